From an optimization exercise on the open Yosys and OpenROAD flow, aimed at small area; shortcuts taken in it are not production practice.
RTL that was checked went through simulation tests only; none was proved equivalent to the original.
The runs stand in the order in which they began. Some may have run side by side, so a run need not build on the results above it, and the first need not be the original design.
Not every run is shown, and edits may drop behaviour that the tests do not exercise.
For run 1, only the layout was checked, not whether the RTL still works.
No activity file was given, so power comes from the tool's default toggle rates.

### run.sh
#!/bin/bash
# synth_recipe.tcl (not shown) runs the flow's synth.tcl, then flattens the netlist and writes it again
# the make line also repeats each setting of config.mk as NAME=value (left out here)
make -C /OpenROAD-flow-scripts/flow DESIGN_CONFIG=/design/flow/config.mk WORK_HOME=/design/flow/orfs CLKGATE_MAP_FILE= SYNTH_SCRIPT=/design/flow/synth_recipe.tcl finish
### config.mk
export PLATFORM = sky130hd
export DESIGN_NAME = regfile2r1w
export DESIGN_NICKNAME = regfile2r1w
export VERILOG_FILES = /design/flow/design.v
export SDC_FILE = /design/flow/constraint.sdc
export NUM_CORES = 4
export LEC_CHECK = 0
export CAP_MARGIN = 20
export CORE_MARGIN = 2
export CORE_UTILIZATION = 40
export SLEW_MARGIN = 20
### constraint.sdc
create_clock -name core_clock -period 5.0 [get_ports {clk}]
set_input_delay 1.0000 -clock core_clock [delete_from_list [all_inputs] [get_ports {clk}]]
set_output_delay 1.0000 -clock core_clock [all_outputs]
set_load 0.01 [all_outputs]
### design.v
module regfile2r1w(
	input clk,
	input reset,
	input [3:0] add1,
	input [3:0] add2,
	output [31:0] dataout1,
	output [31:0] dataout2,
	input  wen,
	input [3:0] addw,
	input [31:0] datain
); 
(* mem2reg *) reg [31:0] regfile [15:0];
always @(posedge clk) 
begin
	if (reset==0) begin
		integer i;
		for(i=0;i<16;i++) regfile[i] <=0;
	end else 
		if (wen == 0) begin
			regfile[addw] <= datain;
		end
	begin
	end
end
assign dataout1 = regfile[add1];
assign dataout2 = regfile[add2];
endmodule
==> metrics.yaml, run 1 <==
required_ns: 4.00
ys_top_cells_by_area: "dfxtp_1, nand2_1, a21boi_0, a22oi_1, a21boi_1"
synth_top_area_share_pct: 37.6
clk_pin_slew_worst_paths_ns: 0.06
regToRegSetupSlack_ns: 4.14
fmax_ghz: 0.207
die_w_um: 265
fin_crit_ns: 4.84
synth-warning-count: 1
cp_slowest_stage_delay_ns: 0.91
yosysSeqAreaShare_pct: 37.6
grt_pass1_vias: 25542
r2r_cells: 2
grt_max_degree: 182
io_buffer_count: 110
crit_fanout: 30
whs_endpoint: "regfile[1][21]"
antenna_found_initial: 3
syn_to_final_growth_pct: 14.8
synth.distinct_cells: 63
path_depth: 7
grt_setup_unrepaired: "false"
crit_chain: "clkdlybuf4s50_1 -> buf_4 -> nor2b_4 -> a221oi_1 -> a21oi_1 -> o32a_1 -> clkdlybuf4s50_1"
cts_resized: 0
cts_sinks: 512
synth_fp_nets: 3594
leakage_nw: 9.79
fin_area_sq_um: 31300
startpoint_type: "primary input"
hold_viol: 0
skew_ns: 0
powerDensity_nw_per_um2: 324
viasPerCell: 6.36
syn_area_sq_um: 27300
cts.htree.levels: 2
arrival_ns: 3.84
clk_latency_ns: 0.63
largest_reg_flops: 512
postCtsSetupRepairBufs: 0
timing.rr.start: "regfile[2][0]"
core_area_sq_um: 67300
wl_per_cell_um: 27.3
clockBufferDepth: 3
place_area_sq_um: 29100
nNetsFinal: 3495
drt-initial-drc-count: 4205
min_from: "regfile[1][21]"
start_util_pct: 40.5
vias: 27804
cts_root_buffer: "clkbuf_16"
status: "finished clean"
path_buf_inv: 3
synth_area_leader_cell: "dfxtp_1"
hold_path_class: "flip-flop to flip-flop"
gp_congestion: 0.897
relSlewSlack_pct: 18.1
ios: 111
setup_viol: 0
synthTopCellsByCount: "nand2_1, dfxtp_1, a21boi_0"
crit_type: "primary input to primary output"
diodes: 0
maxSlewViolCount: 0
top_register: "regfile"
drt-pass1-iter-count: 6
cts_tree: "done"
cts_buffers: 58
drive_gt1_share_pct: 9.21
reg_top3: "regfile: 512 flops"
finalCritPeriodShare_pct: 96.7
min_path_cells: 2
ant_nets: 0
die_y_um: 265
endpoint_kind: "primary output"
grt-ovfl-total: 0
tns_ns: 0
ir_drop_mv: 0.306
synthFlopType: "dfxtp_1"
synthCells: 3547
syn_area_per_cell_sq_um: 7.69
die-area_sq_um: 70300
post-route-drc-count: 0
synthArstFlopShare_pct: 0
holdBufCountCts: 0
r2r-end: "regfile[2][0]"
synth_edf_count: 0
tightest_slew_ns: 1.23
wl_um: 119000
drv_cap: 0
crit_family: "buffers and inverters"
dpl.hpwl_um: 71900
grt_use_total_pct: 32.7
yosysMostFrequentCell: "nand2_1"
grt_pass1_wl_um: 172000
cpMostUsedCell: "clkdlybuf4s50_1"
crit_slowest_cell: "nor2b_4"
rows: 95
yosys_register_bits: 512
## cells by family (layout without fill, tap and decap cells)
kind of cell    count (synthesis)  count (layout)  synth area share (%)
compound gates               1299            1299                  34.6
simple gates                 1271            1271                  18.6
flops                         512             512                  37.6
buf+inv                       399             348                  6.62
mux                            66              66                  2.58
## placed cells by master (no fill, tap or decap), types with 61 or more instances in the layout
cell	netlist	final
o21ai_0	88	88
clkdlybuf4s50_1	0	102
a21boi_0	366	366
a21boi_1	174	174
a21oi_1	148	148
dfxtp_1	512	512
nand2_1	1097	1090
a221oi_1	91	91
clkbuf_16	0	61
nor2_1	85	78
buf_4	20	110
a22oi_1	241	241
## routing by layer
metal,routed length (um),GRT usage (%),vias up,part of all wire [%]
li1,-,-,12286,-
met1,51300,46.5,13275,43
met2,48500,46.5,1891,41
met3,14200,8.46,348,12
met4,5310,13.8,4,4.5
met5,17,0,-,0.014
## metrics by stage
stage	utilization (%)	total power [W]	hold slack, ns	setup slack, ns	cells
2_1_floorplan	-	0.00485	0.441	1.74	3547
3_3_place_gp	43.3	0.00533	0.453	0.243	4260
3_5_place_dp	43.3	0.00533	0.458	0.265	4260
4_1_cts	46.5	0.0101	0.465	0.247	4368
5_1_grt	46.5	0.0104	0.486	0.117	4369
6_report	46.5	0.0101	0.470	0.164	4369
## power by group
part / internal [W] / total (W) / switching (W) / leakage [nW]
clock: 0.00299 / 0.00485 / 0.00186 / 1.05
sequential: 0.00413 / 0.00418 / 0.0000467 / 4.13
combinational: 0.000365 / 0.00111 / 0.000748 / 4.61
## worst register-to-register path, cell delays in order (launching register included)
cell and delay, ns:
dfxtp_1 0.51, nand2_1 0.07, a21boi_0 0.20
## area by class of cell
| cell class | instances | area [sq um] |
|---|---|---|
| Multi-Input combinational cell | 2636 | 15500 |
| Clock buffer | 82 | 1710 |
| Timing Repair Buffer | 236 | 2300 |
| Clock inverter | 26 | 448 |
| Inverter | 4 | 15.0 |
| Fill cell | 6583 | 36000 |
| Tap cell | 873 | 1090 |
| Sequential cell | 512 | 10200 |
## how the worst max path moves through the flow
stage / from / to / slack, ns
5_1_grt: add2[1] / dataout2[0] / 0.12
3_3_place_gp: add2[1] / dataout2[0] / 0.24
2_1_floorplan: add1[2] / dataout1[10] / 1.74
6_report: add2[1] / dataout2[0] / 0.16
4_1_cts: add2[1] / dataout2[27] / 0.25
3_5_place_dp: add2[1] / dataout2[27] / 0.26
==> run 2: changes to the inputs <==
==> design.v (replaced) <==
module regfile2r1w(
	input clk,
	input reset,
	input [3:0] add1,
	input [3:0] add2,
	output [31:0] dataout1,
	output [31:0] dataout2,
	input  wen,
	input [3:0] addw,
	input [31:0] datain
);
reg ph;
always @(posedge clk)
	ph <= ~ph & reset;
wire [31:0] w = ~reset ? 32'hffffffff : (datain ^ {32{ph}});
wire [31:0] s1 [16:0];		 
wire [31:0] s2 [16:0];
assign s1[0] = 32'h0;
assign s2[0] = 32'h0;
genvar i;
generate
	for (i = 0; i < 16; i = i + 1) begin : g
		reg [31:0] q;
		wire ld = ~reset | (~wen & (addw == i));
		always @(posedge clk)
			q <= ~((q | {32{ld}}) & (w | {32{~ld}}));
		assign s1[i+1] = s1[i] | (q & {32{add1 == i}});
		assign s2[i+1] = s2[i] | (q & {32{add2 == i}});
	end
endgenerate
assign dataout1 = s1[16] ^ {32{ph}};
assign dataout2 = s2[16] ^ {32{ph}};
endmodule
--- a/config.mk
+++ b/config.mk
@@ -9,3 +9,3 @@
 export CORE_MARGIN = 2
-export CORE_UTILIZATION = 40
+export CORE_UTILIZATION = 65
 export SLEW_MARGIN = 20
==> run 2 against run 1 <==
Against the previous run:
- now fails the layout checks on negative setup slack
- non-clock buffer count down 11
- clock power down 19%
- routed wire length down 24%
- register-to-register slack worse by 1.5 ns
- sequential power up 21%
- die area down 45%
- flip-flop and latch count up 1
- worst setup slack worse by 0.23 ns
- maximum frequency down 4.6%
- critical path depth up 1
- sequential share of layout area up 4.6 points
- critical endpoint is now dataout2[13]
- largest cell class unchanged
- highest routed layer unchanged
==> metrics.yaml, run 2 <==
synth_top_family_by_area: "compound AO/OA/AOI/OAI gates"
synthFlopType: "dfxtp_1"
relSlewSlack_pct: 12.4  # -5.7 points
yosys_register_bits: 513  # +0.20%
yosysMostFrequentCell: "nand2_1"
cts.htree.levels: 2  # unchanged
top_register: "g.q"
dp.cells: 3317  # -22%
crit_path_start: "add2[0]"
die-area_sq_um: 38500  # -45%
synthXorXnorAreaFrac_pct: 3.50  # +3.5 points
path_buf_inv: 3  # unchanged
crit_family: "buffers and inverters"
synth_area_leader_cell: "dfxtp_1"
yosysSeqAreaShare_pct: 42.7  # +5.1 points
synth_top_area_share_pct: 42.7  # +5.1 points
synthCells: 2964  # -16%
post-route-drc-count: 0  # unchanged
skew_ns: 0.0128  # +0.0128 ns
nNetsFinal: 2952  # -16%
cts_tree: "done"
drt-pass1-iter-count: 7  # +1
hold_viol: 0  # unchanged
grt_pass1_wl_um: 136000  # -21%
rows: 70  # -26%
die_w_um: 196  # -26%
synthTopCellsByCount: "nand2_1, dfxtp_1, o21ai_0"
gp_congestion: 0.948  # +5.7%
power_w: 0.0113  # +11%
crit_slowest_cell: "nor2_2"
timing.rr.start: "ph"
ios: 111  # unchanged
r2r-end: "g[15].q[6]"
cts_sinks: 513  # +0.20%
drv_cap: 0  # unchanged
crit_type: "primary input to primary output"
postCtsSetupRepairBufs: 0  # unchanged
instances_no_fill: 3410  # -22%
min_path_cells: 1  # -1
synth_fp_nets: 3011  # -16%
die_y_um: 196  # -26%
synthArstFlopShare_pct: 0  # unchanged
crit_fanout: 18  # -40%
fin_crit_ns: 5.07  # +0.235 ns
leakage_nw: 9.90  # +1.1%
fmax_ghz: 0.197  # -4.6%
reg_top3: "g.q: 512 flops, ph: 1 flops"
synth-adder-area-share_pct: 0  # unchanged
whs_endpoint: "g[3].q[26]"
finalCritPeriodShare_pct: 101  # +4.7 points
grt_use_total_pct: 45.8  # +13 points
holdBufCountCts: 0  # unchanged
synthSimpleGateAreaFrac_pct: 12.8  # -5.8 points
grt_max_degree: 65  # -64%
powerDensity_nw_per_um2: 410  # +27%
cts_root_buffer: "clkbuf_16"
syn_area_per_cell_sq_um: 8.11  # +5.5%
synth-compound-area-share_pct: 30.1  # -4.6 points
dpl.hpwl_um: 54300  # -24%
wl_um: 91000  # -24%
vias: 24365  # -12%
clk_latency_ns: 0.62  # about the same
synth-warning-count: 1  # unchanged
arrival_ns: 4.07  # +0.23 ns
ant_nets: 0  # unchanged
largest_reg_flops: 512  # unchanged
start_util_pct: 65.8  # +25 points
synth.distinct_cells: 30  # -52%
setup_viol: 3  # +3
fin_ws_ns: -0.0705  # -0.235 ns
failed_checks: "negative setup slack"
final_cell_mix: "nand2_1, dfxtp_1, o21ai_0"
syn_area_sq_um: 24000  # -12%
required_ns: 4.00  # about the same
status: "complete, but fails checks"
ir_drop_mv: 0.318  # +4.0%
clockBufferDepth: 3  # unchanged
ys_top_cells_by_area: "dfxtp_1, a22oi_1, o21ai_0, nand2_1, mux2i_1"
drive_gt1_share_pct: 8.33  # -0.88 points
hold_path_class: "flip-flop to flip-flop"
synthMuxAreaShare_pct: 5.33  # +2.7 points
grt_setup_unrepaired: "false"
synth_edf_count: 0  # unchanged
io_buffer_count: 110  # unchanged
cp_slowest_stage_delay_ns: 1.05  # +0.14 ns
clk_pin_slew_worst_paths_ns: 0.06  # about the same
wl_per_cell_um: 26.7  # -2.3%
endpoint_kind: "primary output"
cts_buffers: 52  # -10%
viasPerCell: 7.15  # +12%
drt-initial-drc-count: 3458  # -18%
final_common_cell: "nand2_1"
crit_chain: "buf_2 -> nor2_2 -> buf_4 -> a22oi_1 -> o22ai_1 -> nor4_2 -> xnor2_1 -> clkdlybuf4s50_1"
antenna_found_initial: 1  # -2
min_from: "g[3].q[26]"
grt_pass1_vias: 23377  # -8.5%
r2r_cells: 5  # +3
core_area_sq_um: 36500  # -46%
tightest_slew_ns: 1.31  # +0.0837 ns
regToRegSetupSlack_ns: 2.66  # -1.48 ns
syn_to_final_growth_pct: 14.4
maxSlewViolCount: 0  # unchanged
startpoint_type: "primary input"
grt-ovfl-total: 0  # unchanged
## run 2: metrics by stage
stage	setup TNS (ns)	utilization, %	area (sq um)	worst slack [ns]	hold WS [ns]
after global placement	-0.223	70.4	25700	-0.140	0.448
after floorplan	0	-	24000	1.43	0.436
final	-0.0953	75.3	27500	-0.0705	0.467
after global routing	0	75.3	27500	0.0200	0.478
after CTS	-0.00398	75.1	27400	-0.00398	0.466
after detailed placement	-0.162	70.5	25700	-0.136	0.454
## run 2: cells by family after synthesis
group / Yosys count
AOI/OAI and AO/OA: 1168
and+or+nand+nor: 720
DFF: 513
buffers and inverters: 339
muxes: 128
xor gates and xnor gates: 96
## run 2: where the power goes
part           switching [W]  internal (W)  total, W
clock                0.00168       0.00226   0.00394
sequential          0.000414       0.00463   0.00504
combinational        0.00133      0.000959   0.00229
total                0.00342       0.00785    0.0113
## run 2: final cells by class
cell class,instances,area [sq um]
antenna,1,2.50
tap,468,586
timing repair buffer,225,2240
multi-input combinational,2113,12700
clock buffer,75,1490
clock inverter,15,183
sequential,513,10300
fill,2741,9010
## run 2: worst reg2reg max path: cells and delay by family (launching register included)
kind	cells	cell delay [ns]
AOI/OAI and AO/OA	1	0.12
xor gates and xnor gates	1	0.29
buffers and inverters	1	0.56
DFF	1	0.47
and+or+nand+nor	2	0.81
## run 2: timing repair
item	in CTS	in global routing
gates resized for setup	2	11
endpoints found under the setup margin	3	20
cloned	0	1
pin swaps	0	1
## run 2: worst max-delay path by stage
stage                               to  depth (start not counted)
after CTS                 dataout1[14]                          9
after detailed placement  dataout1[19]                         11
final                     dataout2[13]                          8
after global routing      dataout2[13]                          8
after floorplan           dataout1[10]                          8
after global placement    dataout1[19]                         11
## run 2: layer usage
layer	GRT usage, %	wire, um	vias to the layer above
met2	68.6	38200	2035
met3	12.9	13700	518
li1	-	-	10560
met1	59.5	33200	11250
met4	25.9	5800	2
met5	0	56	-
==> run 3: changes to the inputs <==
==> flow/run.sh (new file) <==
#!/bin/bash
# Own layout flow: the standard synthesis (for the flip-flops' names and cell
# types), then a hand-mapped netlist of the same design with those flip-flops
# (flow/gen_netlist.py) in place of the synthesised one, then the standard
# layout steps from floorplan to finish.
set -euo pipefail
R=orfs/results/${FLOW_PLATFORM}/regfile2r1w/base

bash standard.sh synth > synth_standard.log 2>&1
cp $R/1_2_yosys.v standard_1_2_yosys.v
python3 flow/gen_netlist.py standard_1_2_yosys.v netlist.v > gen_netlist.log 2>&1
cp netlist.v $R/1_2_yosys.v
rm -f $R/1_synth.odb $R/1_synth.sdc
touch $R/1_2_yosys.v

bash standard.sh \
  "BUFFER_PORTS_ARGS=-buffer_cell sky130_fd_sc_hd__buf_1" \
  finish > layout.log 2>&1
==> flow/gen_netlist.py (new file) <==
#!/usr/bin/env python3
"""Writes a hand-mapped gate netlist of regfile2r1w (the phase-toggled register
file of rtl/regfile.v) on sky130_fd_sc_hd cells.

usage: gen_netlist.py STANDARD_NETLIST OUT_NETLIST

The flip-flops keep the instance names and cell type that the standard
synthesis (STANDARD_NETLIST) gave them; the script stops with an error if that
netlist's flip-flops are not exactly the ones written here.
"""
import re
import sys

P = "sky130_fd_sc_hd__"
cells = []
wires = []
n_inst = [0]


def wire(name):
    wires.append(name)
    return name


def cell(kind, pins, name=None):
    if name is None:
        n_inst[0] += 1
        name = "u%d" % n_inst[0]
    conn = ", ".join(".%s(%s)" % (p, s) for p, s in pins)
    cells.append("  %s%s %s (%s);" % (P, kind, name, conn))


def ffname(i, b):
    return "\\g[%d].q[%d]$_DFF_P_ " % (i, b)


# ---------------------------------------------------------------- phase
ph = wire("ph")
cell("dfxtp_1", [("CLK", "clk"), ("D", wire("ph_d")), ("Q", ph)], "\\ph$_DFF_P_ ")
cell("nor2b_1", [("A", ph), ("B_N", "reset"), ("Y", "ph_d")])   # ~ph & reset

# ---------------------------------------------------------------- write data: w = datain ^ ph
for b in range(32):
    cell("xor2_1", [("A", "datain[%d]" % b), ("B", ph), ("X", wire("w%d" % b))])

# ---------------------------------------------------------------- write decode
# ld_i  = wr_i | ~reset   (load)
# ldn_i = ~(wr_i & reset) (keep; 1 under reset, so a reset loads 0)
rn = wire("rn")
cell("inv_1", [("A", "reset"), ("Y", rn)])
awn = []
for k in range(4):
    awn.append(wire("awn%d" % k))
    cell("inv_1", [("A", "addw[%d]" % k), ("Y", awn[k])])


def lit(bus, inv, k, v):
    # signal that is 0 when bit k equals v (for a NOR decoder)
    return inv[k] if v else "%s[%d]" % (bus, k)


wlo, whw, whr = [], [], []
for j in range(4):
    wlo.append(wire("wlo%d" % j))
    cell("nor2_1", [("A", lit("addw", awn, 1, j >> 1)), ("B", lit("addw", awn, 0, j & 1)), ("Y", wlo[j])])
for k in range(4):
    whw.append(wire("whw%d" % k))
    cell("nor3_1", [("A", "wen"), ("B", lit("addw", awn, 3, k >> 1)), ("C", lit("addw", awn, 2, k & 1)), ("Y", whw[k])])
    whr.append(wire("whr%d" % k))
    cell("nor4_1", [("A", "wen"), ("B", rn), ("C", lit("addw", awn, 3, k >> 1)), ("D", lit("addw", awn, 2, k & 1)), ("Y", whr[k])])
ld, ldn = [], []
for i in range(16):
    ld.append(wire("ld%d" % i))
    cell("a21o_1", [("A1", wlo[i & 3]), ("A2", whw[i >> 2]), ("B1", rn), ("X", ld[i])])
    ldn.append(wire("ldn%d" % i))
    cell("nand2_1", [("A", wlo[i & 3]), ("B", whr[i >> 2]), ("Y", ldn[i])])

# ---------------------------------------------------------------- storage
# q' = ~((ld | q) & (ldn | w)): not loaded -> ~q, loaded -> ~w, reset -> 0
for i in range(16):
    for b in range(32):
        q = wire("q_%d_%d" % (i, b))
        d = wire("d_%d_%d" % (i, b))
        cell("o22ai_1", [("A1", ld[i]), ("A2", q), ("B1", ldn[i]), ("B2", "w%d" % b), ("Y", d)])
        cell("dfxtp_1", [("CLK", "clk"), ("D", d), ("Q", q)], ffname(i, b))

# ---------------------------------------------------------------- read ports
for port, addr, out in ((1, "add1", "dataout1"), (2, "add2", "dataout2")):
    an = []
    for k in range(4):
        an.append(wire("a%dn%d" % (port, k)))
        cell("inv_1", [("A", "%s[%d]" % (addr, k)), ("Y", an[k])])
    lo, hi = [], []
    for j in range(4):
        lo.append(wire("r%dlo%d" % (port, j)))
        cell("nor2_1", [("A", lit(addr, an, 1, j >> 1)), ("B", lit(addr, an, 0, j & 1)), ("Y", lo[j])])
        hi.append(wire("r%dhi%d" % (port, j)))
        cell("nor2_1", [("A", lit(addr, an, 3, j >> 1)), ("B", lit(addr, an, 2, j & 1)), ("Y", hi[j])])
    nsel = []
    for i in range(16):
        nsel.append(wire("r%dns%d" % (port, i)))
        cell("nand2_1", [("A", lo[i & 3]), ("B", hi[i >> 2]), ("Y", nsel[i])])
    for b in range(32):
        ys = []
        for m in range(8):
            y = wire("r%dy_%d_%d" % (port, b, m))
            i0, i1 = 2 * m, 2 * m + 1
            cell("o22ai_1", [("A1", nsel[i0]), ("A2", "q_%d_%d" % (i0, b)),
                             ("B1", nsel[i1]), ("B2", "q_%d_%d" % (i1, b)), ("Y", y)])
            ys.append(y)
        n1 = wire("r%dn1_%d" % (port, b))
        n2 = wire("r%dn2_%d" % (port, b))
        z = wire("r%dz_%d" % (port, b))
        cell("nor4_1", [("A", ys[0]), ("B", ys[1]), ("C", ys[2]), ("D", ys[3]), ("Y", n1)])
        cell("nor4_1", [("A", ys[4]), ("B", ys[5]), ("C", ys[6]), ("D", ys[7]), ("Y", n2)])
        cell("nand2_1", [("A", n1), ("B", n2), ("Y", z)])      # ~stored bit
        cell("xnor2_1", [("A", z), ("B", ph), ("Y", "%s[%d]" % (out, b))])


def check_flops(path):
    want = set(["\\ph$_DFF_P_"] + ["\\g[%d].q[%d]$_DFF_P_" % (i, b) for i in range(16) for b in range(32)])
    got = {}
    text = open(path).read()
    for m in re.finditer(r"^\s*(sky130_fd_sc_hd__\w+)\s+(\\\S+|\w+)\s*\(", text, re.M):
        kind, name = m.group(1), m.group(2)
        if re.search(r"__(dfx|dfr|dfs|edf|sdf|dlx|dlr|sedf|dfb)", kind):
            got[name] = kind
    if set(got) != want or any(k != P + "dfxtp_1" for k in got.values()):
        sys.exit("gen_netlist: the standard synthesis's flip-flops differ from this netlist's: %d vs %d"
                 % (len(got), len(want)))


def main():
    check_flops(sys.argv[1])
    with open(sys.argv[2], "w") as f:
        f.write("module regfile2r1w(clk, reset, add1, add2, dataout1, dataout2, wen, addw, datain);\n")
        f.write("  input clk;\n  input reset;\n  input [3:0] add1;\n  input [3:0] add2;\n")
        f.write("  output [31:0] dataout1;\n  output [31:0] dataout2;\n")
        f.write("  input wen;\n  input [3:0] addw;\n  input [31:0] datain;\n")
        for w in wires:
            f.write("  wire %s;\n" % w)
        f.write("\n".join(cells))
        f.write("\nendmodule\n")


main()
==> standard.sh (new file) <==
#!/bin/bash
# synth_recipe.tcl (not shown) runs the flow's synth.tcl, then flattens the netlist and writes it again
# the make line also repeats each setting of config.mk as NAME=value (left out here)
make -C /OpenROAD-flow-scripts/flow DESIGN_CONFIG=/design/flow/config.mk WORK_HOME=/design/flow/orfs CLKGATE_MAP_FILE= SYNTH_SCRIPT=/design/flow/synth_recipe.tcl "${@:-finish}"
removed: run.sh
==> run 3 against run 2 <==
Against the previous run:
- now clean on timing, DRC and antenna
- utilization is 3.6 points higher
- synthesized cell count shrank 35%
- final cell count is 23% lower
- combinational power decreased by 34%
- worst setup slack gained 0.79 ns
- critical path type unchanged
- critical path depth up 2
- total power is 10% lower
- count of clock-buffer cells in the layout fell by 5
==> metrics.yaml, run 3 <==
rows: 62  # -11%
fin_crit_ns: 4.28  # -0.789 ns
fin_ws_ns: 0.719  # +0.789 ns
cts.htree.levels: 2  # unchanged
start_util_pct: 66.1  # +0.29 points
regArea_sq_um: 10300  # unchanged
r2r_cells: 3  # -2
multiInputGateArea_sq_um: 8920  # -30%
drive_gt1_share_pct: 8.99  # +0.66 points
drt-initial-drc-count: 4956  # +43%
hold_path_class: "flip-flop to flip-flop"
dpl.hpwl_um: 45800  # -16%
startpoint_type: "primary input"
grt_use_total_pct: 53.0  # +7.2 points
status: "finished clean"
holdBufCountCts: 0  # unchanged
die_w_um: 175  # -11%
relSlewSlack_pct: 25.7  # +13 points
grt-ovfl-total: 0  # unchanged
wl_per_cell_um: 32.2  # +21%
largest_reg_flops: 512  # unchanged
leakage_nw: 8.60  # -13%
synthCells: 1931  # -35%
fin_area_sq_um: 22700  # -17%
crit_fanout: 22  # +4
post-place-ws_ns: 0.878  # +1.01 ns
powerDensity_nw_per_um2: 446  # +8.7%
core_area_sq_um: 28800  # -21%
cts_buffers: 49  # -5.8%
place_area_sq_um: 20900  # -19%
crit_path_start: "add2[1]"
grt_setup_unrepaired: "false"
clk_latency_ns: 0.58  # -0.04 ns
clk_pin_slew_worst_paths_ns: 0.06  # about the same
cp-endpoint: "dataout2[29]"
top_register: "g.q"
fillers: 1945  # -29%
viasPerCell: 8.46  # +18%
cts_resized: 0  # -2
gp_congestion: 0.979  # +3.3%
drv_cap: 0  # unchanged
hold_viol: 0  # unchanged
r2r-end: "g[5].q[16]"
ios: 111  # unchanged
crit_type: "primary input to primary output"
arrival_ns: 3.28  # -0.79 ns
required_ns: 4.00  # about the same
post-route-drc-count: 0  # unchanged
ir_drop_mv: 0.339  # +6.6%
vias: 22073  # -9.4%
endpoint_kind: "primary output"
synth_fp_nets: 1978  # -34%
io_buffer_count: 110  # unchanged
wl_um: 84000  # -7.7%
regToRegSetupSlack_ns: 2.83  # +0.17 ns
reg_top3: "g.q: 512 flops, ph: 1 flops"
cts_tree: "done"
die_y_um: 175  # -11%
tns_ns: 0  # +0.0953 ns
syn_to_final_growth_pct: 19.4
postCtsSetupRepairBufs: 0  # unchanged
maxSlewViolCount: 0  # unchanged
final_common_cell: "o22ai_1"
tightest_slew_ns: 1.12  # -0.197 ns
finish.utilization_pct: 79.0  # +3.6 points
cts_sinks: 513  # unchanged
final_cell_mix: "o22ai_1, dfxtp_1, nor4_1"
die-area_sq_um: 30700  # -20%
finalCritPeriodShare_pct: 85.6  # -16 points
ant_nets: 0  # unchanged
fin_hold_ws_ns: 0.469  # +0.00171 ns
clockBufferDepth: 3  # unchanged
timing.rr.start: "ph"
fmax_ghz: 0.234  # +18%
antenna_found_initial: 0  # -1
syn_area_sq_um: 19000  # -21%
grt_pass1_wl_um: 124000  # -8.7%
synth-warning-count: 1  # unchanged
diodes: 0  # -1
drt-pass1-iter-count: 13  # +6
syn_area_per_cell_sq_um: 9.86  # +21%
grt_max_degree: 60  # -7.7%
cts_root_buffer: "clkbuf_16"
grt_pass1_vias: 21088  # -9.8%
nNetsFinal: 2236  # -24%
setup_viol: 0  # -3
skew_ns: 0.0215  # +0.00870 ns
-- run 3: where the power goes --
group	internal, W	switching (W)	total (W)	leakage, nW
registers	0.00445	0.000309	0.00476	4.30
clock network	0.00228	0.00159	0.00387	0.821
logic	0.000573	0.000928	0.00150	3.48
-- run 3: worst max-delay path, stage by stage --
cell and delay, ns:
buf_1 0.10, inv_1 0.08, nor2_1 0.08, nand2_1 0.47, buf_12 0.29, o22ai_1 0.13
nor4_1 0.59, nand2_1 0.17, xnor2_1 0.19, buf_1 0.16
-- run 3: routing by layer --
layer | vias to the layer above | global-route usage [%] | share of wire (%)
met5 | - | 0 | 0
met4 | 0 | 39.0 | 8.9
met3 | 762 | 20.6 | 17
met2 | 2561 | 77.6 | 41
met1 | 9982 | 63.0 | 32
li1 | 8768 | - | -
-- run 3: through the flow --
stage               std cells  power [W]
detailed placement       2521    0.00621
global route             2609     0.0104
finish                   2609     0.0101
floorplan                1931    0.00568
global placement         2520    0.00615
CTS                      2608    0.00997
-- run 3: cell type report --
class	count	area share, %
well taps	384	2.11
inverters	13	0.215
clock buffers	70	6.24
multi-input cells	1405	39.2
clock inverters	17	1.05
repair buffers	207	5.94
flip-flops and latches	513	45.2
-- run 3: how the worst min path moves through the flow --
stage | startpoint | end | slack [ns] | cells after the start
finish | g[14].q[2] | g[14].q[2] | 0.47 | 1
global route | g[7].q[17] | g[7].q[17] | 0.48 | 1
CTS | g[12].q[7] | g[12].q[7] | 0.47 | 1
detailed placement | g[12].q[7] | g[12].q[7] | 0.46 | 1
global placement | g[6].q[7] | g[6].q[7] | 0.45 | 1
floorplan | g[11].q[0] | g[11].q[0] | 0.45 | 1
==> run 4: changes to the inputs <==
--- a/flow/run.sh
+++ b/flow/run.sh
@@ -17,2 +17,3 @@
   "BUFFER_PORTS_ARGS=-buffer_cell sky130_fd_sc_hd__buf_1" \
+  "CTS_ARGS=-sink_clustering_enable -repair_clock_nets -dont_use_dummy_load -buf_list sky130_fd_sc_hd__clkbuf_4 -sink_clustering_size 10 -sink_clustering_max_diameter 40" \
   finish > layout.log 2>&1
--- a/flow/gen_netlist.py
+++ b/flow/gen_netlist.py
@@ -43,3 +43,3 @@
 for b in range(32):
-    cell("xor2_1", [("A", "datain[%d]" % b), ("B", ph), ("X", wire("w%d" % b))])
+    cell("xor2_2", [("A", "datain[%d]" % b), ("B", ph), ("X", wire("w%d" % b))])
 
@@ -73,5 +73,5 @@
     ld.append(wire("ld%d" % i))
-    cell("a21o_1", [("A1", wlo[i & 3]), ("A2", whw[i >> 2]), ("B1", rn), ("X", ld[i])])
+    cell("a21o_2", [("A1", wlo[i & 3]), ("A2", whw[i >> 2]), ("B1", rn), ("X", ld[i])])
     ldn.append(wire("ldn%d" % i))
-    cell("nand2_1", [("A", wlo[i & 3]), ("B", whr[i >> 2]), ("Y", ldn[i])])
+    cell("nand2_2", [("A", wlo[i & 3]), ("B", whr[i >> 2]), ("Y", ldn[i])])
 
@@ -101,3 +101,3 @@
         nsel.append(wire("r%dns%d" % (port, i)))
-        cell("nand2_1", [("A", lo[i & 3]), ("B", hi[i >> 2]), ("Y", nsel[i])])
+        cell("nand2_2", [("A", lo[i & 3]), ("B", hi[i >> 2]), ("Y", nsel[i])])
     for b in range(32):
--- a/config.mk
+++ b/config.mk
@@ -9,3 +9,4 @@
 export CORE_MARGIN = 2
-export CORE_UTILIZATION = 65
+export CORE_UTILIZATION = 70
+export GPL_TIMING_DRIVEN = 0
 export SLEW_MARGIN = 20
==> run 4 against run 3 <==
Against the previous run:
- still clean on timing, DRC and antenna
- first-iteration DRC count is 18% lower
- count of clock-buffer cells in the layout is 11 lower
- area after synthesis is 2.0% higher
- maximum frequency is 8.9% lower
- clock skew is 0.020 ns higher
- synthesized cell count stayed put
- register-to-register slack better by 0.03 ns
- flip-flop and latch count stayed put
- largest power group unchanged
==> metrics.yaml, run 4 <==
dpl.hpwl_um: 37800  # -17%
relSlewSlack_pct: 11.4  # -14 points
p_sw_w: 0.00249  # -12%
setup_viol: 0  # unchanged
top_register: "g.q"
ir_drop_mv: 0.249  # -26%
viasPerCell: 8.62  # +1.9%
final_cell_mix: "o22ai_1, dfxtp_1, nor4_1"
powerDensity_nw_per_um2: 385  # -13%
ios: 111  # unchanged
start_util_pct: 71.6  # +5.5 points
post-place-ws_ns: 0.718  # -0.160 ns
instances_no_fill: 2475  # -5.1%
multiInputGateArea_sq_um: 9100  # +2.1%
arrival_ns: 3.70  # +0.42 ns
crit_fanout: 32  # +45%
regArea_sq_um: 10300  # unchanged
antenna_found_initial: 1  # +1
fillers: 1973  # +1.4%
vias: 21344  # -3.3%
cts_tree: "done"
crit_type: "primary input to primary output"
holdBufCountCts: 0  # unchanged
cts_resized: 0  # unchanged
clockBufferDepth: 3  # unchanged
cts.htree.levels: 2  # unchanged
maxSlewViolCount: 0  # unchanged
fmax_ghz: 0.213  # -8.9%
met2_usage_pct: 77.4  # -0.20 points
tightest_slew_ns: 1.32  # +0.209 ns
combPwrFrac_pct: 18.1  # +3.3 points
post-route-drc-count: 0  # unchanged
cts_buffers: 59  # +20%
reg_top3: "g.q: 512 flops, ph: 1 flops"
ant_nets: 0  # unchanged
leakage_nw: 7.60  # -12%
swShare_pct: 31.1  # +3.2 points
whs_endpoint: "g[12].q[5]"
grt_pass1_wl_um: 116000  # -6.3%
drv_cap: 0  # unchanged
min_path_cells: 1  # unchanged
use_met3_pct: 23.9  # +3.2 points
clk_pin_slew_worst_paths_ns: 0.09  # +0.03 ns
die-area_sq_um: 29100  # -5.2%
p_clk_share_pct: 22.9  # -15 points
regToRegSetupSlack_ns: 2.86  # +0.03 ns
skew_ns: 0.0414  # +0.0199 ns
cpMostUsedCell: "buf_1"
core_area_sq_um: 27100  # -5.8%
min_from: "g[12].q[5]"
cts_root_buffer: "clkbuf_4"
postCtsSetupRepairBufs: 0  # unchanged
syn_to_final_growth_pct: 7.17
final_common_cell: "o22ai_1"
finalCritPeriodShare_pct: 94.0  # +8.4 points
grt_use_met1_pct: 62.8  # -0.25 points
fin_crit_ns: 4.70  # +0.419 ns
wl_per_cell_um: 32.5  # +0.93%
rows: 60  # -3.2%
drive_gt1_share_pct: 7.52  # -1.5 points
busiest_layer: "met2"
grt_setup_unrepaired: "false"
timing.rr.start: "ph"
nNetsFinal: 2151  # -3.8%
largest_reg_flops: 512  # unchanged
drt-initial-drc-count: 4085  # -18%
syn_area_per_cell_sq_um: 10.1  # +2.0%
crit_slowest_cell: "nand2_2"
grt_max_degree: 40  # -33%
pwr-share-seq_pct: 59.0  # +12 points
required_ns: 4.00  # about the same
die_y_um: 171  # -2.6%
tns_ns: 0  # unchanged
drt-pass1-iter-count: 9  # -4
grt_use_total_pct: 53.6  # +0.65 points
fin_ws_ns: 0.300  # -0.419 ns
crit_chain: "buf_1 -> inv_1 -> nor2_1 -> nand2_2 -> o22ai_1 -> nor4_1 -> nand2_1 -> xnor2_1 -> buf_1"
status: "finished clean"
endpoint_kind: "primary output"
synth_fp_nets: 1978  # unchanged
grt-ovfl-total: 0  # unchanged
clk_latency_ns: 0.78  # +0.20 ns
gp_congestion: 0.874  # -11%
syn_area_sq_um: 19400  # +2.0%
r2r-end: "g[1].q[10]"
hold_path_class: "flip-flop to flip-flop"
dp.cells: 2415  # -4.2%
r2r_cells: 3  # unchanged
intPower_w: 0.00553  # -24%
cts_sinks: 513  # unchanged
wl_um: 80400  # -4.3%
cp_slowest_stage_delay_ns: 0.90  # +0.31 ns
synth-warning-count: 1  # unchanged
die_w_um: 171  # -2.6%
grt_pass1_vias: 20434  # -3.1%
startpoint_type: "primary input"
io_buffer_count: 110  # unchanged
hold_viol: 0  # unchanged
synthCells: 1931  # unchanged
run 4: changes by cell type in the layout (fill, tap and decap cells not counted), sizes merged:
cell and delta:
buf -95, bufinv -6, clkbuf -11, clkinv -10
diode +1, inv -1
run 4: worst max path at each step:
stage,startpoint,to,slack (ns),cells after the start
after floorplan,ph,dataout1[0],1.40,1
after global placement,ph,dataout1[29],0.60,2
after detailed placement,add2[3],dataout2[1],0.72,9
after CTS,add1[1],dataout1[4],0.68,9
after global routing,add2[0],dataout2[24],0.18,9
final,add2[3],dataout2[29],0.30,9
run 4: power by group through the flow:
stage / clock [W] / sequential, W / combinational, W
after global placement: 0 / 0.00480 / 0.00131
after global routing: 0.00196 / 0.00477 / 0.00150
after floorplan: 0 / 0.00476 / 0.000934
final: 0.00183 / 0.00473 / 0.00145
after detailed placement: 0 / 0.00481 / 0.00137
after CTS: 0.00179 / 0.00472 / 0.00137
run 4: final cells by class:
class	count	share of cell area (%)
inverters	13	0.235
well taps	372	2.24
multi-input cells	1405	43.8
clock buffers	59	2.13
flip-flops and latches	513	49.4
repair buffers	112	2.25
diodes	1	0.0120
run 4: per-stage QoR:
step | power (W) | util, % | hold slack, ns | instance area, sq um
2_1_floorplan | 0.00570 | - | 0.445 | 19400
3_3_place_gp | 0.00611 | 74.9 | 0.453 | 20300
3_5_place_dp | 0.00618 | 75.1 | 0.461 | 20400
4_1_cts | 0.00788 | 76.7 | 0.473 | 20800
5_1_grt | 0.00823 | 76.8 | 0.490 | 20800
6_report | 0.00802 | 76.8 | 0.477 | 20800
run 4: routing by layer:
metal / part of all wire (%) / wire length [um]
met2: 41 / 32800
met4: 9.3 / 7460
met1: 32 / 25800
met5: 0 / 0
met3: 18 / 14400
run 4: worst max-delay path: cells and delay by family:
kind	cells	cell delay [ns]
AOI/OAI and AO/OA	1	0.24
xor gates and xnor gates	1	0.46
buffers and inverters	3	0.40
and+or+nand+nor	4	1.60
==> run 5: changes to the inputs <==
--- a/flow/run.sh
+++ b/flow/run.sh
@@ -17,3 +17,3 @@
   "BUFFER_PORTS_ARGS=-buffer_cell sky130_fd_sc_hd__buf_1" \
-  "CTS_ARGS=-sink_clustering_enable -repair_clock_nets -dont_use_dummy_load -buf_list sky130_fd_sc_hd__clkbuf_4 -sink_clustering_size 10 -sink_clustering_max_diameter 40" \
+  "CTS_ARGS=-sink_clustering_enable -repair_clock_nets -dont_use_dummy_load -buf_list sky130_fd_sc_hd__clkbuf_4 -sink_clustering_size 9 -sink_clustering_max_diameter 40" \
   finish > layout.log 2>&1
--- a/flow/gen_netlist.py
+++ b/flow/gen_netlist.py
@@ -43,3 +43,3 @@
 for b in range(32):
-    cell("xor2_2", [("A", "datain[%d]" % b), ("B", ph), ("X", wire("w%d" % b))])
+    cell("xor2_1", [("A", "datain[%d]" % b), ("B", ph), ("X", wire("w%d" % b))])
 
==> run 5 against run 4 <==
Against the previous run:
- utilization increased by 0.44 points
- maximum frequency increased by 3.7%
- register-to-register slack got worse by 0.04 ns
- critical endpoint is now dataout2[28]
- largest cell class unchanged
- largest power group unchanged
==> metrics.yaml, run 5 <==
status: "finished clean"
wl_per_cell_um: 32.6  # +0.40%
die-area_sq_um: 28700  # -1.2%
swShare_pct: 30.9  # -0.22 points
synth-warning-count: 1  # unchanged
final_common_cell: "o22ai_1"
powerDensity_nw_per_um2: 390  # +1.3%
io_buffer_count: 110  # unchanged
die_y_um: 170  # -0.61%
intPower_w: 0.00562  # +1.6%
fin_hold_ws_ns: 0.476  # -0.000694 ns
clk_pin_slew_worst_paths_ns: 0.10  # about the same
skew_ns: 0.0682  # +0.0268 ns
cts_root_buffer: "clkbuf_4"
ir_drop_mv: 0.266  # +6.8%
cp_slowest_stage_delay_ns: 0.86  # -0.04 ns
fillers: 1931  # -2.1%
crit_fanout: 32  # unchanged
gp_congestion: 0.892  # +2.1%
endpoint_kind: "primary output"
largest_reg_flops: 512  # unchanged
finalCritPeriodShare_pct: 90.7  # -3.3 points
startpoint_type: "primary input"
drt-initial-drc-count: 3869  # -5.3%
die_w_um: 170  # -0.61%
fin_area_sq_um: 20800  # about the same
p_clk_share_pct: 23.9  # +1.0 points
post-place-ws_ns: 0.734  # +0.0163 ns
syn_area_sq_um: 19200  # -1.2%
clk_latency_ns: 0.74  # -0.04 ns
maxSlewViolCount: 0  # unchanged
cts_buffers: 68  # +15%
cts_tree: "done"
antenna_found_initial: 1  # unchanged
p_sw_w: 0.00251  # +0.60%
final_cell_mix: "o22ai_1, dfxtp_1, nor4_1"
holdBufCountCts: 0  # unchanged
drive_gt1_share_pct: 7.86  # +0.34 points
dpl.hpwl_um: 38300  # +1.3%
grt_setup_unrepaired: "false"
grt_pass1_vias: 20258  # -0.86%
crit_type: "primary input to primary output"
synthCells: 1931  # unchanged
cts.htree.levels: 3  # +1
viasPerCell: 8.73  # +1.2%
wl_um: 80100  # -0.45%
multiInputGateArea_sq_um: 9080  # -0.27%
cts_resized: 0  # unchanged
fmax_ghz: 0.221  # +3.7%
crit_chain: "buf_1 -> nor2_1 -> nand2_2 -> o22ai_1 -> nor4_1 -> nand2_1 -> xnor2_1 -> buf_1"
fin_ws_ns: 0.465  # +0.166 ns
tightest_slew_ns: 1.24  # -0.0834 ns
drv_cap: 0  # unchanged
ios: 111  # unchanged
ant_nets: 0  # unchanged
start_util_pct: 71.1  # -0.49 points
cpMostUsedCell: "buf_1"
required_ns: 4.00  # about the same
core_area_sq_um: 27000  # -0.55%
setup_viol: 0  # unchanged
grt_max_degree: 40  # unchanged
regArea_sq_um: 10300  # unchanged
cts_sinks: 513  # unchanged
grt-ovfl-total: 0  # unchanged
clockBufferDepth: 3  # unchanged
arrival_ns: 3.53  # -0.17 ns
synth_fp_nets: 1978  # unchanged
vias: 21416  # +0.34%
fin_crit_ns: 4.53  # -0.166 ns
syn_area_per_cell_sq_um: 9.93  # -1.2%
top_register: "g.q"
leakage_nw: 7.62  # +0.24%
crit_slowest_cell: "nand2_2"
postCtsSetupRepairBufs: 0  # unchanged
grt_pass1_wl_um: 116000  # -0.31%
syn_to_final_growth_pct: 8.54
relSlewSlack_pct: 17.0  # +5.6 points
nNetsFinal: 2161  # +0.46%
grt_use_total_pct: 53.2  # -0.37 points
place_area_sq_um: 20100  # -1.1%
rows: 60  # unchanged
reg_top3: "g.q: 512 flops, ph: 1 flops"
post-route-drc-count: 0  # unchanged
hold_viol: 0  # unchanged
drt-pass1-iter-count: 14  # +5
pwr-share-seq_pct: 58.3  # -0.7 points
hold_path_class: "flip-flop to flip-flop"
combPwrFrac_pct: 17.8  # -0.3 points
## run 5: final timing paths
kind                                   from            to  slack [ns]  depth (start not counted)
worst min-delay path            g[11].q[23]   g[11].q[23]        0.48                          1
worst min register to register  g[11].q[23]   g[11].q[23]        0.48                          1
worst max-delay path                add2[2]  dataout2[28]        0.47                          8
worst max register to register           ph   g[11].q[13]        2.82                          3
## run 5: metrics by stage
step / total power, W / TNS (ns) / instances / util, %
3_3_place_gp: 0.00610 / -640.46 / 2382 / 74.3
3_5_place_dp: 0.00617 / 0 / 2384 / 74.7
4_1_cts: 0.00799 / 0 / 2452 / 76.6
2_1_floorplan: 0.00569 / 0 / 1931 / -
5_1_grt: 0.00834 / 0 / 2454 / 77.2
6_report: 0.00812 / 0 / 2454 / 77.2
## run 5: layout make-up
class	count	area share, %
Antenna cell	1	0.0120
Clock buffer	68	2.45
Inverter	13	0.234
Multi-Input combinational cell	1405	43.6
Sequential cell	513	49.4
Tap cell	341	2.05
Timing Repair Buffer	113	2.25
## run 5: power groups by stage
stage	Clock, W	Sequential [W]	Combinational [W]
global placement	0	0.00480	0.00130
global route	0.00207	0.00477	0.00150
finish	0.00194	0.00473	0.00145
CTS	0.00192	0.00472	0.00136
floorplan	0	0.00476	0.000929
detailed placement	0	0.00481	0.00136
## run 5: critical path, delay by kind of cell
| family | cells | cell delay (ns) |
|---|---|---|
| compound gates | 1 | 0.24 |
| simple gates | 4 | 1.70 |
| buf+inv | 2 | 0.34 |
| xor+xnor | 1 | 0.19 |
## run 5: per-layer routing
| layer | vias up | wire, um | GRT usage (%) |
|---|---|---|---|
| li1 | 8580 | - | - |
| met1 | 9624 | 25500 | 62.7 |
| met2 | 2394 | 32800 | 78.9 |
| met3 | 818 | 13600 | 19.0 |
| met4 | 0 | 8220 | 42.0 |
| met5 | - | 0 | 0.522 |
==> run 6: changes to the inputs <==
--- a/config.mk
+++ b/config.mk
@@ -7,3 +7,3 @@
 export LEC_CHECK = 0
-export CAP_MARGIN = 20
+export CAP_MARGIN = 5
 export CORE_MARGIN = 2
@@ -11,2 +11,2 @@
 export GPL_TIMING_DRIVEN = 0
-export SLEW_MARGIN = 20
+export SLEW_MARGIN = 5
==> run 6 against run 5 <==
Against the previous run:
- sequential power about the same
- global-route usage up 0.75 points
- total power about the same
- largest power group unchanged
- still clean on timing, DRC and antenna
==> metrics.yaml, run 6 <==
status: "finished clean"
relSlewSlack_pct: 10.7  # -6.3 points
gp_congestion: 0.892  # unchanged
synth_fp_nets: 1978  # unchanged
start_util_pct: 71.1  # unchanged
grt_use_total_pct: 54.0  # +0.75 points
hold_path_class: "flip-flop to flip-flop"
core_area_sq_um: 27000  # unchanged
die-area_sq_um: 28700  # unchanged
fmax_ghz: 0.215  # -2.7%
grt_pass1_vias: 20482  # +1.1%
rows: 60  # unchanged
top_register: "g.q"
syn_to_final_growth_pct: 7.41
crit_fanout: 32  # unchanged
cts.htree.levels: 3  # unchanged
endpoint_kind: "primary output"
fin_crit_ns: 4.66  # +0.125 ns
wl_per_cell_um: 32.7  # +0.17%
fillers: 1978  # +2.4%
viasPerCell: 8.80  # +0.87%
powerDensity_nw_per_um2: 395  # +1.1%
wl_um: 80200  # +0.21%
power_w: 0.00813  # about the same
post-route-drc-count: 0  # unchanged
setup_viol: 0  # unchanged
startpoint_type: "primary input"
synth-warning-count: 1  # unchanged
clk_pin_slew_worst_paths_ns: 0.09  # about the same
arrival_ns: 3.66  # +0.13 ns
required_ns: 4.00  # about the same
final_common_cell: "o22ai_1"
leakage_nw: 7.59  # -0.43%
syn_area_per_cell_sq_um: 9.93  # unchanged
finalCritPeriodShare_pct: 93.2  # +2.5 points
die_y_um: 170  # unchanged
clk_latency_ns: 0.75  # about the same
grt_max_degree: 40  # unchanged
drive_gt1_share_pct: 6.49  # -1.4 points
ant_nets: 0  # unchanged
cts_buffers: 69  # +1.5%
cts_tree: "done"
tightest_slew_ns: 1.34  # +0.0948 ns
ir_drop_mv: 0.284  # +6.8%
dpl.hpwl_um: 38100  # -0.49%
syn_area_sq_um: 19200  # unchanged
crit_slowest_cell: "nand2_2"
holdBufCountCts: 0  # unchanged
nNetsFinal: 2161  # unchanged
antenna_found_initial: 2  # +1
io_buffer_count: 110  # unchanged
fin_hold_ws_ns: 0.474  # -0.00193 ns
skew_ns: 0.0963  # +0.0281 ns
vias: 21612  # +0.92%
cts_root_buffer: "clkbuf_4"
crit_chain: "buf_1 -> inv_1 -> nor2_1 -> nand2_2 -> o22ai_1 -> nor4_1 -> nand2_1 -> xnor2_1 -> buf_1"
cpMostUsedCell: "buf_1"
postCtsSetupRepairBufs: 0  # unchanged
final_cell_mix: "o22ai_1, dfxtp_1, nor4_1"
grt-ovfl-total: 0  # unchanged
die_w_um: 170  # unchanged
drv_cap: 0  # unchanged
hold_viol: 0  # unchanged
largest_reg_flops: 512  # unchanged
drt-initial-drc-count: 4456  # +15%
cp_slowest_stage_delay_ns: 0.89  # +0.03 ns
drt-pass1-iter-count: 13  # -1
clockBufferDepth: 3  # unchanged
maxSlewViolCount: 0  # unchanged
cts_resized: 0  # unchanged
grt_pass1_wl_um: 117000  # +0.80%
reg_top3: "g.q: 512 flops, ph: 1 flops"
ios: 111  # unchanged
grt_setup_unrepaired: "false"
crit_type: "primary input to primary output"
cts_sinks: 513  # unchanged
synthCells: 1931  # unchanged
regToRegSetupSlack_ns: 2.57  # -0.25 ns
-- run 6: critical path, delay by kind of cell --
family                    cells  cell delay, ns
and+or+nand+nor               4            1.83
buffers and inverters         3            0.36
AOI/OAI and AO/OA             1            0.22
xor gates and xnor gates      1            0.22
-- run 6: layer usage --
metal	global-route usage, %	wire [um]
met5	0.870	0
met4	43.0	7940
met3	23.2	14000
met2	77.5	32700
met1	63.0	25600
-- run 6: metrics by stage --
stage	area [sq um]	setup TNS [ns]	util, %	std cells	setup slack (ns)
final	20600	0	76.4	2455	0.340
after global routing	20600	0	76.4	2454	0.342
after CTS	20600	0	76.4	2453	0.698
after detailed placement	20100	0	74.4	2384	0.699
after global placement	20000	-640.46	74.3	2382	-1.35
after floorplan	19200	0	-	1931	0.404
-- run 6: where the power goes --
part / switching (W) / internal (W) / leakage (nW) / total (W)
logic: 0.000895 / 0.000534 / 2.97 / 0.00143
clock network: 0.00133 / 0.000637 / 0.317 / 0.00197
registers: 0.000285 / 0.00445 / 4.30 / 0.00473
total: 0.00251 / 0.00562 / 7.59 / 0.00813
-- run 6: layout make-up --
cell class / instances / area, sq um / share of cell area, %
Antenna cell: 2 / 5.00 / 0.0243
Sequential cell: 513 / 10300 / 49.9
Clock buffer: 69 / 518 / 2.52
Inverter: 13 / 48.8 / 0.237
Tap cell: 341 / 427 / 2.07
Timing Repair Buffer: 112 / 460 / 2.24
Multi-Input combinational cell: 1405 / 8860 / 43.0
-- run 6: path summary, 6_finish.rpt --
path                                 start      endpoint  cells after the start
worst min-delay path            g[6].q[29]    g[6].q[29]                      1
worst min register to register  g[6].q[29]    g[6].q[29]                      1
worst max-delay path               add1[0]  dataout1[28]                      9
worst max register to register          ph   g[12].q[18]                      3
==> run 7: changes to the inputs <==
--- a/flow/run.sh
+++ b/flow/run.sh
@@ -15,5 +15,7 @@
 
+export PRE_GLOBAL_PLACE_SKIP_IO_TCL=$PWD/flow/place.tcl
+export POST_GLOBAL_PLACE_TCL=$PWD/flow/unfix.tcl
 bash standard.sh \
   "BUFFER_PORTS_ARGS=-buffer_cell sky130_fd_sc_hd__buf_1" \
-  "CTS_ARGS=-sink_clustering_enable -repair_clock_nets -dont_use_dummy_load -buf_list sky130_fd_sc_hd__clkbuf_4 -sink_clustering_size 9 -sink_clustering_max_diameter 40" \
+  "CTS_ARGS=-sink_clustering_enable -repair_clock_nets -dont_use_dummy_load -buf_list sky130_fd_sc_hd__clkbuf_4 -sink_clustering_size 10 -sink_clustering_max_diameter 50" \
   finish > layout.log 2>&1
--- a/flow/gen_netlist.py
+++ b/flow/gen_netlist.py
@@ -41,5 +41,10 @@
 
-# ---------------------------------------------------------------- write data: w = datain ^ ph
+# ---------------------------------------------------------------- write data: w = datain ^ ph = xnor(datain, ~ph)
+# ph is fanned out through three inverters, each driving 32 XOR/XNOR inputs
+phn = []
+for k in range(3):
+    phn.append(wire("phn%d" % k))
+    cell("inv_2", [("A", ph), ("Y", phn[k])])
 for b in range(32):
-    cell("xor2_1", [("A", "datain[%d]" % b), ("B", ph), ("X", wire("w%d" % b))])
+    cell("xnor2_1", [("A", "datain[%d]" % b), ("B", phn[0]), ("Y", wire("w%d" % b))])
 
@@ -83,3 +88,4 @@
         d = wire("d_%d_%d" % (i, b))
-        cell("o22ai_1", [("A1", ld[i]), ("A2", q), ("B1", ldn[i]), ("B2", "w%d" % b), ("Y", d)])
+        cell("o22ai_1", [("A1", ld[i]), ("A2", q), ("B1", ldn[i]), ("B2", "w%d" % b), ("Y", d)],
+             "nx_%d_%d" % (i, b))
         cell("dfxtp_1", [("CLK", "clk"), ("D", d), ("Q", q)], ffname(i, b))
@@ -108,3 +114,4 @@
             cell("o22ai_1", [("A1", nsel[i0]), ("A2", "q_%d_%d" % (i0, b)),
-                             ("B1", nsel[i1]), ("B2", "q_%d_%d" % (i1, b)), ("Y", y)])
+                             ("B1", nsel[i1]), ("B2", "q_%d_%d" % (i1, b)), ("Y", y)],
+                 "rd%d_%d_%d" % (port, m, b))
             ys.append(y)
@@ -116,3 +123,3 @@
         cell("nand2_1", [("A", n1), ("B", n2), ("Y", z)])      # ~stored bit
-        cell("xnor2_1", [("A", z), ("B", ph), ("Y", "%s[%d]" % (out, b))])
+        cell("xor2_1", [("A", z), ("B", phn[port]), ("X", "%s[%d]" % (out, b))])
 
==> flow/place.tcl (new file) <==
# Structured pre-placement, run before the first global placement: the 512
# storage bits are laid out as an array. Registers 2m and 2m+1 share a band
# of rows; in it, bit b is a unit of the two flip-flops, their next-state
# gates and the two read gates of the pair. Units sit at the same place in
# every band, so a bit's column runs through all bands. The array cells are
# FIRM during global placement (unfix.tcl releases them afterwards).
set block [ord::get_db_block]
set rows {}
foreach r [$block getRows] { lappend rows [list [lindex [$r getOrigin] 1] $r] }
set rows [lsort -integer -index 0 $rows]
set nrows [llength $rows]
set site_w [[[lindex [lindex $rows 0] 1] getSite] getWidth]

set NB 8
set UPR 5
set RPB [expr {(32 + $UPR - 1) / $UPR}]
set first [expr {($nrows - $NB * $RPB) / 2}]
if {$first < 0} { error "place.tcl: $nrows rows are too few for the array" }

# blocked intervals (fixed cells, i.e. tap cells) per row y
array set blocked {}
foreach inst [$block getInsts] {
  if {[$inst isFixed]} {
    set bb [$inst getBBox]
    lappend blocked([$bb yMin]) [list [$bb xMin] [$bb xMax]]
  }
}

proc find_inst {name} {
  set i [[ord::get_db_block] findInst $name]
  if {$i eq "NULL"} { error "place.tcl: no instance $name" }
  return $i
}

set placed 0
for {set m 0} {$m < $NB} {incr m} {
  for {set b 0} {$b < 32} {incr b} {
    set r [expr {$first + $m * $RPB + $b / $UPR}]
    set k [expr {$b % $UPR}]
    set row [lindex [lindex $rows $r] 1]
    set y [lindex [lindex $rows $r] 0]
    set x0 [lindex [$row getOrigin] 0]
    set nsites [$row getSiteCount]
    set pitch [expr {$nsites / $UPR}]
    set x [expr {$x0 + ($k * $pitch + ($pitch - 52) / 2) * $site_w}]
    set i0 [expr {2 * $m}]
    set i1 [expr {2 * $m + 1}]
    set names [list "g\[$i0\].q\[$b\]\$_DFF_P_" nx_${i0}_$b rd1_${m}_$b rd2_${m}_$b nx_${i1}_$b "g\[$i1\].q\[$b\]\$_DFF_P_"]
    foreach n $names {
      set inst [find_inst $n]
      set w [[$inst getMaster] getWidth]
      set moved 1
      while {$moved} {
        set moved 0
        if {[info exists blocked($y)]} {
          foreach iv $blocked($y) {
            if {$x < [lindex $iv 1] && $x + $w > [lindex $iv 0]} { set x [lindex $iv 1]; set moved 1 }
          }
        }
      }
      if {$x + $w > $x0 + $nsites * $site_w} { error "place.tcl: row $r overflows" }
      $inst setOrient [$row getOrient]
      $inst setLocation $x $y
      $inst setPlacementStatus FIRM
      lappend blocked($y) [list $x [expr {$x + $w}]]
      set x [expr {$x + $w}]
      incr placed
    }
  }
}
puts "place.tcl: placed $placed array cells in rows $first..[expr {$first + $NB * $RPB - 1}] of $nrows"
==> flow/unfix.tcl (new file) <==
# Releases the array cells that place.tcl fixed, once global placement is done.
set n 0
foreach inst [[ord::get_db_block] getInsts] {
  if {[$inst getPlacementStatus] eq "FIRM"} { $inst setPlacementStatus PLACED; incr n }
}
puts "unfix.tcl: released $n cells"
--- a/config.mk
+++ b/config.mk
@@ -9,3 +9,3 @@
 export CORE_MARGIN = 2
-export CORE_UTILIZATION = 70
+export CORE_UTILIZATION = 65
 export GPL_TIMING_DRIVEN = 0
==> run 7 against run 6 <==
Against the previous run:
- the flow now stops in global placement without I/O (3_1_place_gp_skip_io)
- area after synthesis about the same
- synthesized cell count grew 0.16%
==> metrics.yaml, run 7 <==
status: "stopped before the end"
stop_stage: "global placement without I/O (3_1_place_gp_skip_io)"
tool.error: "Error: global_place_skip_io.tcl, 4 place.tcl: no instance g[0].q[0]$_DFF_P_"
syn_area_per_cell_sq_um: 9.92  # about the same
rows: 62  # +3.3%
start_util_pct: 66.5  # -4.7 points
synthCells: 1934  # +0.16%
synth-warning-count: 1  # unchanged
die_w_um: 176  # +3.7%
syn_area_sq_um: 19200  # about the same
synth_fp_nets: 1981  # +0.15%
die_y_um: 176  # +3.7%
==> run 8: changes to the inputs <==
--- a/flow/place.tcl
+++ b/flow/place.tcl
@@ -47,3 +47,6 @@
     set i1 [expr {2 * $m + 1}]
-    set names [list "g\[$i0\].q\[$b\]\$_DFF_P_" nx_${i0}_$b rd1_${m}_$b rd2_${m}_$b nx_${i1}_$b "g\[$i1\].q\[$b\]\$_DFF_P_"]
+    # the database keeps the backslashes of the escaped Verilog names
+    set f0 [format {g\[%d\].q\[%d\]$_DFF_P_} $i0 $b]
+    set f1 [format {g\[%d\].q\[%d\]$_DFF_P_} $i1 $b]
+    set names [list $f0 nx_${i0}_$b rd1_${m}_$b rd2_${m}_$b nx_${i1}_$b $f1]
     foreach n $names {
==> run 8 against run 7 <==
Against the previous run:
- synthesized cell count did not move
- area after synthesis did not move
- now clean on timing, DRC and antenna
==> metrics.yaml, run 8 <==
status: "finished clean"
crit_fanout: 32
setup_viol: 0
drt-pass1-iter-count: 14
clk_latency_ns: 0.75
syn_area_per_cell_sq_um: 9.92  # unchanged
die_w_um: 176  # unchanged
start_util_pct: 66.5  # unchanged
cts_resized: 0
fmax_ghz: 0.216
endpoint_kind: "primary output"
fin_crit_ns: 4.63
vias: 18967
post-route-drc-count: 0
drive_gt1_share_pct: 7.56
synth_fp_nets: 1981  # unchanged
maxSlewViolCount: 0
arrival_ns: 3.63
powerDensity_nw_per_um2: 384
grt_pass1_vias: 16225
largest_reg_flops: 512
syn_to_final_growth_pct: 8.34
power_w: 0.00799
timing.rr.start: "ph"
p_sw_w: 0.00249
intPower_w: 0.00550
p_clk_share_pct: 21.7
relSlewSlack_pct: 16.3
syn_area_sq_um: 19200  # unchanged
synth-warning-count: 1  # unchanged
grt_use_total_pct: 42.5
tightest_slew_ns: 1.25
holdBufCountCts: 0
grt_setup_unrepaired: "false"
drv_cap: 0
drt-initial-drc-count: 4604
grt_max_degree: 33
grt-ovfl-total: 0
startpoint_type: "primary input"
cts.htree.levels: 2
min_from: "g[0].q[3]"
clk_pin_slew_worst_paths_ns: 0.10
wl_um: 68400
core_area_sq_um: 28900
crit_path_start: "add2[0]"
cts_tree: "done"
final_cell_mix: "o22ai_1, dfxtp_1, nor4_1"
hold_viol: 0
cts_buffers: 58
cts_root_buffer: "clkbuf_4"
skew_ns: 0.0318
reg_top3: "g.q: 512 flops, ph: 1 flops"
die_y_um: 176  # unchanged
io_buffer_count: 110
viasPerCell: 7.62
crit_type: "primary input to primary output"
synthCells: 1934  # unchanged
postCtsSetupRepairBufs: 0
dpl.hpwl_um: 46000
ios: 111
final_common_cell: "o22ai_1"
swShare_pct: 31.1
die-area_sq_um: 30900
required_ns: 4.00
top_register: "g.q"
tns_ns: 0
antenna_found_initial: 3
rows: 62  # unchanged
leakage_nw: 7.78
nNetsFinal: 2153
dp.cells: 2430
fillers: 1760
ant_nets: 0
clockBufferDepth: 3
combPwrFrac_pct: 19.2
instances_no_fill: 2490
finalCritPeriodShare_pct: 92.6
ir_drop_mv: 0.239
cts_sinks: 513
grt_pass1_wl_um: 100000
hold_path_class: "flip-flop to flip-flop"
wl_per_cell_um: 27.5
pwr-share-seq_pct: 59.1
-- run 8: power groups by stage --
stage | Clock (W) | Combinational, W | Sequential, W
after floorplan | 0 | 0.000916 | 0.00474
after CTS | 0.00173 | 0.00143 | 0.00470
after global routing | 0.00191 | 0.00157 | 0.00477
final | 0.00173 | 0.00153 | 0.00472
after global placement | 0 | 0.00140 | 0.00479
after detailed placement | 0 | 0.00143 | 0.00478
-- run 8: per-layer routing --
layer / global-route usage [%] / vias up / share of wire (%)
met5: 0 / - / 0.12
met4: 24.2 / 6 / 10
met3: 10.3 / 617 / 17
met2: 64.0 / 2338 / 39
met1: 56.4 / 7387 / 34
li1: - / 8619 / -
-- run 8: through the flow --
step	utilization [%]	setup WS [ns]	hold slack, ns	instance area [sq um]
floorplan	-	1.75	0.445	19200
global placement	69.6	0.628	0.466	20100
detailed placement	70.5	0.617	0.461	20300
CTS	72.0	0.595	0.476	20800
global route	72.0	0.414	0.493	20800
finish	72.0	0.370	0.474	20800
-- run 8: area by class of cell --
type	instances	area [sq um]	share of cell area, %
flip-flops and latches	513	10300	49.4
multi-input cells	1405	9090	43.8
well taps	384	480	2.31
clock buffers	58	435	2.09
repair buffers	112	435	2.09
inverters	16	62.6	0.301
diodes	2	5.00	0.0241
-- run 8: critical path, cell delays in order --
cell,delay [ns]
buf_1,0.13
inv_1,0.09
nor2_1,0.12
nand2_2,0.56
o22ai_1,0.26
nor4_1,0.82
nand2_1,0.14
xor2_1,0.29
buf_1,0.19
-- run 8: path summary, 6_finish.rpt --
kind	endpoint	cells past startpoint	slack, ns
setup / recovery	dataout2[28]	9	0.37
hold / removal	g[0].q[3]	1	0.47
setup reg to reg	g[3].q[21]	3	2.79
hold reg to reg	g[0].q[3]	1	0.47
==> run 9: changes to the inputs <==
--- a/flow/run.sh
+++ b/flow/run.sh
@@ -15,7 +15,5 @@
 
-export PRE_GLOBAL_PLACE_SKIP_IO_TCL=$PWD/flow/place.tcl
-export POST_GLOBAL_PLACE_TCL=$PWD/flow/unfix.tcl
 bash standard.sh \
   "BUFFER_PORTS_ARGS=-buffer_cell sky130_fd_sc_hd__buf_1" \
-  "CTS_ARGS=-sink_clustering_enable -repair_clock_nets -dont_use_dummy_load -buf_list sky130_fd_sc_hd__clkbuf_4 -sink_clustering_size 10 -sink_clustering_max_diameter 50" \
+  "CTS_ARGS=-sink_clustering_enable -repair_clock_nets -dont_use_dummy_load -buf_list sky130_fd_sc_hd__clkbuf_4 -sink_clustering_size 9 -sink_clustering_max_diameter 40" \
   finish > layout.log 2>&1
--- a/flow/gen_netlist.py
+++ b/flow/gen_netlist.py
@@ -88,4 +88,3 @@
         d = wire("d_%d_%d" % (i, b))
-        cell("o22ai_1", [("A1", ld[i]), ("A2", q), ("B1", ldn[i]), ("B2", "w%d" % b), ("Y", d)],
-             "nx_%d_%d" % (i, b))
+        cell("o22ai_1", [("A1", ld[i]), ("A2", q), ("B1", ldn[i]), ("B2", "w%d" % b), ("Y", d)])
         cell("dfxtp_1", [("CLK", "clk"), ("D", d), ("Q", q)], ffname(i, b))
@@ -114,4 +113,3 @@
             cell("o22ai_1", [("A1", nsel[i0]), ("A2", "q_%d_%d" % (i0, b)),
-                             ("B1", nsel[i1]), ("B2", "q_%d_%d" % (i1, b)), ("Y", y)],
-                 "rd%d_%d_%d" % (port, m, b))
+                             ("B1", nsel[i1]), ("B2", "q_%d_%d" % (i1, b)), ("Y", y)])
             ys.append(y)
--- a/config.mk
+++ b/config.mk
@@ -9,4 +9,5 @@
 export CORE_MARGIN = 2
-export CORE_UTILIZATION = 65
+export CORE_UTILIZATION = 70
 export GPL_TIMING_DRIVEN = 0
+export SETUP_SLACK_MARGIN = 0.1
 export SLEW_MARGIN = 5
removed: flow/place.tcl
removed: flow/unfix.tcl
==> run 9 against run 8 <==
Against the previous run:
- the layout now fails its checks (negative setup slack)
- synthesized cell count is the same
- first-iteration DRC count grew 4.3%
- clock skew grew 0.022 ns
- worst hold slack lost 0.00073 ns
- total power grew 3.0%
- area after synthesis is the same
- final cell count shrank 1.4%
- clock power grew 13%
- worst setup slack lost 0.44 ns
- largest cell class unchanged
==> metrics.yaml, run 9 <==
cts_root_buffer: "clkbuf_4"
clockBufferDepth: 3  # unchanged
cpMostUsedCell: "buf_1"
setup_viol: 1  # +1
post-place-ws_ns: 0.517  # -0.0993 ns
nNetsFinal: 2163  # +0.46%
top_register: "g.q"
gp_congestion: 0.969
die_w_um: 170  # -3.6%
grt_pass1_vias: 21090  # +30%
die-area_sq_um: 28700  # -7.0%
cts_sinks: 513  # unchanged
power_w: 0.00823  # +3.0%
cts.htree.levels: 3  # +1
finalCritPeriodShare_pct: 101  # +8.8 points
dpl.hpwl_um: 41800  # -9.2%
arrival_ns: 4.07  # +0.44 ns
tns_ns: -0.0690  # -0.0690 ns
drv_cap: 0  # unchanged
endpoint_kind: "primary output"
drt-pass1-iter-count: 11  # -3
die_y_um: 170  # -3.6%
grt_pass1_wl_um: 121000  # +21%
fin_area_sq_um: 20800  # about the same
fmax_ghz: 0.197  # -8.7%
startpoint_type: "primary input"
powerDensity_nw_per_um2: 396  # +3.1%
syn_to_final_growth_pct: 8.30  # about the same
hold_path_class: "flip-flop to flip-flop"
grt_setup_unrepaired: "false"
maxSlewViolCount: 0  # unchanged
grt_use_total_pct: 56.2  # +14 points
finish.utilization_pct: 77.1  # +5.1 points
leakage_nw: 7.82  # +0.44%
cp_slowest_stage_delay_ns: 0.84  # +0.02 ns
clk_pin_slew_worst_paths_ns: 0.05  # -0.05 ns
crit_type: "primary input to primary output"
synth-warning-count: 1  # unchanged
drt-initial-drc-count: 4800  # +4.3%
final_common_cell: "o22ai_1"
required_ns: 4.00  # about the same
wl_um: 84300  # +23%
start_util_pct: 71.2  # +4.7 points
busiest_layer: "met2"
largest_reg_flops: 512  # unchanged
grt_use_met1_pct: 64.9  # +8.5 points
core_area_sq_um: 27000  # -6.6%
fin_crit_ns: 5.07  # +0.439 ns
ios: 111  # unchanged
failed_checks: "negative setup slack"
reg_top3: "g.q: 512 flops, ph: 1 flops"
fin_ws_ns: -0.0690  # -0.439 ns
vias: 21922  # +16%
final_cell_mix: "o22ai_1, dfxtp_1, nor4_1"
met2_usage_pct: 80.5  # +16 points
wl_per_cell_um: 34.3  # +25%
skew_ns: 0.0541  # +0.0222 ns
syn_area_per_cell_sq_um: 9.92  # unchanged
hold_viol: 0  # unchanged
place_area_sq_um: 20000  # -1.5%
relSlewSlack_pct: 8.99  # -7.3 points
io_buffer_count: 110  # unchanged
viasPerCell: 8.93  # +17%
crit_chain: "buf_1 -> inv_1 -> nor2_1 -> nand2_2 -> o22ai_1 -> nor4_1 -> nand2_1 -> xor2_1 -> buf_1"
clk_latency_ns: 0.75  # about the same
use_met3_pct: 23.8  # +14 points
crit_fanout: 32  # unchanged
tightest_slew_ns: 1.36  # +0.105 ns
post-route-drc-count: 0  # unchanged
cts_buffers: 68  # +17%
grt_max_degree: 33  # unchanged
crit_slowest_cell: "nand2_2"
synthCells: 1934  # unchanged
rows: 60  # -3.2%
synth_fp_nets: 1981  # unchanged
syn_area_sq_um: 19200  # unchanged
ant_nets: 0  # unchanged
status: "complete, but fails checks"
ir_drop_mv: 0.260  # +9.1%
antenna_found_initial: 1  # -2
cts_tree: "done"
grt-ovfl-total: 0  # unchanged
drive_gt1_share_pct: 7.85  # +0.30 points
[run 9: report_power, final]
part           switching, W  internal, W  leakage (nW)  total, W
registers          0.000279      0.00445          4.30   0.00472
clock network       0.00133     0.000628         0.313   0.00196
logic               0.00102     0.000528          3.20   0.00155
total               0.00263      0.00560          7.82   0.00823
[run 9: worst max-delay path, delay by kind of cell]
family / cells / cell delay [ns]
AND/OR/NAND/NOR: 4 / 1.90
buffers and inverters: 3 / 0.41
AO/OA/AOI/OAI: 1 / 0.24
XOR/XNOR: 1 / 0.48
[run 9: worst paths after layout]
kind                             startpoint     endpoint  slack, ns  cells past startpoint
worst max-delay path                add1[3]  dataout1[4]      -0.07                      9
worst min-delay path            g[15].q[10]  g[15].q[10]       0.47                      1
worst max register to register           ph   g[3].q[11]       1.56                      3
worst min register to register  g[15].q[10]  g[15].q[10]       0.47                      1
[run 9: repair_timing]
| action | in CTS | in global routing |
|---|---|---|
| setup buffers | 0 | 0 |
| hold buffers | 0 | 0 |
| endpoints found under the setup margin | 0 | 1 |
| resized for setup | 0 | 1 |
| endpoints found under the hold margin | 0 | 0 |
[run 9: layout make-up]
cell class,instances,area (sq um)
clock buffer,68,510
antenna,1,2.50
sequential,513,10300
tap,341,427
multi-input combinational,1405,9080
fill,1913,6170
inverter,16,61.3
timing repair buffer,112,428
[run 9: per-layer routing]
layer | share of wire, % | up-vias
met4 | 11 | 0
met2 | 40 | 2522
met1 | 31 | 9801
met5 | 0 | -
met3 | 18 | 982
li1 | - | 8617
[run 9: metrics by stage]
stage               hold WS (ns)  cells
detailed placement         0.461   2386
floorplan                  0.445   1934
global route               0.487   2456
finish                     0.473   2456
global placement           0.453   2385
CTS                        0.470   2454
==> run 10: changes to the inputs <==
--- a/config.mk
+++ b/config.mk
@@ -10,3 +10,3 @@
 export CORE_UTILIZATION = 70
-export GPL_TIMING_DRIVEN = 0
+export GPL_TIMING_DRIVEN = 1
 export SETUP_SLACK_MARGIN = 0.1
==> run 10 against run 9 <==
Against the previous run:
- now clean on timing, DRC and antenna
- clock power is essentially flat
- utilization grew 2.3 points
- first-iteration DRC count grew 2.8%
- maximum frequency grew 8.2%
- die area is the same
- final cell count grew 3.7%
- worst hold slack gained 0.0024 ns
- clock skew grew 0.0018 ns
- critical path type unchanged
==> metrics.yaml, run 10 <==
grt-ovfl-total: 0  # unchanged
holdBufCountCts: 0  # unchanged
die_y_um: 170  # unchanged
fillers: 1813  # -5.2%
viasPerCell: 8.65  # -3.1%
largest_reg_flops: 512  # unchanged
syn_area_per_cell_sq_um: 9.92  # unchanged
nNetsFinal: 2253  # +4.2%
crit_slowest_cell: "nor4_1"
final_common_cell: "o22ai_1"
cp-endpoint: "dataout2[30]"
crit_chain: "buf_1 -> inv_1 -> nor2_1 -> nand2_2 -> o22ai_1 -> nor4_1 -> nand2_1 -> xor2_1 -> buf_1"
power_w: 0.00831  # +0.91%
grt_use_total_pct: 54.0  # -2.3 points
clk_latency_ns: 0.78  # +0.03 ns
required_ns: 4.00  # about the same
arrival_ns: 3.68  # -0.39 ns
syn_to_final_growth_pct: 11.5
die-area_sq_um: 28700  # unchanged
dp.cells: 2477  # +3.8%
drt-initial-drc-count: 4934  # +2.8%
clk_pin_slew_worst_paths_ns: 0.09  # +0.04 ns
startpoint_type: "primary input"
finalCritPeriodShare_pct: 93.7  # -7.7 points
cts.htree.levels: 3  # unchanged
crit_path_start: "add2[1]"
vias: 22033  # +0.51%
grt_pass1_vias: 20319  # -3.7%
multiInputGateArea_sq_um: 8950  # -1.4%
cts_root_buffer: "clkbuf_4"
synth_fp_nets: 1981  # unchanged
syn_area_sq_um: 19200  # unchanged
r2r_cells: 4  # +1
relSlewSlack_pct: 15.6  # +6.6 points
core_area_sq_um: 27000  # unchanged
timing.rr.start: "ph"
postCtsSetupRepairBufs: 0  # unchanged
clockBufferDepth: 3  # unchanged
leakage_nw: 8.14  # +4.1%
top_register: "g.q"
cpMostUsedCell: "buf_1"
tightest_slew_ns: 1.26  # -0.0949 ns
skew_ns: 0.0559  # +0.00184 ns
regToRegSetupSlack_ns: 2.73  # +1.17 ns
wl_per_cell_um: 31.8  # -7.2%
wl_um: 81100  # -3.8%
maxSlewViolCount: 0  # unchanged
ant_nets: 0  # unchanged
r2r-end: "g[11].q[25]"
place_area_sq_um: 20900  # +4.2%
drive_gt1_share_pct: 10.9  # +3.0 points
final_cell_mix: "o22ai_1, dfxtp_1, nor4_1"
ir_drop_mv: 0.349  # +34%
status: "finished clean"
dpl.hpwl_um: 48600  # +16%
reg_top3: "g.q: 512 flops, ph: 1 flops"
hold_viol: 0  # unchanged
drv_cap: 0  # unchanged
tns_ns: 0  # +0.0690 ns
io_buffer_count: 110  # unchanged
powerDensity_nw_per_um2: 388  # -2.0%
antenna_found_initial: 1  # unchanged
fin_area_sq_um: 21400  # +3.0%
fin_crit_ns: 4.68  # -0.386 ns
drt-pass1-iter-count: 17  # +6
grt_pass1_wl_um: 119000  # -2.2%
gp_congestion: 1.09  # +12%
instances_no_fill: 2547  # +3.7%
regArea_sq_um: 10300  # unchanged
rows: 60  # unchanged
crit_type: "primary input to primary output"
cts_buffers: 68  # unchanged
endpoint_kind: "primary output"
synth-warning-count: 1  # unchanged
fmax_ghz: 0.214  # +8.2%
hold_path_class: "flip-flop to flip-flop"
ios: 111  # unchanged
post-route-drc-count: 0  # unchanged
cp_slowest_stage_delay_ns: 0.88  # +0.04 ns
cts_tree: "done"
start_util_pct: 71.2  # unchanged
grt_setup_unrepaired: "false"
cts_sinks: 513  # unchanged
setup_viol: 0  # -1
synthCells: 1934  # unchanged
crit_fanout: 23  # -28%
cts_resized: 0  # unchanged
grt_max_degree: 33  # unchanged
die_w_um: 170  # unchanged
## run 10: changes by cell type in the layout (fill, tap and decap cells not counted), sizes merged
cell and change:
buf +90, clkinv -1, diode +1, inv +1
## run 10: final cells by class
type,count,area share (%)
Antenna cell,2,0.0234
Multi-Input combinational cell,1405,41.9
Inverter,16,0.281
Clock buffer,68,2.39
Tap cell,341,1.99
Timing Repair Buffer,202,5.45
Sequential cell,513,48.0
## run 10: power breakdown
part           internal (W)  switching, W
Combinational      0.000567       0.00105
Sequential          0.00445      0.000297
Clock              0.000628       0.00132
Total               0.00564       0.00267
## run 10: per-stage QoR
step | hold slack [ns] | worst slack (ns) | util, %
after floorplan | 0.445 | 1.75 | -
after global placement | 0.453 | 0.744 | 77.5
after detailed placement | 0.461 | 0.700 | 77.5
after CTS | 0.472 | 0.691 | 79.4
after global routing | 0.492 | 0.441 | 79.4
final | 0.475 | 0.317 | 79.4
## run 10: how the worst min path moves through the flow
stage                start          end  cells past startpoint
6_report        g[9].q[31]   g[9].q[31]                      1
5_1_grt          g[1].q[8]    g[1].q[8]                      1
4_1_cts        g[11].q[11]  g[11].q[11]                      1
3_5_place_dp   g[11].q[11]  g[11].q[11]                      1
3_3_place_gp    g[4].q[16]   g[4].q[16]                      1
2_1_floorplan   g[11].q[0]   g[11].q[0]                      1
## run 10: critical path: cells and delay by family
family          cells  cell delay, ns
simple gates        4            1.90
buf+inv             3            0.36
xor+xnor            1            0.23
compound gates      1            0.19
## run 10: metal layers
layer	track usage (%)	share of wire [%]	wire, um
met5	0	0	0
met4	31.7	8.6	6990
met3	20.4	18	14300
met2	79.0	41	32900
met1	68.2	33	26900
==> run 11: changes to the inputs <==
--- a/config.mk
+++ b/config.mk
@@ -10,4 +10,4 @@
 export CORE_UTILIZATION = 70
-export GPL_TIMING_DRIVEN = 1
-export SETUP_SLACK_MARGIN = 0.1
+export GPL_TIMING_DRIVEN = 0
+export SETUP_SLACK_MARGIN = 0.3
 export SLEW_MARGIN = 5
==> run 11 against run 10 <==
Against the previous run:
- non-clock buffer count is 90 lower
- routed wire length grew 4.0%
- count of clock-buffer cells in the layout stayed put
- first-iteration DRC count down 1.5%
- final area shrank 2.5%
- total power shrank 0.82%
- global-route usage increased by 2.3 points
- sequential share of layout area rose by 1.2 points
- area after synthesis is the same
- clock power about the same
- die area unchanged
- synthesized cell count stayed put
- largest cell class unchanged
==> metrics.yaml, run 11 <==
status: "finished clean"
dpl.hpwl_um: 41800  # -14%
grt_pass1_vias: 21090  # +3.8%
drv_cap: 0  # unchanged
grt_use_total_pct: 56.2  # +2.3 points
relSlewSlack_pct: 11.5  # -4.1 points
fin_crit_ns: 4.86  # +0.178 ns
reg_top3: "g.q: 512 flops, ph: 1 flops"
wl_um: 84400  # +4.0%
antenna_found_initial: 1  # unchanged
post-route-drc-count: 0  # unchanged
drive_gt1_share_pct: 7.85  # -3.0 points
whs_endpoint: "g[3].q[18]"
fin_area_sq_um: 20900  # -2.5%
wl_per_cell_um: 34.3  # +7.9%
clk_pin_slew_worst_paths_ns: 0.08  # about the same
power_w: 0.00824  # -0.82%
tns_ns: 0  # unchanged
grt_pass1_wl_um: 121000  # +2.2%
syn_area_sq_um: 19200  # unchanged
crit_chain: "buf_1 -> nor2_1 -> nand2_2 -> o22ai_1 -> nor4_1 -> nand2_1 -> xor2_1 -> buf_1"
ir_drop_mv: 0.263  # -25%
cp_slowest_stage_delay_ns: 0.95  # +0.07 ns
required_ns: 4.00  # about the same
top_register: "g.q"
powerDensity_nw_per_um2: 395  # +1.7%
regToRegSetupSlack_ns: 1.60  # -1.13 ns
tightest_slew_ns: 1.32  # +0.0580 ns
clk_latency_ns: 0.75  # -0.03 ns
die-area_sq_um: 28700  # unchanged
min_path_cells: 1  # unchanged
vias: 22138  # +0.48%
cts_buffers: 68  # unchanged
min_from: "g[3].q[18]"
arrival_ns: 3.86  # +0.18 ns
syn_to_final_growth_pct: 8.75
skew_ns: 0.0590  # +0.00315 ns
crit_fanout: 32  # +39%
synth-warning-count: 1  # unchanged
grt_max_degree: 33  # unchanged
finalCritPeriodShare_pct: 97.2  # +3.6 points
r2r-end: "g[15].q[11]"
timing.rr.start: "ph"
crit_slowest_cell: "nand2_2"
cts_tree: "done"
crit_type: "primary input to primary output"
clockBufferDepth: 3  # unchanged
maxSlewViolCount: 0  # unchanged
synthCells: 1934  # unchanged
ant_nets: 0  # unchanged
startpoint_type: "primary input"
nNetsFinal: 2163  # -4.0%
cts_sinks: 513  # unchanged
fmax_ghz: 0.206  # -3.7%
die_y_um: 170  # unchanged
grt_setup_unrepaired: "true"
die_w_um: 170  # unchanged
hold_path_class: "flip-flop to flip-flop"
cts_resized: 0  # unchanged
cts.htree.levels: 3  # unchanged
endpoint_kind: "primary output"
start_util_pct: 71.2  # unchanged
syn_area_per_cell_sq_um: 9.92  # unchanged
largest_reg_flops: 512  # unchanged
postCtsSetupRepairBufs: 0  # unchanged
hold_viol: 0  # unchanged
setup_viol: 0  # unchanged
cts_root_buffer: "clkbuf_4"
r2r_cells: 3  # -1
leakage_nw: 7.98  # -2.0%
rows: 60  # unchanged
gp_congestion: 0.969  # -11%
holdBufCountCts: 0  # unchanged
io_buffer_count: 110  # unchanged
final_cell_mix: "o22ai_1, dfxtp_1, nor4_1"
drt-pass1-iter-count: 14  # -3
viasPerCell: 9.01  # +4.2%
grt-ovfl-total: 0  # unchanged
core_area_sq_um: 27000  # unchanged
cpMostUsedCell: "buf_1"
final_common_cell: "o22ai_1"
drt-initial-drc-count: 4862  # -1.5%
ios: 111  # unchanged
synth_fp_nets: 1981  # unchanged
place_area_sq_um: 20000  # -4.0%
==> run 11: how the worst max path moves through the flow <==
stage,from,end,slack (ns),cells past startpoint
2_1_floorplan,add1[3],dataout1[0],1.75,7
3_3_place_gp,add2[1],dataout2[4],0.57,9
3_5_place_dp,add2[1],dataout2[4],0.52,9
4_1_cts,add2[1],dataout2[4],0.51,9
5_1_grt,add1[0],dataout1[6],0.19,9
6_report,add2[1],dataout2[13],0.14,8
==> run 11: power breakdown <==
group	switching, W	internal [W]
combinational	0.00103	0.000528
sequential	0.000280	0.00445
clock	0.00133	0.000628
total	0.00263	0.00560
==> run 11: per-stage QoR <==
step	setup slack, ns	utilization, %	hold slack (ns)	instances
finish	0.139	77.4	0.473	2457
global route	0.187	77.4	0.487	2456
CTS	0.507	76.2	0.470	2454
detailed placement	0.517	74.4	0.461	2386
global placement	0.569	74.3	0.453	2385
floorplan	1.75	-	0.445	1934
==> run 11: cell type report <==
class / count / area (sq um)
fill: 1904 / 6090
tap: 341 / 427
timing repair buffer: 112 / 428
antenna: 2 / 5.00
multi-input combinational: 1405 / 9160
sequential: 513 / 10300
inverter: 16 / 61.3
clock buffer: 68 / 510
==> run 11: layer usage <==
| layer | global-route usage (%) | part of all wire [%] | vias to the layer above | routed length [um] |
|---|---|---|---|---|
| met2 | 80.5 | 40 | 2633 | 33600 |
| met1 | 64.9 | 31 | 9940 | 26200 |
| met3 | 23.8 | 18 | 946 | 15400 |
| met4 | 47.9 | 11 | 2 | 9130 |
| met5 | 0.522 | 0.039 | - | 33 |
| li1 | - | - | 8617 | - |
==> run 11: worst max-delay path, delay by kind of cell <==
kind | cells | cell delay, ns
simple gates | 4 | 1.98
xor+xnor | 1 | 0.25
buf+inv | 2 | 0.33
compound gates | 1 | 0.26
==> run 12: changes to the inputs <==
--- a/flow/gen_netlist.py
+++ b/flow/gen_netlist.py
@@ -103,6 +103,9 @@
         cell("nor2_1", [("A", lit(addr, an, 3, j >> 1)), ("B", lit(addr, an, 2, j & 1)), ("Y", hi[j])])
+    # each select line is driven twice, once for bits 0-15 and once for 16-31
     nsel = []
-    for i in range(16):
-        nsel.append(wire("r%dns%d" % (port, i)))
-        cell("nand2_2", [("A", lo[i & 3]), ("B", hi[i >> 2]), ("Y", nsel[i])])
+    for h in range(2):
+        nsel.append([])
+        for i in range(16):
+            nsel[h].append(wire("r%dns%d_%d" % (port, i, h)))
+            cell("nand2_2", [("A", lo[i & 3]), ("B", hi[i >> 2]), ("Y", nsel[h][i])])
     for b in range(32):
@@ -112,4 +115,5 @@
             i0, i1 = 2 * m, 2 * m + 1
-            cell("o22ai_1", [("A1", nsel[i0]), ("A2", "q_%d_%d" % (i0, b)),
-                             ("B1", nsel[i1]), ("B2", "q_%d_%d" % (i1, b)), ("Y", y)])
+            ns = nsel[b >> 4]
+            cell("o22ai_1", [("A1", ns[i0]), ("A2", "q_%d_%d" % (i0, b)),
+                             ("B1", ns[i1]), ("B2", "q_%d_%d" % (i1, b)), ("Y", y)])
             ys.append(y)
--- a/config.mk
+++ b/config.mk
@@ -11,3 +11,3 @@
 export GPL_TIMING_DRIVEN = 0
-export SETUP_SLACK_MARGIN = 0.3
+export SETUP_SLACK_MARGIN = 0.2
 export SLEW_MARGIN = 5
==> run 12 against run 11 <==
Against the previous run:
- still clean on timing, DRC and antenna
- count of clock-buffer cells in the layout shrank 1
- routed wire length shrank 6.4%
- via count shrank 2.9%
- critical path depth is the same
- maximum frequency grew 0.61%
- synthesized cell count grew 1.7%
- global-route usage shrank 3.7 points
- total power grew 0.18%
- non-clock buffer count is the same
- worst hold slack is essentially flat
- sequential power is essentially flat
- critical path type unchanged
==> metrics.yaml, run 12 <==
status: "finished clean"
clockBufferDepth: 3  # unchanged
crit_type: "primary input to primary output"
multiInputGateArea_sq_um: 9300  # +1.5%
wl_um: 79000  # -6.4%
cp-endpoint: "dataout1[30]"
final_cell_mix: "o22ai_1, dfxtp_1, nor4_1"
hold_path_class: "flip-flop to flip-flop"
syn_to_final_growth_pct: 8.61
die-area_sq_um: 29000  # +1.0%
grt_pass1_vias: 19556  # -7.3%
reg_top3: "g.q: 512 flops, ph: 1 flops"
cts_buffers: 67  # -1.5%
cts_sinks: 513  # unchanged
maxSlewViolCount: 0  # unchanged
fillers: 1931  # +1.4%
place_area_sq_um: 20400  # +1.9%
postCtsSetupRepairBufs: 0  # unchanged
drt-initial-drc-count: 4958  # +2.0%
ant_nets: 0  # unchanged
cts_resized: 0  # unchanged
tns_ns: 0  # unchanged
syn_area_sq_um: 19400  # +1.0%
regArea_sq_um: 10300  # unchanged
nNetsFinal: 2194  # +1.4%
powerDensity_nw_per_um2: 392  # -0.72%
grt_pass1_wl_um: 115000  # -4.8%
finalCritPeriodShare_pct: 96.6  # -0.59 points
dpl.hpwl_um: 45500  # +9.1%
viasPerCell: 8.52  # -5.5%
gp_congestion: 1.04  # +7.4%
die_w_um: 170  # +0.51%
ir_drop_mv: 0.274  # +4.3%
required_ns: 4.00  # about the same
die_y_um: 170  # +0.51%
clk_latency_ns: 0.77  # +0.02 ns
fmax_ghz: 0.207  # +0.61%
r2r_cells: 4  # +1
rows: 60  # unchanged
wl_per_cell_um: 31.3  # -8.8%
endpoint_kind: "primary output"
grt_max_degree: 33  # unchanged
grt_setup_unrepaired: "true"
drt-pass1-iter-count: 9  # -5
power_w: 0.00825  # +0.18%
regToRegSetupSlack_ns: 1.90  # +0.30 ns
timing.rr.start: "ph"
top_register: "g.q"
largest_reg_flops: 512  # unchanged
instances_no_fill: 2524  # +2.7%
io_buffer_count: 110  # unchanged
final_common_cell: "o22ai_1"
core_area_sq_um: 27100  # +0.56%
vias: 21502  # -2.9%
holdBufCountCts: 0  # unchanged
fin_hold_ws_ns: 0.473  # +0.000153 ns
arrival_ns: 3.83  # -0.03 ns
cts.htree.levels: 3  # unchanged
tightest_slew_ns: 1.20  # -0.123 ns
fin_crit_ns: 4.83  # -0.0297 ns
crit_fanout: 16  # -50%
ios: 111  # unchanged
fin_area_sq_um: 21100  # +0.91%
synthCells: 1966  # +1.7%
hold_viol: 0  # unchanged
skew_ns: 0.0816  # +0.0225 ns
cts_tree: "done"
grt_use_total_pct: 52.5  # -3.7 points
synth_fp_nets: 2013  # +1.6%
startpoint_type: "primary input"
cts_root_buffer: "clkbuf_4"
synth-warning-count: 1  # unchanged
relSlewSlack_pct: 20.3  # +8.8 points
crit_path_start: "add1[0]"
drv_cap: 0  # unchanged
grt-ovfl-total: 0  # unchanged
syn_area_per_cell_sq_um: 9.86  # -0.60%
dp.cells: 2450  # +2.7%
clk_pin_slew_worst_paths_ns: 0.09  # about the same
drive_gt1_share_pct: 9.56  # +1.7 points
leakage_nw: 7.86  # -1.5%
antenna_found_initial: 9  # +8
setup_viol: 0  # unchanged
start_util_pct: 71.5  # +0.34 points
post-route-drc-count: 0  # unchanged
r2r-end: "g[3].q[24]"
## run 12: changes by cell type in the layout (fill, tap and decap cells not counted), moves of 2 or more
cell / previous run / this run
nor2_2: 0 / 6
nor2_1: 20 / 14
nand2_4: 18 / 0
buf_4: 2 / 0
nand2_2: 30 / 80
diode_2: 2 / 7
buf_6: 0 / 2
## run 12: worst min-delay path by stage
stage | from | end | slack, ns | cells after the start
finish | g[7].q[11] | g[7].q[11] | 0.47 | 1
global route | g[15].q[4] | g[15].q[4] | 0.49 | 1
CTS | g[0].q[29] | g[0].q[29] | 0.47 | 1
detailed placement | g[9].q[23] | g[9].q[23] | 0.46 | 1
global placement | g[0].q[24] | g[0].q[24] | 0.45 | 1
floorplan | g[11].q[0] | g[11].q[0] | 0.45 | 1
## run 12: critical path, stage by stage
cell,delay (ns)
buf_1,0.23
nor2_1,0.30
nand2_2,0.46
o22ai_1,0.17
nor4_1,0.94
nand2_1,0.16
xor2_1,0.36
buf_1,0.19
## run 12: report_power, final
group | internal (W) | switching [W] | leakage [nW]
registers | 0.00445 | 0.000284 | 4.30
clock network | 0.000619 | 0.00132 | 0.308
logic | 0.000531 | 0.00105 | 3.24
## run 12: area by class of cell
class	count	area share, %
Multi-Input combinational cell	1437	44.2
Antenna cell	7	0.0832
Sequential cell	513	48.8
Tap cell	372	2.21
Inverter	16	0.291
Timing Repair Buffer	112	2.07
Clock buffer	67	2.39
## run 12: per-layer routing
| layer | share of wire, % | wire, um | global-route usage, % |
|---|---|---|---|
| met1 | 34 | 27000 | 68.2 |
| met2 | 40 | 31600 | 74.2 |
| met3 | 19 | 14900 | 23.6 |
| met4 | 7.0 | 5520 | 25.2 |
| met5 | 0 | 0 | 0 |
## run 12: stage by stage
stage               util [%]  setup slack (ns)
floorplan                  -              1.58
global placement        74.8             0.546
detailed placement      75.4             0.405
global route            77.7             0.156
finish                  77.7             0.168
CTS                     77.2             0.412
==> run 13: changes to the inputs <==
--- a/flow/gen_netlist.py
+++ b/flow/gen_netlist.py
@@ -41,10 +41,10 @@
 
-# ---------------------------------------------------------------- write data: w = datain ^ ph = xnor(datain, ~ph)
-# ph is fanned out through three inverters, each driving 32 XOR/XNOR inputs
-phn = []
-for k in range(3):
+# ---------------------------------------------------------------- write data: w = datain ^ ph
+for b in range(32):
+    cell("xor2_1", [("A", "datain[%d]" % b), ("B", ph), ("X", wire("w%d" % b))])
+# for the read ports, ph is fanned out through two inverters, one per port
+phn = [None]
+for k in (1, 2):
     phn.append(wire("phn%d" % k))
     cell("inv_2", [("A", ph), ("Y", phn[k])])
-for b in range(32):
-    cell("xnor2_1", [("A", "datain[%d]" % b), ("B", phn[0]), ("Y", wire("w%d" % b))])
 
@@ -103,9 +103,6 @@
         cell("nor2_1", [("A", lit(addr, an, 3, j >> 1)), ("B", lit(addr, an, 2, j & 1)), ("Y", hi[j])])
-    # each select line is driven twice, once for bits 0-15 and once for 16-31
     nsel = []
-    for h in range(2):
-        nsel.append([])
-        for i in range(16):
-            nsel[h].append(wire("r%dns%d_%d" % (port, i, h)))
-            cell("nand2_2", [("A", lo[i & 3]), ("B", hi[i >> 2]), ("Y", nsel[h][i])])
+    for i in range(16):
+        nsel.append(wire("r%dns%d" % (port, i)))
+        cell("nand2_2", [("A", lo[i & 3]), ("B", hi[i >> 2]), ("Y", nsel[i])])
     for b in range(32):
@@ -115,5 +112,4 @@
             i0, i1 = 2 * m, 2 * m + 1
-            ns = nsel[b >> 4]
-            cell("o22ai_1", [("A1", ns[i0]), ("A2", "q_%d_%d" % (i0, b)),
-                             ("B1", ns[i1]), ("B2", "q_%d_%d" % (i1, b)), ("Y", y)])
+            cell("o22ai_1", [("A1", nsel[i0]), ("A2", "q_%d_%d" % (i0, b)),
+                             ("B1", nsel[i1]), ("B2", "q_%d_%d" % (i1, b)), ("Y", y)])
             ys.append(y)
==> run 13 against run 12 <==
Against the previous run:
- first-iteration DRC count fell by 7.9%
- final cell count fell by 2.7%
- worst setup slack improved by 0.081 ns
- flip-flop and latch count did not move
- global-route usage rose by 2.3 points
- worst hold slack improved by 0.00098 ns
- clock power barely moved
- combinational power fell by 5%
- area after synthesis fell by 1.1%
- non-clock buffer count did not move
==> metrics.yaml, run 13 <==
status: "finished clean"
finalCritPeriodShare_pct: 95.0  # -1.6 points
ir_drop_mv: 0.293  # +7.0%
maxSlewViolCount: 0  # unchanged
powerDensity_nw_per_um2: 397  # +1.4%
ant_nets: 0  # unchanged
hold_viol: 0  # unchanged
clockBufferDepth: 3  # unchanged
start_util_pct: 71.2  # -0.36 points
relSlewSlack_pct: 7.50  # -13 points
setup_viol: 0  # unchanged
syn_to_final_growth_pct: 7.55
p_sw_w: 0.00262  # -1.5%
antenna_found_initial: 1  # -8
arrival_ns: 3.75  # -0.08 ns
gp_congestion: 0.911  # -12%
cts_resized: 0  # unchanged
crit_slowest_cell: "nand2_2"
cts.htree.levels: 3  # unchanged
syn_area_per_cell_sq_um: 9.92  # +0.64%
die_w_um: 170  # -0.51%
cp_slowest_stage_delay_ns: 0.86  # -0.08 ns
fmax_ghz: 0.210  # +1.7%
regToRegSetupSlack_ns: 2.65  # +0.75 ns
leakage_nw: 7.72  # -1.7%
grt_pass1_wl_um: 119000  # +3.0%
cts_root_buffer: "clkbuf_4"
grt_pass1_vias: 20777  # +6.2%
wl_per_cell_um: 33.3  # +6.3%
hold_path_class: "flip-flop to flip-flop"
tns_ns: 0  # unchanged
rows: 60  # unchanged
r2r_cells: 3  # -1
cpMostUsedCell: "buf_1"
timing.rr.start: "ph"
die-area_sq_um: 28700  # -1.0%
ios: 111  # unchanged
clk_pin_slew_worst_paths_ns: 0.10  # about the same
reg_top3: "g.q: 512 flops, ph: 1 flops"
intPower_w: 0.00558  # -0.29%
viasPerCell: 8.83  # +3.6%
vias: 21669  # +0.78%
drive_gt1_share_pct: 6.91  # -2.6 points
tightest_slew_ns: 1.38  # +0.187 ns
fin_hold_ws_ns: 0.474  # +0.000979 ns
drt-initial-drc-count: 4566  # -7.9%
dpl.hpwl_um: 41800  # -8.2%
grt-ovfl-total: 0  # unchanged
fin_ws_ns: 0.249  # +0.0806 ns
skew_ns: 0.102  # +0.0206 ns
synth-warning-count: 1  # unchanged
path_buf_inv: 3  # +1
crit_chain: "buf_1 -> inv_1 -> nor2_1 -> nand2_2 -> o22ai_1 -> nor4_1 -> nand2_1 -> xor2_1 -> buf_1"
grt_max_degree: 33  # unchanged
post-place-ws_ns: 0.593  # +0.188 ns
cts_buffers: 68  # +1.5%
combPwrFrac_pct: 18.3  # -0.9 points
swShare_pct: 31.9  # -0.27 points
synth_fp_nets: 1980  # -1.6%
clk_latency_ns: 0.76  # about the same
grt_use_total_pct: 54.8  # +2.3 points
wl_um: 81700  # +3.4%
startpoint_type: "primary input"
postCtsSetupRepairBufs: 0  # unchanged
largest_reg_flops: 512  # unchanged
r2r-end: "g[2].q[17]"
holdBufCountCts: 0  # unchanged
crit_family: "simple AND/OR/NAND/NOR gates"
min_from: "g[2].q[5]"
finish.utilization_pct: 76.5  # -1.1 points
post-route-drc-count: 0  # unchanged
drv_cap: 0  # unchanged
p_clk_share_pct: 24.0  # +0.5 points
top_register: "g.q"
syn_area_sq_um: 19200  # -1.1%
whs_endpoint: "g[2].q[5]"
synthCells: 1933  # -1.7%
die_y_um: 170  # -0.51%
min_path_cells: 1  # unchanged
grt_setup_unrepaired: "false"
core_area_sq_um: 27000  # -0.55%
endpoint_kind: "primary output"
crit_fanout: 32  # +16
required_ns: 4.00  # about the same
final_common_cell: "o22ai_1"
drt-pass1-iter-count: 15  # +6
crit_type: "primary input to primary output"
cts_sinks: 513  # unchanged
cts_tree: "done"
final_cell_mix: "o22ai_1, dfxtp_1, nor4_1"
fin_crit_ns: 4.75  # -0.0806 ns
io_buffer_count: 110  # unchanged
pwr-share-seq_pct: 57.7  # +0.4 points
nNetsFinal: 2162  # -1.5%
## run 13: how the worst max path moves through the flow
stage,start,end,slack (ns),cells after the start
3_5_place_dp,add2[3],dataout2[22],0.59,9
4_1_cts,add2[3],dataout2[22],0.58,9
3_3_place_gp,ph,dataout2[13],0.45,3
2_1_floorplan,ph,dataout1[0],1.69,2
6_report,add2[1],dataout2[19],0.25,9
5_1_grt,add2[0],dataout2[29],0.34,9
## run 13: per-layer routing
| metal | wire, um | GRT usage, % | vias up |
|---|---|---|---|
| met4 | 8890 | 46.7 | 4 |
| li1 | - | - | 8576 |
| met5 | 97 | 1.04 | - |
| met3 | 13700 | 22.4 | 897 |
| met2 | 33100 | 79.0 | 2420 |
| met1 | 25900 | 63.0 | 9772 |
## run 13: power by group through the flow
stage / clock network [W] / logic, W / registers [W]
after floorplan: 0 / 0.000902 / 0.00475
after global placement: 0 / 0.00134 / 0.00478
after detailed placement: 0 / 0.00138 / 0.00481
after CTS: 0.00193 / 0.00139 / 0.00471
after global routing: 0.00208 / 0.00153 / 0.00477
final: 0.00197 / 0.00150 / 0.00473
## run 13: per-stage QoR
| stage | area, sq um | power (W) | std cells |
|---|---|---|---|
| 2_1_floorplan | 19200 | 0.00565 | 1933 |
| 3_3_place_gp | 20000 | 0.00612 | 2384 |
| 3_5_place_dp | 20000 | 0.00619 | 2385 |
| 4_1_cts | 20600 | 0.00802 | 2453 |
| 5_1_grt | 20600 | 0.00837 | 2455 |
| 6_report | 20600 | 0.00820 | 2455 |
## run 13: area by class of cell
type / instances / area (sq um)
fill: 1950 / 6320
sequential: 513 / 10300
antenna: 1 / 2.50
tap: 341 / 427
inverter: 15 / 56.3
clock buffer: 68 / 510
multi-input combinational: 1405 / 8920
timing repair buffer: 112 / 440
==> run 14: changes to the inputs <==
--- a/flow/run.sh
+++ b/flow/run.sh
@@ -4,3 +4,4 @@
 # (flow/gen_netlist.py) in place of the synthesised one, then the standard
-# layout steps from floorplan to finish.
+# layout steps from floorplan to finish, with the storage array pre-placed
+# (flow/place.tcl).
 set -euo pipefail
@@ -15,2 +16,4 @@
 
+export PRE_GLOBAL_PLACE_SKIP_IO_TCL=$PWD/flow/place.tcl
+export POST_GLOBAL_PLACE_TCL=$PWD/flow/unfix.tcl
 bash standard.sh \
--- a/flow/gen_netlist.py
+++ b/flow/gen_netlist.py
@@ -88,3 +88,4 @@
         d = wire("d_%d_%d" % (i, b))
-        cell("o22ai_1", [("A1", ld[i]), ("A2", q), ("B1", ldn[i]), ("B2", "w%d" % b), ("Y", d)])
+        cell("o22ai_1", [("A1", ld[i]), ("A2", q), ("B1", ldn[i]), ("B2", "w%d" % b), ("Y", d)],
+             "nx_%d_%d" % (i, b))
         cell("dfxtp_1", [("CLK", "clk"), ("D", d), ("Q", q)], ffname(i, b))
@@ -113,3 +114,4 @@
             cell("o22ai_1", [("A1", nsel[i0]), ("A2", "q_%d_%d" % (i0, b)),
-                             ("B1", nsel[i1]), ("B2", "q_%d_%d" % (i1, b)), ("Y", y)])
+                             ("B1", nsel[i1]), ("B2", "q_%d_%d" % (i1, b)), ("Y", y)],
+                 "rd%d_%d_%d" % (port, m, b))
             ys.append(y)
@@ -118,4 +120,5 @@
         z = wire("r%dz_%d" % (port, b))
-        cell("nor4_1", [("A", ys[0]), ("B", ys[1]), ("C", ys[2]), ("D", ys[3]), ("Y", n1)])
-        cell("nor4_1", [("A", ys[4]), ("B", ys[5]), ("C", ys[6]), ("D", ys[7]), ("Y", n2)])
+        # even and odd register pairs, so that both NOR4s sit mid-column
+        cell("nor4_1", [("A", ys[0]), ("B", ys[2]), ("C", ys[4]), ("D", ys[6]), ("Y", n1)])
+        cell("nor4_1", [("A", ys[1]), ("B", ys[3]), ("C", ys[5]), ("D", ys[7]), ("Y", n2)])
         cell("nand2_1", [("A", n1), ("B", n2), ("Y", z)])      # ~stored bit
==> flow/place.tcl (new file) <==
# Structured pre-placement, run before the first global placement: the 512
# storage bits are laid out as an array. Registers 2m and 2m+1 share a band
# of rows; in it, bit b is a unit of the two flip-flops, their next-state
# gates and the two read gates of the pair. Units sit at the same place in
# every band, so a bit's column runs through all bands. The array cells are
# FIRM during global placement (unfix.tcl releases them afterwards).
set block [ord::get_db_block]
set rows {}
foreach r [$block getRows] { lappend rows [list [lindex [$r getOrigin] 1] $r] }
set rows [lsort -integer -index 0 $rows]
set nrows [llength $rows]
set site_w [[[lindex [lindex $rows 0] 1] getSite] getWidth]

set NB 8
set UPR 6
set RPB [expr {(32 + $UPR - 1) / $UPR}]
set first [expr {($nrows - $NB * $RPB) / 2}]
if {$first < 0} { error "place.tcl: $nrows rows are too few for the array" }

# blocked intervals (fixed cells, i.e. tap cells) per row y
array set blocked {}
foreach inst [$block getInsts] {
  if {[$inst isFixed]} {
    set bb [$inst getBBox]
    lappend blocked([$bb yMin]) [list [$bb xMin] [$bb xMax]]
  }
}

proc find_inst {name} {
  set i [[ord::get_db_block] findInst $name]
  if {$i eq "NULL"} { error "place.tcl: no instance $name" }
  return $i
}

set placed 0
for {set m 0} {$m < $NB} {incr m} {
  for {set b 0} {$b < 32} {incr b} {
    set r [expr {$first + $m * $RPB + $b / $UPR}]
    set k [expr {$b % $UPR}]
    set row [lindex [lindex $rows $r] 1]
    set y [lindex [lindex $rows $r] 0]
    set x0 [lindex [$row getOrigin] 0]
    set nsites [$row getSiteCount]
    set pitch [expr {$nsites / $UPR}]
    set x [expr {$x0 + ($k * $pitch + ($pitch - 52) / 2) * $site_w}]
    set i0 [expr {2 * $m}]
    set i1 [expr {2 * $m + 1}]
    # the database keeps the backslashes of the escaped Verilog names
    set f0 [format {g\[%d\].q\[%d\]$_DFF_P_} $i0 $b]
    set f1 [format {g\[%d\].q\[%d\]$_DFF_P_} $i1 $b]
    set names [list $f0 nx_${i0}_$b rd1_${m}_$b rd2_${m}_$b nx_${i1}_$b $f1]
    foreach n $names {
      set inst [find_inst $n]
      set w [[$inst getMaster] getWidth]
      set moved 1
      while {$moved} {
        set moved 0
        if {[info exists blocked($y)]} {
          foreach iv $blocked($y) {
            if {$x < [lindex $iv 1] && $x + $w > [lindex $iv 0]} { set x [lindex $iv 1]; set moved 1 }
          }
        }
      }
      if {$x + $w > $x0 + $nsites * $site_w} { error "place.tcl: row $r overflows" }
      $inst setOrient [$row getOrient]
      $inst setLocation $x $y
      $inst setPlacementStatus FIRM
      lappend blocked($y) [list $x [expr {$x + $w}]]
      set x [expr {$x + $w}]
      incr placed
    }
  }
}
puts "place.tcl: placed $placed array cells in rows $first..[expr {$first + $NB * $RPB - 1}] of $nrows"
==> flow/unfix.tcl (new file) <==
# Releases the array cells that place.tcl fixed, once global placement is done.
set n 0
foreach inst [[ord::get_db_block] getInsts] {
  if {[$inst getPlacementStatus] eq "FIRM"} { $inst setPlacementStatus PLACED; incr n }
}
puts "unfix.tcl: released $n cells"
--- a/config.mk
+++ b/config.mk
@@ -11,3 +11,3 @@
 export GPL_TIMING_DRIVEN = 0
-export SETUP_SLACK_MARGIN = 0.2
+export SETUP_SLACK_MARGIN = 0.1
 export SLEW_MARGIN = 5
==> run 14 against run 13 <==
Against the previous run:
- area after synthesis unchanged
- synthesized cell count unchanged
- the run now fails in global placement without I/O (3_1_place_gp_skip_io)
==> metrics.yaml, run 14 <==
tool.error: "[ERROR GPL-0305] RePlAce diverged during gradient descent calculation, resulting in an invalid step length (Inf or NaN). This is often caused by numerical instability ..."
synthCells: 1933  # unchanged
die_w_um: 170  # unchanged
status: "stopped before the end"
rows: 60  # unchanged
synth-warning-count: 1  # unchanged
syn_area_sq_um: 19200  # unchanged
die_y_um: 170  # unchanged
syn_area_per_cell_sq_um: 9.92  # unchanged
synth_fp_nets: 1980  # unchanged
stop_stage: "global placement without I/O (3_1_place_gp_skip_io)"
start_util_pct: 71.2  # unchanged
==> run 15: changes to the inputs <==
--- a/config.mk
+++ b/config.mk
@@ -9,3 +9,3 @@
 export CORE_MARGIN = 2
-export CORE_UTILIZATION = 70
+export CORE_UTILIZATION = 65
 export GPL_TIMING_DRIVEN = 0
==> run 15 against run 14 <==
Against the previous run:
- the run again fails in global placement without I/O (3_1_place_gp_skip_io)
- area after synthesis unchanged
- synthesized cell count unchanged
==> metrics.yaml, run 15 <==
synth_fp_nets: 1980  # unchanged
start_util_pct: 66.5  # -4.7 points
syn_area_per_cell_sq_um: 9.92  # unchanged
die_w_um: 176  # +3.7%
stop_stage: "global placement without I/O (3_1_place_gp_skip_io)"
synth-warning-count: 1  # unchanged
syn_area_sq_um: 19200  # unchanged
synthCells: 1933  # unchanged
tool.error: "Error: global_place_skip_io.tcl, 4 place.tcl: row 7 overflows"
rows: 62  # +3.3%
die_y_um: 176  # +3.7%
status: "stopped before the end"
==> run 16: changes to the inputs <==
--- a/flow/place.tcl
+++ b/flow/place.tcl
@@ -14,3 +14,3 @@
 set NB 8
-set UPR 6
+set UPR 5
 set RPB [expr {(32 + $UPR - 1) / $UPR}]
==> run 16 against run 15 <==
Against the previous run:
- the flow stops in global routing (5_1_grt)
- synthesized cell count is the same
- area after synthesis is the same
==> metrics.yaml, run 16 <==
cts.htree.levels: 3
grt_pass1_vias: 19627
syn_area_per_cell_sq_um: 9.92  # unchanged
place_area_sq_um: 20400
syn_area_sq_um: 19200  # unchanged
start_util_pct: 66.5  # unchanged
grt_use_total_pct: 63.9
cts_root_buffer: "clkbuf_4"
io_buffer_count: 110
synthCells: 1933  # unchanged
ios: 111
tool.error: "[ERROR GRT-0116] Global routing finished with congestion. Check the congestion regions in the DRC Viewer."
dp.cells: 2432
grt_pass1_wl_um: 143000
stop_stage: "global routing (5_1_grt)"
holdBufCountCts: 0
synth_fp_nets: 1980  # unchanged
cts_buffers: 69
synth-warning-count: 1  # unchanged
rows: 62  # unchanged
grt_max_degree: 33
clockBufferDepth: 3
grt-ovfl-total: 64
die_w_um: 176  # unchanged
die_y_um: 176  # unchanged
status: "stopped before the end"
dpl.hpwl_um: 65100
[run 16: what timing repair did]
item,4_1_cts
gates resized for setup,13
endpoints found under the hold margin,0
endpoints found under the setup margin,7
buffers inserted,0
[run 16: per-layer routing]
| layer | overflow | global-route usage [%] |
|---|---|---|
| met5 | 0 | 2.56 |
| met2 | 38 | 80.3 |
| met4 | 26 | 62.7 |
| met3 | 0 | 41.9 |
| met1 | 0 | 70.0 |
[run 16: stage by stage]
step	power [W]	setup slack [ns]
4_1_cts	0.00816	0.0909
3_5_place_dp	0.00636	-0.0599
3_3_place_gp	0.00639	-0.292
2_1_floorplan	0.00565	1.69
[run 16: how the worst min path moves through the flow]
stage                     start     endpoint  slack (ns)  cells past startpoint
floorplan            g[11].q[0]   g[11].q[0]        0.45                      1
detailed placement  g[15].q[27]  g[15].q[27]        0.46                      1
global placement      g[0].q[0]    g[0].q[0]        0.47                      1
CTS                   g[2].q[3]    g[2].q[3]        0.47                      1
[run 16: power by group through the flow]
| stage | Sequential, W | Clock, W | Combinational (W) |
|---|---|---|---|
| 2_1_floorplan | 0.00475 | 0 | 0.000902 |
| 3_3_place_gp | 0.00480 | 0 | 0.00159 |
| 3_5_place_dp | 0.00479 | 0 | 0.00157 |
| 4_1_cts | 0.00471 | 0.00188 | 0.00157 |
==> run 17: changes to the inputs <==
--- a/flow/place.tcl
+++ b/flow/place.tcl
@@ -14,3 +14,3 @@
 set NB 8
-set UPR 5
+set UPR 6
 set RPB [expr {(32 + $UPR - 1) / $UPR}]
@@ -44,3 +44,3 @@
     set pitch [expr {$nsites / $UPR}]
-    set x [expr {$x0 + ($k * $pitch + ($pitch - 52) / 2) * $site_w}]
+    set x [expr {$x0 + $k * $pitch * $site_w}]
     set i0 [expr {2 * $m}]
==> run 17 against run 16 <==
Against the previous run:
- the run fails in global placement without I/O (3_1_place_gp_skip_io)
- synthesized cell count did not move
- area after synthesis stayed put
==> metrics.yaml, run 17 <==
synth-warning-count: 1  # unchanged
syn_area_sq_um: 19200  # unchanged
status: "stopped before the end"
die_y_um: 176  # unchanged
die_w_um: 176  # unchanged
tool.error: "Error: global_place_skip_io.tcl, 4 place.tcl: row 7 overflows"
synth_fp_nets: 1980  # unchanged
start_util_pct: 66.5  # unchanged
synthCells: 1933  # unchanged
stop_stage: "global placement without I/O (3_1_place_gp_skip_io)"
rows: 62  # unchanged
syn_area_per_cell_sq_um: 9.92  # unchanged
==> run 18: changes to the inputs <==
--- a/flow/gen_netlist.py
+++ b/flow/gen_netlist.py
@@ -120,5 +120,4 @@
         z = wire("r%dz_%d" % (port, b))
-        # even and odd register pairs, so that both NOR4s sit mid-column
-        cell("nor4_1", [("A", ys[0]), ("B", ys[2]), ("C", ys[4]), ("D", ys[6]), ("Y", n1)])
-        cell("nor4_1", [("A", ys[1]), ("B", ys[3]), ("C", ys[5]), ("D", ys[7]), ("Y", n2)])
+        cell("nor4_1", [("A", ys[0]), ("B", ys[1]), ("C", ys[2]), ("D", ys[3]), ("Y", n1)])
+        cell("nor4_1", [("A", ys[4]), ("B", ys[5]), ("C", ys[6]), ("D", ys[7]), ("Y", n2)])
         cell("nand2_1", [("A", n1), ("B", n2), ("Y", z)])      # ~stored bit
--- a/flow/place.tcl
+++ b/flow/place.tcl
@@ -43,3 +43,4 @@
     set nsites [$row getSiteCount]
-    set pitch [expr {$nsites / $UPR}]
+    # a unit is 52 sites, plus up to 16 more where a cell has to jump a tap
+    set pitch [expr {($nsites - 68) / ($UPR - 1)}]
     set x [expr {$x0 + $k * $pitch * $site_w}]
==> run 18 against run 17 <==
Against the previous run:
- the layout now fails its checks (max-capacitance violations, max-slew violations)
- area after synthesis unchanged
- synthesized cell count unchanged
==> metrics.yaml, run 18 <==
failed_checks: "max-capacitance violations, max-slew violations"
crit_slowest_cell: "nor4_1"
multiInputGateArea_sq_um: 9070
cp_slowest_stage_delay_ns: 0.83
finish.utilization_pct: 72.2
vias: 19170
path_buf_inv: 3
grt_pass1_wl_um: 102000
post-route-drc-count: 0
antenna_found_initial: 2
grt_setup_unrepaired: "false"
drt-initial-drc-count: 5363
grt_use_total_pct: 44.0
cts_buffers: 68
top_register: "g.q"
wl_met1_um: 22600
status: "complete, but fails checks"
maxSlewViolCount: 51
arrival_ns: 3.72
cts_tree: "done"
relSlewSlack_pct: -17.5
crit_chain: "buf_1 -> inv_1 -> nor2_1 -> nand2_2 -> o22ai_1 -> nor4_1 -> nand2_1 -> xor2_1 -> buf_1"
leakage_nw: 7.75
synth_fp_nets: 1980  # unchanged
grt_max_degree: 33
grt-ovfl-total: 0
drt-pass1-iter-count: 17
clockBufferDepth: 3
cts.htree.levels: 3
cts_root_buffer: "clkbuf_4"
synth-warning-count: 1  # unchanged
tns_ns: 0
powerDensity_nw_per_um2: 390
startpoint_type: "primary input"
tightest_slew_ns: 1.76
fin_crit_ns: 4.72
cpMostUsedCell: "buf_1"
viasPerCell: 7.67
syn_area_per_cell_sq_um: 9.92  # unchanged
ant_nets: 0
ir_drop_mv: 0.272
clk_latency_ns: 0.78
reg_top3: "g.q: 512 flops, ph: 1 flops"
final_common_cell: "o22ai_1"
endpoint_kind: "primary output"
start_util_pct: 66.5  # unchanged
dr_wl_met2_um: 27500
required_ns: 4.00
die_y_um: 176  # unchanged
rows: 62  # unchanged
largest_reg_flops: 512
crit_type: "primary input to primary output"
io_buffer_count: 110
drive_gt1_share_pct: 7.86
synthCells: 1933  # unchanged
met3_length_um: 11700
fmax_ghz: 0.212
cts_sinks: 513
syn_to_final_growth_pct: 8.64
syn_area_sq_um: 19200  # unchanged
finalCritPeriodShare_pct: 94.3
nNetsFinal: 2162
grt_pass1_vias: 17119
die-area_sq_um: 30900
clk_pin_slew_worst_paths_ns: 0.08
regArea_sq_um: 10300
drv_cap: 3
postCtsSetupRepairBufs: 0
hold_viol: 0
crit_family: "simple AND/OR/NAND/NOR gates"
crit_fanout: 32
ios: 111
wl_per_cell_um: 27.6
final_cell_mix: "o22ai_1, dfxtp_1, nor4_1"
fillers: 1706
die_w_um: 176  # unchanged
dpl.hpwl_um: 45800
skew_ns: 0.0475
core_area_sq_um: 28900
highest_layer: "met4"
wl_um: 68900
hold_path_class: "flip-flop to flip-flop"
setup_viol: 0
[run 18: area by class of cell]
cell class,count,area share (%)
Sequential cell,513,49.3
Clock buffer,68,2.45
Tap cell,384,2.31
Antenna cell,3,0.0360
Timing Repair Buffer,112,2.11
Multi-Input combinational cell,1405,43.5
Inverter,15,0.270
[run 18: timing repair]
item,4_1_cts,5_1_grt
resized for setup,0,1
setup endpoints to repair,0,1
hold buffers,0,0
[run 18: worst reg2reg max path: stages, from the launching register on]
cell,delay [ns]
dfxtp_2,0.68
buf_12,0.32
xor2_1,1.37
o22ai_1,0.30
[run 18: worst paths after layout]
path,depth (start not counted),startpoint,slack [ns],to
setup reg to reg,3,ph,2.10,g[5].q[12]
hold reg to reg,1,g[0].q[5],0.47,g[0].q[5]
hold / removal,1,g[0].q[5],0.47,g[0].q[5]
setup / recovery,9,add2[0],0.28,dataout2[13]
[run 18: power breakdown]
part           internal [W]  switching, W  total, W
logic              0.000509       0.00100   0.00151
registers           0.00445      0.000286   0.00473
clock network      0.000629       0.00125   0.00188
total               0.00558       0.00254   0.00812
[run 18: metrics by stage]
step	power, W	hold WS [ns]	area, sq um	setup WS [ns]	cells
after floorplan	0.00565	0.445	19200	1.69	1933
after global placement	0.00618	0.466	20100	0.394	2427
after detailed placement	0.00619	0.461	20200	0.382	2428
after CTS	0.00796	0.474	20800	0.383	2496
after global routing	0.00838	0.479	20800	0.333	2500
final	0.00812	0.473	20800	0.284	2500
[run 18: layer usage]
metal | vias up | global-route usage [%]
li1 | 8572 | -
met1 | 7601 | 56.8
met3 | 561 | 12.6
met5 | - | 0
met2 | 2436 | 64.4
met4 | 0 | 29.6
==> run 19: changes to the inputs <==
--- a/flow/place.tcl
+++ b/flow/place.tcl
@@ -14,3 +14,3 @@
 set NB 8
-set UPR 6
+set UPR 5
 set RPB [expr {(32 + $UPR - 1) / $UPR}]
==> run 19 against run 18 <==
Against the previous run:
- now clean on timing, DRC and antenna
- register-to-register slack gained 0.53 ns
- worst hold slack got worse by 0.0073 ns
- via count rose by 1.6%
- clock power barely moved
- critical path depth unchanged
- final cell count grew 0.16%
- first-iteration DRC count is 12% lower
- utilization increased by 0.10 points
- critical endpoint is now dataout2[30]
==> metrics.yaml, run 19 <==
status: "finished clean"
viasPerCell: 7.77  # +1.4%
skew_ns: 0.0731  # +0.0256 ns
synth-warning-count: 1  # unchanged
min_path_cells: 1  # unchanged
finalCritPeriodShare_pct: 96.4  # +2.1 points
ant_nets: 0  # unchanged
wl_um: 71800  # +4.2%
hold_viol: 0  # unchanged
reg_top3: "g.q: 512 flops, ph: 1 flops"
clockBufferDepth: 3  # unchanged
regToRegSetupSlack_ns: 2.63  # +0.53 ns
cts_root_buffer: "clkbuf_4"
clk_pin_slew_worst_paths_ns: 0.04  # -0.04 ns
grt-ovfl-total: 0  # unchanged
endpoint_kind: "primary output"
antenna_found_initial: 9  # +7
cts.htree.levels: 3  # unchanged
drt-initial-drc-count: 4702  # -12%
drive_gt1_share_pct: 8.04  # +0.19 points
hold_path_class: "flip-flop to flip-flop"
grt_setup_unrepaired: "false"
synthCells: 1933  # unchanged
min_from: "g[1].q[1]"
crit_type: "primary input to primary output"
die_w_um: 176  # unchanged
synth_fp_nets: 1980  # unchanged
largest_reg_flops: 512  # unchanged
post-route-drc-count: 0  # unchanged
final_cell_mix: "o22ai_1, dfxtp_1, nor4_1"
required_ns: 4.00  # about the same
fin_area_sq_um: 20900  # +0.14%
tightest_slew_ns: 1.20  # -0.559 ns
timing.rr.start: "ph"
fmax_ghz: 0.207  # -2.2%
relSlewSlack_pct: 20.1  # +38 points
die_y_um: 176  # unchanged
start_util_pct: 66.5  # unchanged
place_area_sq_um: 20300  # +0.32%
die-area_sq_um: 30900  # unchanged
grt_max_degree: 36  # +9.1%
cts_buffers: 71  # +4.4%
postCtsSetupRepairBufs: 0  # unchanged
r2r-end: "g[13].q[0]"
arrival_ns: 3.82  # +0.10 ns
drv_cap: 0  # -3
vias: 19468  # +1.6%
crit_fanout: 32  # unchanged
powerDensity_nw_per_um2: 391  # +0.43%
cts_sinks: 513  # unchanged
syn_to_final_growth_pct: 8.79
whs_endpoint: "g[1].q[1]"
startpoint_type: "primary input"
r2r_cells: 2  # -1
maxSlewViolCount: 0  # -100%
grt_pass1_vias: 17156  # +0.22%
nNetsFinal: 2163  # +0.046%
top_register: "g.q"
setup_viol: 0  # unchanged
fin_crit_ns: 4.82  # +0.104 ns
drt-pass1-iter-count: 17  # unchanged
io_buffer_count: 110  # unchanged
final_common_cell: "o22ai_1"
holdBufCountCts: 0  # unchanged
tns_ns: 0  # unchanged
wl_per_cell_um: 28.7  # +4.0%
dpl.hpwl_um: 47600  # +3.9%
grt_use_total_pct: 45.4  # +1.4 points
syn_area_sq_um: 19200  # unchanged
cts_tree: "done"
clk_latency_ns: 0.76  # -0.02 ns
syn_area_per_cell_sq_um: 9.92  # unchanged
rows: 62  # unchanged
ios: 111  # unchanged
leakage_nw: 7.75  # about the same
cts_resized: 0  # unchanged
grt_pass1_wl_um: 105000  # +2.6%
core_area_sq_um: 28900  # unchanged
ir_drop_mv: 0.276  # +1.5%
[run 19: cell types whose count changed in the layout (fill, tap and decap cells not counted), sizes merged]
| cell | change |
|---|---|
| clkbuf | +3 |
| diode | +3 |
| buf | -2 |
[run 19: metrics by stage]
stage / hold slack [ns] / instances / util (%) / setup WS, ns / power, W
3_3_place_gp: 0.466 / 2427 / 69.6 / 0.603 / 0.00619
4_1_cts: 0.471 / 2498 / 72.2 / 0.599 / 0.00802
2_1_floorplan: 0.445 / 1933 / - / 1.69 / 0.00565
6_report: 0.466 / 2504 / 72.3 / 0.180 / 0.00817
3_5_place_dp: 0.461 / 2427 / 70.4 / 0.601 / 0.00621
5_1_grt: 0.487 / 2499 / 72.3 / 0.259 / 0.00841
[run 19: final cells by class]
type / count / area (sq um)
inverter: 15 / 56.3
multi-input combinational: 1405 / 9090
antenna: 6 / 15.0
clock buffer: 71 / 533
tap: 384 / 480
fill: 1797 / 7990
timing repair buffer: 110 / 413
sequential: 513 / 10300
[run 19: worst max path at each step]
| stage | startpoint | endpoint | slack, ns | cells past startpoint |
|---|---|---|---|---|
| 5_1_grt | add2[0] | dataout2[31] | 0.26 | 9 |
| 2_1_floorplan | ph | dataout1[0] | 1.69 | 2 |
| 3_3_place_gp | add2[0] | dataout2[30] | 0.60 | 9 |
| 3_5_place_dp | add2[0] | dataout2[30] | 0.60 | 9 |
| 6_report | add2[0] | dataout2[30] | 0.18 | 9 |
| 4_1_cts | add2[0] | dataout2[30] | 0.60 | 9 |
[run 19: report_power, final]
group / internal (W) / total (W) / switching [W]
clock: 0.000654 / 0.00189 / 0.00124
combinational: 0.000507 / 0.00153 / 0.00103
sequential: 0.00445 / 0.00474 / 0.000297
[run 19: critical path, cell delays in order]
cell and delay [ns]:
buf_1 0.12, inv_1 0.09, nor2_1 0.13, nand2_2 0.55, o22ai_1 0.28, nor4_1 0.93
nand2_1 0.21, xor2_1 0.22, buf_1 0.25
[run 19: per-layer routing]
| metal | routed length (um) | track usage [%] | vias to the layer above | part of all wire [%] |
|---|---|---|---|---|
| met5 | 97 | 0 | - | 0.14 |
| met1 | 22900 | 57.8 | 7633 | 32 |
| li1 | - | - | 8577 | - |
| met2 | 27700 | 64.0 | 2580 | 39 |
| met3 | 12900 | 15.3 | 670 | 18 |
| met4 | 8150 | 33.9 | 8 | 11 |
==> run 20: changes to the inputs <==
--- a/flow/run.sh
+++ b/flow/run.sh
@@ -4,4 +4,3 @@
 # (flow/gen_netlist.py) in place of the synthesised one, then the standard
-# layout steps from floorplan to finish, with the storage array pre-placed
-# (flow/place.tcl).
+# layout steps from floorplan to finish.
 set -euo pipefail
@@ -16,4 +15,2 @@
 
-export PRE_GLOBAL_PLACE_SKIP_IO_TCL=$PWD/flow/place.tcl
-export POST_GLOBAL_PLACE_TCL=$PWD/flow/unfix.tcl
 bash standard.sh \
--- a/flow/gen_netlist.py
+++ b/flow/gen_netlist.py
@@ -88,4 +88,3 @@
         d = wire("d_%d_%d" % (i, b))
-        cell("o22ai_1", [("A1", ld[i]), ("A2", q), ("B1", ldn[i]), ("B2", "w%d" % b), ("Y", d)],
-             "nx_%d_%d" % (i, b))
+        cell("o22ai_1", [("A1", ld[i]), ("A2", q), ("B1", ldn[i]), ("B2", "w%d" % b), ("Y", d)])
         cell("dfxtp_1", [("CLK", "clk"), ("D", d), ("Q", q)], ffname(i, b))
@@ -114,4 +113,3 @@
             cell("o22ai_1", [("A1", nsel[i0]), ("A2", "q_%d_%d" % (i0, b)),
-                             ("B1", nsel[i1]), ("B2", "q_%d_%d" % (i1, b)), ("Y", y)],
-                 "rd%d_%d_%d" % (port, m, b))
+                             ("B1", nsel[i1]), ("B2", "q_%d_%d" % (i1, b)), ("Y", y)])
             ys.append(y)
--- a/config.mk
+++ b/config.mk
@@ -9,5 +9,4 @@
 export CORE_MARGIN = 2
-export CORE_UTILIZATION = 65
+export CORE_UTILIZATION = 70
 export GPL_TIMING_DRIVEN = 0
-export SETUP_SLACK_MARGIN = 0.1
 export SLEW_MARGIN = 5
removed: flow/place.tcl
removed: flow/unfix.tcl
==> run 20 against run 19 <==
Against the previous run:
- routed wire length is 14% higher
- maximum frequency is 1.5% higher
- register-to-register slack better by 0.02 ns
- highest routed layer unchanged
==> metrics.yaml, run 20 <==
status: "finished clean"
cts_tree: "done"
skew_ns: 0.102  # +0.0291 ns
clk_pin_slew_worst_paths_ns: 0.10  # +0.06 ns
crit_chain: "buf_1 -> inv_1 -> nor2_1 -> nand2_2 -> o22ai_1 -> nor4_1 -> nand2_1 -> xor2_1 -> buf_1"
required_ns: 4.00  # about the same
start_util_pct: 71.2  # +4.7 points
ios: 111  # unchanged
drv_cap: 0  # unchanged
grt_use_total_pct: 54.8  # +9.3 points
postCtsSetupRepairBufs: 0  # unchanged
crit_path_start: "add2[1]"
cp_slowest_stage_delay_ns: 0.86  # -0.07 ns
finalCritPeriodShare_pct: 95.0  # -1.4 points
arrival_ns: 3.75  # -0.07 ns
holdBufCountCts: 0  # unchanged
endpoint_kind: "primary output"
regToRegSetupSlack_ns: 2.65  # +0.02 ns
fin_crit_ns: 4.75  # -0.0692 ns
largest_reg_flops: 512  # unchanged
grt_max_degree: 33  # -8.3%
power_w: 0.00820  # +0.36%
powerDensity_nw_per_um2: 397  # +1.5%
syn_area_sq_um: 19200  # unchanged
top_register: "g.q"
r2r_cells: 3  # +1
die_y_um: 170  # -3.6%
maxSlewViolCount: 0  # unchanged
drt-initial-drc-count: 4566  # -2.9%
ant_nets: 0  # unchanged
hold_viol: 0  # unchanged
clk_latency_ns: 0.76  # about the same
cts.htree.levels: 3  # unchanged
syn_area_per_cell_sq_um: 9.92  # unchanged
place_area_sq_um: 20000  # -1.3%
syn_to_final_growth_pct: 7.55
grt-ovfl-total: 0  # unchanged
reg_top3: "g.q: 512 flops, ph: 1 flops"
tightest_slew_ns: 1.38  # +0.186 ns
die_w_um: 170  # -3.6%
r2r-end: "g[2].q[17]"
vias: 21669  # +11%
fmax_ghz: 0.210  # +1.5%
cp-endpoint: "dataout2[19]"
hold_path_class: "flip-flop to flip-flop"
synth_fp_nets: 1980  # unchanged
final_cell_mix: "o22ai_1, dfxtp_1, nor4_1"
grt_pass1_vias: 20777  # +21%
grt_setup_unrepaired: "false"
cts_buffers: 68  # -4.2%
crit_slowest_cell: "nand2_2"
cts_root_buffer: "clkbuf_4"
fin_area_sq_um: 20600  # -1.1%
cpMostUsedCell: "buf_1"
crit_fanout: 32  # unchanged
dpl.hpwl_um: 41800  # -12%
setup_viol: 0  # unchanged
post-route-drc-count: 0  # unchanged
gp_congestion: 0.911
die-area_sq_um: 28700  # -7.0%
synth-warning-count: 1  # unchanged
relSlewSlack_pct: 7.50  # -13 points
rows: 60  # -3.2%
cts_sinks: 513  # unchanged
wl_per_cell_um: 33.3  # +16%
antenna_found_initial: 1  # -8
ir_drop_mv: 0.293  # +6.1%
nNetsFinal: 2162  # -0.046%
io_buffer_count: 110  # unchanged
clockBufferDepth: 3  # unchanged
cts_resized: 0  # unchanged
viasPerCell: 8.83  # +14%
startpoint_type: "primary input"
drive_gt1_share_pct: 6.91  # -1.1 points
synthCells: 1933  # unchanged
grt_pass1_wl_um: 119000  # +13%
tns_ns: 0  # unchanged
drt-pass1-iter-count: 15  # -2
timing.rr.start: "ph"
wl_um: 81700  # +14%
core_area_sq_um: 27000  # -6.6%
final_common_cell: "o22ai_1"
crit_type: "primary input to primary output"
leakage_nw: 7.72  # -0.34%
## run 20: cell count changes in the layout (fill, tap and decap cells not counted)
| cell | previous run | this run |
|---|---|---|
| buf_12 | 0 | 1 |
| buf_4 | 0 | 1 |
| clkbuf_4 | 71 | 68 |
| dfxtp_2 | 0 | 1 |
| dfxtp_4 | 1 | 0 |
| diode_2 | 6 | 1 |
| xor2_1 | 64 | 87 |
| xor2_2 | 32 | 9 |
## run 20: layout make-up
cell class	instances	area (sq um)
inverter	15	56.3
fill	1950	6320
multi-input combinational	1405	8920
antenna	1	2.50
clock buffer	68	510
sequential	513	10300
timing repair buffer	112	440
tap	341	427
## run 20: power breakdown
| part | total, W | switching (W) | internal (W) |
|---|---|---|---|
| Combinational | 0.00150 | 0.000991 | 0.000506 |
| Clock | 0.00197 | 0.00134 | 0.000628 |
| Sequential | 0.00473 | 0.000283 | 0.00445 |
## run 20: worst min path at each step
| stage | start | endpoint | depth (start not counted) |
|---|---|---|---|
| 4_1_cts | g[7].q[23] | g[7].q[23] | 1 |
| 2_1_floorplan | g[11].q[0] | g[11].q[0] | 1 |
| 3_5_place_dp | g[2].q[5] | g[2].q[5] | 1 |
| 3_3_place_gp | g[1].q[2] | g[1].q[2] | 1 |
| 5_1_grt | g[6].q[3] | g[6].q[3] | 1 |
| 6_report | g[2].q[5] | g[2].q[5] | 1 |
## run 20: critical path: cells and delay by family
family / cells / cell delay [ns]
xor+xnor: 1 / 0.38
compound gates: 1 / 0.22
simple gates: 4 / 1.76
buf+inv: 3 / 0.38
## run 20: metrics by stage
step	utilization, %	std cells	hold slack [ns]	setup slack (ns)
floorplan	-	1933	0.445	1.69
global placement	74.3	2384	0.454	0.453
detailed placement	74.4	2385	0.461	0.593
CTS	76.3	2453	0.474	0.576
global route	76.5	2455	0.489	0.343
finish	76.5	2455	0.474	0.249
## run 20: layer usage
metal  track usage [%]  wire length, um
met1              63.0            25900
met2              79.0            33100
met3              22.4            13700
met4              46.7             8890
met5              1.04               97

[port drivers added, routing unchanged]
Ports are ideal in the flow. The routed layouts listed here were re-timed in OpenROAD. Step 1, drivers: a clkbuf_16 drives clk and a buf_2 each remaining input, both assumed. Step 2, shift: input delay + t, output delay - t, t = (earliest + latest rising clock arrival at the registers) / 2. This alone moves slack from input paths to output paths. Slacks: no drivers / after step 1 / after step 2; pairs: no drivers / after step 1.
| run | shift t [ns] | slack for setup (ns) | worst data-port slew with drivers (ns) |
|---|---|---|---|
| run 1 | 0.696 | 0.164 / 0.138 / 0.138 | 0.10 |
| run 2 | 0.669 | -0.070 / -0.090 / -0.090 | 0.04 |
| run 3 | 0.619 | 0.719 / 0.696 / 0.696 | 0.04 |
| run 4 | 0.793 | 0.300 / 0.277 / 0.277 | 0.04 |
| run 5 | 0.750 | 0.465 / 0.442 / 0.442 | 0.05 |
| run 6 | 0.749 | 0.340 / 0.318 / 0.318 | 0.06 |
| run 8 | 0.775 | 0.370 / 0.346 / 0.346 | 0.10 |
| run 9 | 0.752 | -0.069 / -0.107 / -0.107 | 0.06 |
| run 10 | 0.776 | 0.317 / 0.291 / 0.291 | 0.06 |
| run 11 | 0.750 | 0.139 / 0.100 / 0.100 | 0.07 |
| run 12 | 0.778 | 0.168 / 0.143 / 0.143 | 0.11 |
| run 13 | 0.761 | 0.249 / 0.227 / 0.227 | 0.06 |
| run 18 | 0.780 | 0.284 / 0.258 / 0.258 | 0.04 |
| run 19 | 0.755 | 0.180 / 0.157 / 0.157 | 0.12 |
| run 20 | 0.761 | 0.249 / 0.227 / 0.227 | 0.06 |
For run 11, which loses most, drivers alone change the setup slack by -0.039 ns; drivers and shift together by -0.039 ns.
